Background: an optimization exercise with open tools, aiming at small area. Do not read the settings as production practice.
At most, simulation tests tie the RTL to the original design; equivalence was not proved.
The runs stand in the order in which they began. Some may have run side by side, so a run need not build on the results above it, and the first need not be the original design.
Some runs may be left out. An edit can pass the tests and still lose a function that they never use.
Only the layout flow was run in runs 1 and 2; the RTL was not checked for function there.
The clock cells of runs 8 and 9 come from the design's own scripts or RTL, not from TritonCTS.
The clock port is modelled as an ideal driver, which makes a skipped or thinned clock tree look cheaper than it is; a real chip needs a root buffer or a tree.
No activity file was given, so power comes from the tool's default toggle rates.

### design/flow/design.v
`timescale 1ns / 1ps
module spi_master (
    input  logic        clk,
    input  logic        rst_n,
    input  logic        start,
    input  logic [7:0]  tx_data,
    output logic [7:0]  rx_bits,    
    output logic        rx_load,    
    output logic        busy,
    output logic        done,
    output logic        sclk,
    output logic        mosi,
    input  logic        miso,
    output logic        cs_n
);
    logic [1:0] st;
    logic [6:0] cnt;
    logic [2:0] bit_cnt;
    logic [6:0] sr;
    wire idle   = ~st[1] & ~st[0];
    wire in_st  = ~st[1] &  st[0];
    wire trans  =  st[1] &  st[0];
    wire sample = trans & (&cnt[5:0]);
    wire fall   = trans & (&cnt[6:4]);
    wire last   = fall & (bit_cnt == 3'd0);
    wire shift  = fall & (bit_cnt != 3'd0);
    wire load   = idle & start;
    assign busy    = st[1] | st[0];
    assign cs_n    = ~st[1];
    assign sclk    = st[1] & cnt[6];
    assign rx_bits = {mosi, sr};
    assign rx_load = st[1] & ~st[0];
    always_ff @(posedge clk or negedge rst_n) begin
        if (!rst_n) begin
            st   <= 2'b00;
            done <= 1'b0;
            mosi <= 1'b0;
        end else begin
            st[1] <= st[0];
            st[0] <= (~st[1] & (st[0] | start)) | (trans & ~last);
            done  <= st[1] & ~st[0];
            if (in_st)      mosi <= sr[0];
            else if (shift) mosi <= sr[6];
        end
    end
    always_ff @(posedge clk) begin
        if (trans & ~fall) cnt <= cnt + 7'd1;
        else               cnt <= 7'd13;
        if (!trans)    bit_cnt <= 3'd7;
        else if (fall) bit_cnt <= bit_cnt - 3'd1;
        if (load)        sr <= {tx_data[6:1], tx_data[7]};
        else if (shift)  sr[6:1] <= sr[5:0];
        else if (sample) sr[0] <= miso;
    end
endmodule
`timescale 1ns / 1ps
module spi_ip #
(
    parameter integer C_S_AXI_DATA_WIDTH = 32,
    parameter integer C_S_AXI_ADDR_WIDTH = 4
)
(
    input  logic                                s_axi_aclk,
    input  logic                                s_axi_aresetn,
    input  logic [C_S_AXI_ADDR_WIDTH-1 : 0]     s_axi_awaddr,
    input  logic [2 : 0]                        s_axi_awprot,
    input  logic                                s_axi_awvalid,
    output logic                                s_axi_awready,
    input  logic [C_S_AXI_DATA_WIDTH-1 : 0]     s_axi_wdata,
    input  logic [(C_S_AXI_DATA_WIDTH/8)-1 : 0] s_axi_wstrb,
    input  logic                                s_axi_wvalid,
    output logic                                s_axi_wready,
    output logic [1 : 0]                        s_axi_bresp,
    output logic                                s_axi_bvalid,
    input  logic                                s_axi_bready,
    input  logic [C_S_AXI_ADDR_WIDTH-1 : 0]     s_axi_araddr,
    input  logic [2 : 0]                        s_axi_arprot,
    input  logic                                s_axi_arvalid,
    output logic                                s_axi_arready,
    output logic [C_S_AXI_DATA_WIDTH-1 : 0]     s_axi_rdata,
    output logic [1 : 0]                        s_axi_rresp,
    output logic                                s_axi_rvalid,
    input  logic                                s_axi_rready,
    output logic                                spi_sclk,
    output logic                                spi_mosi,
    input  logic                                spi_miso,
    output logic                                spi_cs_n
);
    logic [31:0] reg_ctrl;
    logic [31:0] reg_tx;
    logic [7:0]  reg_rx;
    logic axi_ready_w, axi_bvalid, axi_arready, axi_rvalid;
    logic        rd_ctrl, rd_tx;
    logic [7:0]  rd_lo;
    logic [7:0]  rx_bits;
    logic        rx_load, spi_busy, spi_done;
    spi_master u_spi_master (
        .clk     (s_axi_aclk),
        .rst_n   (s_axi_aresetn),
        .start   (reg_ctrl[0]),
        .tx_data (reg_tx[7:0]),
        .rx_bits (rx_bits),
        .rx_load (rx_load),
        .busy    (spi_busy),
        .done    (spi_done),
        .sclk    (spi_sclk),
        .mosi    (spi_mosi),
        .miso    (spi_miso),
        .cs_n    (spi_cs_n)
    );
    assign s_axi_awready = axi_ready_w;
    assign s_axi_wready  = axi_ready_w;
    assign s_axi_bvalid  = axi_bvalid;
    assign s_axi_bresp   = 2'b00;
    assign s_axi_arready = axi_arready;
    assign s_axi_rvalid  = axi_rvalid;
    assign s_axi_rresp   = 2'b00;
    assign s_axi_rdata   = ({32{rd_ctrl}} & reg_ctrl) | ({32{rd_tx}} & reg_tx) | {24'b0, rd_lo};
    wire rstn   = s_axi_aresetn;
    wire wr     = rstn & axi_ready_w;
    wire wr_c   = wr & (s_axi_awaddr[3:2] == 2'b00);
    wire wr_t   = wr & (s_axi_awaddr[3:2] == 2'b10);
    wire keep_c = rstn & ~wr_c;
    wire keep_t = rstn & ~wr_t;
    wire ld_rx  = rstn & rx_load;
    wire keep_rx = rstn & ~rx_load;
    wire cap    = ~axi_rvalid;
    wire cap_st = cap & (s_axi_araddr[3:2] == 2'b01);
    wire cap_rx = cap & (s_axi_araddr[3:2] == 2'b11);
    always_ff @(posedge s_axi_aclk) begin
        reg_ctrl <= ({32{wr_c}} & s_axi_wdata) | ({32{keep_c}} & reg_ctrl);
        reg_tx   <= ({32{wr_t}} & s_axi_wdata) | ({32{keep_t}} & reg_tx);
        reg_rx   <= ({8{ld_rx}} & rx_bits)     | ({8{keep_rx}} & reg_rx);
        axi_ready_w <= rstn & ~axi_ready_w & s_axi_awvalid & s_axi_wvalid;
        axi_bvalid  <= rstn & (axi_ready_w | (axi_bvalid & ~s_axi_bready));
        axi_arready <= rstn & ~axi_arready & s_axi_arvalid;
        axi_rvalid  <= rstn & ((axi_arready & s_axi_arvalid & ~axi_rvalid) |
                               (axi_rvalid & ~s_axi_rready));
        rd_ctrl <= (axi_rvalid & rd_ctrl) | (cap & (s_axi_araddr[3:2] == 2'b00));
        rd_tx   <= (axi_rvalid & rd_tx)   | (cap & (s_axi_araddr[3:2] == 2'b10));
        rd_lo   <= ({8{axi_rvalid}} & rd_lo) | ({8{cap_rx}} & reg_rx) |
                   ({8{cap_st}} & {6'b0, spi_done, spi_busy});
    end
endmodule
### design/flow/run.sh
#!/bin/bash
# synth_recipe.tcl (not shown) runs the flow's synth.tcl, then flattens the netlist and writes it again
# the make line also repeats each setting of config.mk as NAME=value (left out here)
make -C /OpenROAD-flow-scripts/flow DESIGN_CONFIG=/design/flow/config.mk WORK_HOME=/design/flow/orfs CLKGATE_MAP_FILE= SYNTH_SCRIPT=/design/flow/synth_recipe.tcl finish
### design/flow/config.mk
export PLATFORM = sky130hd
export DESIGN_NAME = spi_ip
export DESIGN_NICKNAME = spi_ip
export VERILOG_FILES = /design/flow/design.v
export SDC_FILE = /design/flow/constraint.sdc
export NUM_CORES = 4
export LEC_CHECK = 0
export CAP_MARGIN = 20
export CORE_MARGIN = 2
export CORE_UTILIZATION = 40
export SLEW_MARGIN = 20
### design/flow/constraint.sdc
create_clock -name core_clock -period 10.0 [get_ports {s_axi_aclk}]
set_input_delay 2.0000 -clock core_clock [delete_from_list [all_inputs] [get_ports {s_axi_aclk}]]
set_output_delay 2.0000 -clock core_clock [all_outputs]
set_load 0.01 [all_outputs]
==> flow_summary_export.csv, run 1 <==
group,metric,value,unit
worst_setup_path,endpoint_kind,"output pin",
drt,first_pass_iters,4,
worst_setup_path,worstRegToRegCells,4,
drt,top_layer_used,"met4",
die,dieArea,0.0115,mm²
drt,dr_wl_met2,4390,µm
power,ir_drop,0.0000928,V
global_route,grt_usage,17.8,%
worst_setup_path,cp.buffers_inverters,2,
timing,slew_headroom,36.1,%
worst_setup_path,worst-setup-path-type,"reg -> out",
timing,setup-violations-final,0,
worst_setup_path,required,8.00,ns
timing,setup_tns,0,ns
final_layout,drive_above_1_share,5.89,%
worst_setup_path,cp.arrival,1.94,ns
drt,avgRoutedWirePerCell,14.2,µm
drt,drcViolationCount,0,
worst_hold_path,hp-class,"reg -> reg",
drt,wl_met1,5020,µm
drt,drtIter0Drc,139,
timing,skew,0.00748,ns
logic_synthesis,syn-cell-area,0.00426,mm²
global_route,grt_max_degree,83,
drt,drt-total-wl,9910,µm
die,num_io_pins,102,
clock_tree,post_cts_buffers,0,
global_route,grt_pass1_wl,16100,µm
worst_setup_path,regToRegSetupSlack,8.01,ns
worst_setup_path,critPathTopFamily,"buffers and inverters",
drt,avgViaCountPerCell,5.08,
worst_hold_path,hold_depth,1,
global_route,antenna_found_initial,0,
job,drv_cap,0,
final_layout,fin_nets,616,
logic_synthesis,ys.flop_type,"dfxtp_1",
clock_tree,cts-root-buf,"clkbuf_8",
clock_tree,cts.repair.resized,0,
logic_synthesis,synth_most_common_cell,"nand2_1",
final_layout,antenna_cells,0,
worst_setup_path,r2r_start,"u_spi_master.bit_cnt[0]",
place,dp_hpwl,6090,µm
clock_tree,postCtsHoldBufs,0,
timing,rsz0062_at_grt,"no",
worst_setup_path,slowest_delay,0.50,ns
logic_synthesis,synthArstFlopShare,3.74,%
timing,report.final.slew_viol_count,0,
logic_synthesis,ys_ff_latch,107,
drt,vias,3537,
logic_synthesis,ys_types,40,
logic_synthesis,synth_top_area_share,44.1,%
clock_tree,clkTransAtPathRegs,0.09,ns
die,start_util,41.3,%
worst_hold_path,hold_path.startpoint,"u_spi_master.cnt[0]",
worst_setup_path,cp.depth,3,
clock_tree,cts_buffers,9,
worst_setup_path,timing.rr.end,"u_spi_master.sr[6]",
worst_hold_path,holdPathEnd,"u_spi_master.cnt[0]",
logic_synthesis,synth_common_cells,"nand2_1, dfxtp_1, o21ai_0, a22o_1, clkbuf_1",
final_layout,fillers,982,
place,port_buffers,83,
global_route,overflow,0,
die,rows,37,
worst_setup_path,cp_max_fo,32,
power,power_leakage,1.91,nW
timing,hold_violations,0,
final_layout,synthToLayoutAreaGrowth,25.6,%
drt,wl_met3,358,µm
worst_setup_path,worst_path_max_delay_cell,"clkdlybuf4s50_1",
clock_tree,cts_tree,"yes",
clock_tree,cts_max_level,3,
timing,finalCritPeriodShare,39.4,%
worst_setup_path,worstPathCellList,"buf_4 -> a221o_1 -> clkdlybuf4s50_1",
run_status,outcome,"finished clean",
logic_synthesis,postSynthCellCount,493,
logic_synthesis,synth_seq_area_share,52.8,%
place,post-place-cells,680,
clock_tree,clockBufferDepth,2,
worst_setup_path,critPathLaunchType,"register",
die,core_area,0.0103,mm²
logic_synthesis,yosysWarnings,2,
timing,max_freq,254,MHz
timing,worst_slew_pin_slew,0.951,ns
timing,period_minus_slack,3.94,ns
logic_synthesis,synth_area_leaders,"dfxtp_1, nand2_1, o21ai_0",
drt,ant_nets,0,
die,die_width,107,µm
logic_synthesis,synth.avg_cell_area,8.65,µm²
clock_tree,clk-insertion-delay-late,0.37,ns
final_layout,instances_no_fill,696,
place,place_congestion,0.754,
die,die_y,107,µm
logic_synthesis,yosysTopAreaCell,"dfxtp_1",
global_route,grt_pass1_vias,3330,
clock_tree,cts.sinks,107,
logic_synthesis,synth_edf_count,9,
power,powerDensity,166,mW/mm²
==> state kept, by name, summed over array words and instances (netlist names), named ones only <==
signal and flops:
reg_rx 8, axi_bvalid 1, reg_tx 32, u_spi_master.done 1
u_spi_master.cnt 7, axi_ready_w 1, u_spi_master.mosi 1, u_spi_master.st 2
u_spi_master.bit_cnt 3, axi_arready 1, rd_lo 8, axi_rvalid 1
u_spi_master.sr 7, reg_ctrl 32
==> cells in the final DEF (no fill, tap or decap), types with 8 or more instances in the layout <==
cell,n
nand2_1,166
dfxtp_1,94
clkdlybuf4s50_1,82
o21ai_0,73
a22o_1,25
edfxtp_1,9
clkbuf_8,9
mux2_2,8
a21boi_0,8
a221o_1,8
==> worst register-to-register path: stages (launching register included) <==
cell,delay [ns]
dfxtp_1,0.35
inv_1,0.05
ha_1,0.19
ha_1,0.23
o31ai_1,0.82
==> stage by stage <==
step	hold WS [ns]	power (mW)	util, %	worst slack, ns	area, µm²
floorplan	0.349	0.539	-	6.98	4280
global placement	0.399	0.587	49.5	5.72	5110
detailed placement	0.405	0.589	49.5	5.61	5110
CTS	0.429	0.899	51.8	6.02	5350
global route	0.446	0.933	51.9	5.97	5360
finish	0.430	0.889	51.9	6.06	5360
==> how the worst max path moves through the flow <==
stage                        startpoint             end
final                          register  s_axi_rdata[6]
after global routing           register  s_axi_rdata[6]
after CTS                 s_axi_aresetn      reg_tx[13]
after detailed placement  s_axi_aresetn      reg_tx[13]
after global placement    s_axi_aresetn       reg_tx[9]
after floorplan                register  s_axi_rdata[1]
==> final cells by class <==
class | count | area [µm²] | share of cell area (%)
inverter | 6 | 22.5 | 0.421
clock inverter | 7 | 116 | 2.17
multi-input combinational | 344 | 1810 | 33.9
timing repair buffer | 87 | 856 | 16.0
tap | 136 | 170 | 3.18
sequential | 107 | 2250 | 42.1
clock buffer | 9 | 124 | 2.31
==> where the power goes <==
group | switching (mW) | leakage [nW] | total (mW) | internal [mW]
logic | 0.0552 | 0.901 | 0.106 | 0.0506
clock network | 0.145 | 0.109 | 0.311 | 0.165
registers | 0.0199 | 0.896 | 0.473 | 0.453
==> metal layers <==
metal  global-route usage [%]  vias to the layer above
li1                         -                     1784
met1                     23.2                     1674
met2                     29.3                       67
met3                     2.78                       12
met4                     7.42                        0
met5                        0                        -
==> cells by family (layout without fill, tap and decap cells) <==
group | Yosys count | in the layout | synth area share, %
AO/OA/AOI/OAI | 124 | 124 | 18.6
other | 1 | 4 | 0.0879
buffers and inverters | 45 | 109 | 4.99
multiplexers | 8 | 8 | 2.11
AND/OR/NAND/NOR | 201 | 201 | 19.7
XOR/XNOR | 4 | 4 | 0.822
flip-flops | 107 | 107 | 52.8
adder cells (fa/ha/maj) | 3 | 3 | 0.880
==> inputs of run 2 (changes only) <==
--- a/design/flow/config.mk
+++ b/design/flow/config.mk
@@ -6,6 +6,8 @@
 export NUM_CORES = 4
 export LEC_CHECK = 0
+export ABC_AREA = 1
 export CAP_MARGIN = 20
 export CORE_MARGIN = 2
-export CORE_UTILIZATION = 40
+export CORE_UTILIZATION = 70
+export CTS_BUF_LIST = sky130_fd_sc_hd__clkbuf_2 sky130_fd_sc_hd__clkbuf_4 sky130_fd_sc_hd__clkbuf_8
 export SLEW_MARGIN = 20
==> flow_summary_export.csv, run 2 <==
group,metric,value,unit
run_status,outcome,"finished clean",
final_layout,synthToLayoutAreaGrowth,25.1,%
clock_tree,cts-root-buf,"clkbuf_8",
logic_synthesis,yosysTopAreaCell,"dfxtp_1",
logic_synthesis,synthArstFlopShare,3.74,%
global_route,grt_pass1_wl,18200,µm
worst_hold_path,hold_depth,1,
die,num_io_pins,102,
logic_synthesis,synth_top_area_share,46.2,%
drt,ant_nets,0,
worst_setup_path,worstRegToRegCells,6,
timing,max_freq,226,MHz
final_layout,largestRegisters,"reg_ctrl: 32 flops, reg_tx: 32 flops",
final_layout,final_common_cell,"inv_1",
drt,avgViaCountPerCell,6.06,
worst_setup_path,r2r_start,"axi_ready_w",
worst_hold_path,hold_path.startpoint,"u_spi_master.cnt[0]",
timing,setup_tns,0,ns
clock_tree,clk-insertion-delay-late,0.37,ns
final_layout,fin_nets,628,
worst_setup_path,timing.rr.end,"reg_ctrl[31]",
worst_setup_path,required,8.00,ns
worst_setup_path,critPathTopFamily,"buffers and inverters",
die,dieArea,0.00645,mm²
logic_synthesis,ys_ff_latch,107,
die,start_util,73.1,%
logic_synthesis,synth_seq_area_share,55.2,%
die,rows,27,
place,place_congestion,0.791,
logic_synthesis,synth_area_leaders,"dfxtp_1, o22ai_1, inv_1",
timing,period_minus_slack,4.43,ns
logic_synthesis,synth_most_common_cell,"inv_1",
clock_tree,clkTransAtPathRegs,0.10,ns
power,ir_drop,0.000164,V
place,port_buffers,83,
clock_tree,cts_buffers,9,
die,core_area,0.00557,mm²
timing,setup-violations-final,0,
final_layout,final_cell_mix,"inv_1, dfxtp_1, clkdlybuf4s50_1, o22ai_1, nand2_1",
drt,first_pass_iters,8,
logic_synthesis,yosysWarnings,2,
power,powerDensity,168,mW/mm²
worst_setup_path,endpoint_kind,"output pin",
final_layout,antenna_cells,0,
clock_tree,cts.sinks,107,
die,die_y,80.3,µm
timing,rsz0062_at_grt,"no",
timing,hold_violations,0,
clock_tree,postCtsHoldBufs,0,
logic_synthesis,synth_common_cells,"inv_1, dfxtp_1, o22ai_1, nand2_1, nand3_1",
worst_setup_path,worstPathCellList,"inv_1 -> o22ai_1 -> clkdlybuf4s50_1",
drt,vias,3902,
worst_hold_path,hp-class,"reg -> reg",
worst_setup_path,cp_max_fo,24,
clock_tree,cts_max_level,3,
global_route,grt_max_degree,42,
logic_synthesis,ys.flop_type,"dfxtp_1",
clock_tree,post_cts_buffers,0,
worst_setup_path,regToRegSetupSlack,7.86,ns
logic_synthesis,synth_edf_count,9,
logic_synthesis,postSynthCellCount,494,
timing,slew_headroom,28.0,%
worst_setup_path,worst-setup-path-type,"reg -> out",
drt,drt-total-wl,11400,µm
global_route,grt_usage,37.2,%
global_route,antenna_found_initial,0,
power,total_power,857,µW
clock_tree,cts.repair.resized,0,
final_layout,postLayoutCoreUtil,91.5,%
clock_tree,clockBufferDepth,2,
drt,drtIter0Drc,630,
timing,skew,0.00823,ns
die,die_width,80.3,µm
drt,avgRoutedWirePerCell,17.7,µm
worst_setup_path,slowest_delay,0.74,ns
clock_tree,cts_tree,"yes",
global_route,grt_pass1_vias,3831,
timing,worst_slew_pin_slew,1.08,ns
timing,report.final.slew_viol_count,0,
global_route,overflow,0,
worst_hold_path,holdPathEnd,"u_spi_master.cnt[0]",
timing,finalCritPeriodShare,44.3,%
worst_setup_path,worst_path_max_delay_cell,"inv_1",
drt,drcViolationCount,0,
worst_setup_path,cp.buffers_inverters,2,
logic_synthesis,syn-cell-area,0.00408,mm²
logic_synthesis,synth.avg_cell_area,8.25,µm²
worst_setup_path,cp.arrival,2.43,ns
final_layout,drive_above_1_share,3.67,%
power,power_leakage,2.05,nW
worst_setup_path,critPathLaunchType,"register",
logic_synthesis,ys_types,21,
place,dp_hpwl,6510,µm
job,drv_cap,0,
==> run 2: power breakdown <==
part	leakage (nW)	total, mW	internal (mW)	switching, mW
clock	0.107	0.269	0.125	0.144
sequential	0.896	0.472	0.453	0.0189
combinational	1.05	0.116	0.0485	0.0672
total	2.05	0.857	0.626	0.230
==> run 2: area by class of cell <==
cell class                      instances  area (µm²)
Sequential cell                       107        2250
Multi-Input combinational cell        244        1260
Timing Repair Buffer                   86         853
Fill cell                             238         474
Inverter                              119         447
Clock buffer                           11         145
Tap cell                               72        90.1
Clock inverter                          5        51.3
==> run 2: worst max-delay path by stage <==
stage,end,cells after the start,from
CTS,s_axi_rdata[5],3,register
detailed placement,reg_tx[12],8,s_axi_aresetn
global placement,reg_tx[25],8,s_axi_aresetn
floorplan,s_axi_rdata[11],4,register
finish,s_axi_rdata[31],3,register
global route,s_axi_rdata[5],3,register
==> run 2: kinds of logic (layout without fill, tap and decap cells) <==
logic type	Yosys count	after routing	share of synthesized area (%)
AO/OA/AOI/OAI	135	135	19.1
other	1	4	0.0920
flip-flops	107	107	55.2
AND/OR/NAND/NOR	101	101	10.3
adder cells (fa/ha/maj)	3	3	0.921
buffers and inverters	146	221	14.1
XOR/XNOR	1	1	0.215
==> run 2: routing by layer <==
| metal | global-route usage [%] | vias to the layer above | share of wire [%] |
|---|---|---|---|
| met5 | 0 | - | 0 |
| met4 | 21.9 | 0 | 5.8 |
| met3 | 9.10 | 76 | 9.8 |
| met2 | 61.4 | 318 | 47 |
| met1 | 43.9 | 1751 | 37 |
| li1 | - | 1757 | - |
==> run 2: worst register-to-register path: stages, from the launching register on <==
cell and delay [ns]:
dfxtp_1 0.35, nand2_1 0.10, inv_2 0.04, nand2_1 0.05
buf_4 0.39, nand2_1 0.68, o22ai_1 0.41
==> run 2: per-stage QoR <==
step                      std cells  hold WS (ns)  setup WS, ns  cell area, µm²
after floorplan                 497         0.396          6.90            4090
after global placement          628         0.413          5.55            4900
after detailed placement        628         0.422          5.51            4900
after CTS                       644         0.450          5.60            5100
after global routing            644         0.460          5.46            5100
final                           644         0.449          5.57            5100
==> inputs of run 3 (changes only) <==
--- a/design/flow/design.v
+++ b/design/flow/design.v
@@ -118,19 +118,21 @@
     assign s_axi_rdata   = ({32{rd_ctrl}} & reg_ctrl) | ({32{rd_tx}} & reg_tx) | {24'b0, rd_lo};
     wire rstn   = s_axi_aresetn;
-    wire wr     = rstn & axi_ready_w;
-    wire wr_c   = wr & (s_axi_awaddr[3:2] == 2'b00);
-    wire wr_t   = wr & (s_axi_awaddr[3:2] == 2'b10);
-    wire keep_c = rstn & ~wr_c;
-    wire keep_t = rstn & ~wr_t;
-    wire ld_rx  = rstn & rx_load;
-    wire keep_rx = rstn & ~rx_load;
+    wire aw_go  = rstn & ~axi_ready_w & s_axi_awvalid & s_axi_wvalid;
+    wire go_c   = aw_go & (s_axi_awaddr[3:2] == 2'b00);
+    wire go_t   = aw_go & (s_axi_awaddr[3:2] == 2'b10);
+    logic wr_c, keep_c, wr_t, keep_t;
     wire cap    = ~axi_rvalid;
     wire cap_st = cap & (s_axi_araddr[3:2] == 2'b01);
     wire cap_rx = cap & (s_axi_araddr[3:2] == 2'b11);
     always_ff @(posedge s_axi_aclk) begin
-        reg_ctrl <= ({32{wr_c}} & s_axi_wdata) | ({32{keep_c}} & reg_ctrl);
-        reg_tx   <= ({32{wr_t}} & s_axi_wdata) | ({32{keep_t}} & reg_tx);
-        reg_rx   <= ({8{ld_rx}} & rx_bits)     | ({8{keep_rx}} & reg_rx);
-        axi_ready_w <= rstn & ~axi_ready_w & s_axi_awvalid & s_axi_wvalid;
+        wr_c   <= go_c;
+        keep_c <= rstn & ~go_c;
+        wr_t   <= go_t;
+        keep_t <= rstn & ~go_t;
+        reg_ctrl[31:1] <= ({31{wr_c}} & s_axi_wdata[31:1]) | ({31{keep_c}} & reg_ctrl[31:1]);
+        reg_ctrl[0]    <= rstn & (wr_c ? s_axi_wdata[0] : reg_ctrl[0]);
+        reg_tx         <= ({32{wr_t}} & s_axi_wdata) | ({32{keep_t}} & reg_tx);
+        reg_rx         <= ({8{rx_load}} & rx_bits) | ({8{~rx_load & rstn}} & reg_rx);
+        axi_ready_w <= aw_go;
         axi_bvalid  <= rstn & (axi_ready_w | (axi_bvalid & ~s_axi_bready));
         axi_arready <= rstn & ~axi_arready & s_axi_arvalid;
==> design/flow/flow/run.sh (new file) <==
#!/bin/bash
# Standard layout, with the port buffers made from the smallest buffer cell.
set -euo pipefail
export BUFFER_PORTS_ARGS="-buffer_cell sky130_fd_sc_hd__buf_1"
bash standard.sh > standard.log 2>&1
==> design/flow/standard.sh (new file) <==
#!/bin/bash
# synth_recipe.tcl (not shown) runs the flow's synth.tcl, then flattens the netlist and writes it again
# the make line also repeats each setting of config.mk as NAME=value (left out here)
make -C /OpenROAD-flow-scripts/flow DESIGN_CONFIG=/design/flow/config.mk WORK_HOME=/design/flow/orfs CLKGATE_MAP_FILE= SYNTH_SCRIPT=/design/flow/synth_recipe.tcl "${@:-finish}"
==> design/flow/config.mk (replaced) <==
export PLATFORM = sky130hd
export DESIGN_NAME = spi_ip
export DESIGN_NICKNAME = spi_ip
export VERILOG_FILES = /design/flow/design.v
export SDC_FILE = /design/flow/constraint.sdc
export NUM_CORES = 4
export LEC_CHECK = 0
export CAP_MARGIN = 20
export CORE_MARGIN = 2
export CORE_UTILIZATION = 40
export SLEW_MARGIN = 20
removed: design/flow/run.sh
==> flow_summary_export.csv, run 3 <==
group,metric,value,unit
power,power_leakage,1.76,nW
logic_synthesis,synth_seq_area_share,57.6,%
clock_tree,cts.sinks,111,
logic_synthesis,synth_compound_area_share,24.9,%
logic_synthesis,synthAdderAreaFrac,0.926,%
logic_synthesis,synth_common_cells,"dfxtp_1, a22o_1, nand2_1, clkbuf_1, o21ai_0",
logic_synthesis,synth.avg_cell_area,11.1,µm²
clock_tree,cts_buffers,9,
global_route,top_usage_layer,"met2",
drt,vias,3069,
worst_hold_path,hp-class,"reg -> reg",
timing,skew,0.0121,ns
logic_synthesis,ys_types,41,
clock_tree,cts_max_level,3,
final_layout,drive_above_1_share,7.67,%
logic_synthesis,synth_mux_area_share,2.47,%
timing,rsz0062_at_grt,"no",
die,num_io_pins,102,
global_route,grt_pass1_wl,14800,µm
die,rows,36,
timing,slew_headroom,39.4,%
final_layout,instances_no_fill,576,
clock_tree,clk-insertion-delay-late,0.36,ns
logic_synthesis,synth_top_area_share,48.4,%
place,dpl_cell_area,0.00445,mm²
timing,setup-violations-final,0,
global_route,antenna_found_initial,0,
final_layout,fin_nets,499,
clock_tree,clockBufferDepth,2,
drt,first_pass_iters,5,
clock_tree,postCtsHoldBufs,0,
final_layout,postLayoutCoreUtil,47.3,%
timing,max_freq,278,MHz
run_status,outcome,"finished clean",
drt,drcViolationCount,0,
logic_synthesis,synth_most_common_cell,"dfxtp_1",
drt,avgViaCountPerCell,5.33,
drt,drtIter0Drc,154,
clock_tree,cts-root-buf,"clkbuf_8",
final_layout,seqCellArea,0.00233,mm²
logic_synthesis,synth_edf_count,9,
worst_setup_path,cp_max_fo,32,
power,powerDensity,185,mW/mm²
logic_synthesis,synth_xor_area_share,0.865,%
logic_synthesis,yosysTopAreaCell,"dfxtp_1",
place,place_congestion,0.771,
worst_setup_path,cp.arrival,1.60,ns
timing,worst_slew_pin_slew,0.901,ns
logic_synthesis,synth_area_leaders,"dfxtp_1, a22o_1, edfxtp_1",
timing,layout_setup_ws,6.40,ns
logic_synthesis,postSynthCellCount,366,
final_layout,synthToLayoutAreaGrowth,14.8,%
logic_synthesis,ys_ff_latch,111,
final_layout,finalInstanceArea,0.00465,mm²
timing,finalCritPeriodShare,36.0,%
timing,setup_tns,0,ns
final_layout,multi_input_area,0.00157,mm²
power,ir_drop,0.000101,V
die,dieArea,0.0109,mm²
die,die_y,105,µm
clock_tree,cts_tree,"yes",
global_route,grt_max_degree,33,
timing,whs,0.430,ns
die,die_width,105,µm
place,post-place-cells,560,
final_layout,largestRegisters,"reg_ctrl: 32 flops, reg_tx: 32 flops",
worst_setup_path,worst-setup-path-type,"reg -> out",
logic_synthesis,synthArstFlopShare,3.60,%
global_route,grt_pass1_vias,3007,
worst_setup_path,critPathLaunchType,"register",
global_route,grt_usage,16.6,%
clock_tree,clkTransAtPathRegs,0.10,ns
place,dp_hpwl,5800,µm
global_route,grt_use_met1,22.6,%
timing,hold_violations,0,
place,place_ws,6.79,ns
final_layout,antenna_cells,0,
worst_setup_path,required,8.00,ns
global_route,grt_use_met2,26.0,%
drt,drt-total-wl,8990,µm
clock_tree,cts.repair.resized,0,
job,drv_cap,0,
logic_synthesis,syn-cell-area,0.00405,mm²
power,total_power,859,µW
place,port_buffers,83,
global_route,grt_util_met3,3.81,%
die,core_area,0.00982,mm²
global_route,overflow,0,
logic_synthesis,yosysWarnings,2,
timing,period_minus_slack,3.60,ns
logic_synthesis,synth_top_family_by_area,"compound AO/OA/AOI/OAI gates",
drt,avgRoutedWirePerCell,15.6,µm
logic_synthesis,synthSimpleGateAreaFrac,9.08,%
clock_tree,post_cts_buffers,0,
drt,ant_nets,0,
final_layout,final_cell_mix,"dfxtp_1, a22o_1, buf_1, nand2_1, o21ai_0",
final_layout,final_common_cell,"dfxtp_1",
timing,report.final.slew_viol_count,0,
worst_setup_path,endpoint_kind,"output pin",
final_layout,fillers,955,
die,start_util,41.3,%
logic_synthesis,ys.flop_type,"dfxtp_1",
[run 3: power by group]
group | switching, mW | internal (mW)
logic | 0.0518 | 0.0347
registers | 0.0239 | 0.482
clock network | 0.157 | 0.110
total | 0.232 | 0.626
[run 3: logic make-up after synthesis]
| logic type | Yosys count |
|---|---|
| simple gates | 77 |
| flops | 111 |
| fa+ha+maj | 3 |
| compound gates | 123 |
| other cells | 1 |
| buf+inv | 38 |
| xor+xnor | 4 |
| mux | 9 |
[run 3: worst max-delay path, cell delays in order (launching register included)]
cell and delay (ns):
edfxtp_1 0.39, buf_4 0.26, a221o_1 0.44, buf_1 0.15
[run 3: final timing paths]
check / startpoint / endpoint / slack, ns / depth (start not counted)
min in group asynchronous: s_axi_aresetn / u_spi_master.done / 1.57 / 2
worst min register to register: u_spi_master.cnt[0] / u_spi_master.cnt[0] / 0.43 / 1
worst max register to register: u_spi_master.bit_cnt[0] / u_spi_master.sr[5] / 8.02 / 4
worst max-delay path: register / s_axi_rdata[7] / 6.40 / 3
max in group asynchronous: s_axi_aresetn / u_spi_master.st[1] / 8.25 / 2
worst min-delay path: u_spi_master.cnt[0] / u_spi_master.cnt[0] / 0.43 / 1
[run 3: routing by layer]
layer / vias up / share of wire [%]
met2: 81 / 46
met5: - / 0
met4: 0 / 1.7
met3: 13 / 4.5
met1: 1487 / 48
li1: 1488 / -
[run 3: final cells by class]
type | instances | area share (%)
clock inverters | 6 | 1.05
inverters | 6 | 0.484
clock buffers | 10 | 3.20
repair buffers | 90 | 7.83
multi-input cells | 220 | 33.7
well taps | 133 | 3.58
flip-flops and latches | 111 | 50.2
==> inputs of run 4 (changes only) <==
==> design/flow/flow/run.sh (replaced) <==
#!/bin/bash
# Standard layout (standard.sh, unchanged synthesis), except that the port
# buffers use the smallest buffer cell and clock tree synthesis adds no
# dummy loads. Each step's full log is under orfs/logs; make's own output
# goes to standard.log.
set -euo pipefail
export BUFFER_PORTS_ARGS="-buffer_cell sky130_fd_sc_hd__buf_1"
export CTS_ARGS="-sink_clustering_enable -repair_clock_nets -dont_use_dummy_load"
bash standard.sh > standard.log 2>&1
==> flow_summary_export.csv, run 4 <==
group,metric,value,unit
run_status,outcome,"finished clean",
logic_synthesis,yosysWarnings,2,
timing,worst_slew_pin_slew,0.889,ns
final_layout,drive_above_1_share,6.19,%
worst_setup_path,worst_path_max_delay_cell,"a221o_1",
drt,vias,3073,
logic_synthesis,synth_most_common_cell,"dfxtp_1",
die,rows,36,
logic_synthesis,synth.avg_cell_area,11.1,µm²
logic_synthesis,synth_top_area_share,48.4,%
worst_setup_path,worstPathCellList,"buf_4 -> a221o_1 -> buf_1",
final_layout,largestRegisters,"reg_ctrl: 32 flops, reg_tx: 32 flops",
logic_synthesis,postSynthCellCount,366,
final_layout,synthToLayoutAreaGrowth,12.9,%
die,core_area,0.00982,mm²
place,dpl_cell_area,0.00445,mm²
logic_synthesis,synth_area_leaders,"dfxtp_1, a22o_1, edfxtp_1",
timing,finalCritPeriodShare,35.6,%
job,drv_cap,0,
logic_synthesis,synthArstFlopShare,3.60,%
place,dp_hpwl,5800,µm
power,powerDensity,175,mW/mm²
logic_synthesis,ys.flop_type,"dfxtp_1",
timing,setup_tns,0,ns
logic_synthesis,yosysTopAreaCell,"dfxtp_1",
timing,slew_headroom,40.3,%
logic_synthesis,ys_types,41,
place,post-place-cells,560,
power,power_leakage,1.72,nW
clock_tree,clk-insertion-delay-late,0.35,ns
clock_tree,cts_tree,"yes",
global_route,antenna_found_initial,0,
final_layout,instances_no_fill,569,
logic_synthesis,synth_edf_count,9,
drt,ant_nets,0,
worst_setup_path,slowest_delay,0.44,ns
die,die_y,105,µm
clock_tree,cts-root-buf,"clkbuf_8",
clock_tree,cts.repair.resized,0,
clock_tree,cts_max_level,3,
final_layout,antenna_cells,0,
clock_tree,clkTransAtPathRegs,0.07,ns
drt,avgViaCountPerCell,5.40,
timing,setup-violations-final,0,
global_route,grt_pass1_wl,14800,µm
place,place_congestion,0.771,
clock_tree,postCtsHoldBufs,0,
power,power_frac_comb,10.8,%
final_layout,final_cell_mix,"dfxtp_1, a22o_1, buf_1, nand2_1, o21ai_0",
final_layout,fin_nets,499,
global_route,grt_pass1_vias,2993,
timing,skew,0.0268,ns
place,port_buffers,83,
timing,rsz0062_at_grt,"no",
die,start_util,41.3,%
drt,drt-total-wl,9030,µm
die,dieArea,0.0109,mm²
worst_setup_path,worst-setup-path-type,"reg -> out",
timing,report.final.slew_viol_count,0,
final_layout,postLayoutCoreUtil,46.6,%
global_route,overflow,0,
drt,first_pass_iters,4,
worst_setup_path,cp.depth,3,
power,switching_share,25.5,%
logic_synthesis,synth_common_cells,"dfxtp_1, a22o_1, nand2_1, clkbuf_1, o21ai_0",
worst_setup_path,endpoint_kind,"output pin",
worst_setup_path,required,8.00,ns
final_layout,fillers,967,
timing,max_freq,281,MHz
final_layout,finalInstanceArea,0.00458,mm²
power,ir_drop,0.0000756,V
timing,period_minus_slack,3.56,ns
drt,avgRoutedWirePerCell,15.9,µm
global_route,grt_max_degree,33,
clock_tree,clockBufferDepth,2,
logic_synthesis,ys_ff_latch,111,
worst_setup_path,critPathTopFamily,"compound AO/OA/AOI/OAI gates",
power,power.switching,205,µW
worst_setup_path,cp.buffers_inverters,2,
final_layout,seqCellArea,0.00233,mm²
worst_setup_path,r2r_start,"u_spi_master.bit_cnt[0]",
timing,hold_violations,0,
drt,drcViolationCount,0,
final_layout,multi_input_area,0.00157,mm²
final_layout,final_common_cell,"dfxtp_1",
power,total_power,803,µW
worst_setup_path,worstRegToRegCells,4,
worst_setup_path,cp.arrival,1.56,ns
power,p_int,598,µW
worst_setup_path,endpoint,"s_axi_rdata[7]",
worst_setup_path,timing.rr.end,"u_spi_master.sr[5]",
clock_tree,cts.sinks,111,
worst_setup_path,critPathLaunchType,"register",
worst_setup_path,regToRegSetupSlack,8.02,ns
die,die_width,105,µm
logic_synthesis,synth_seq_area_share,57.6,%
clock_tree,post_cts_buffers,0,
power,p_clk_share,26.3,%
worst_setup_path,cp_max_fo,32,
worst_hold_path,hp-class,"reg -> reg",
clock_tree,cts_buffers,9,
logic_synthesis,syn-cell-area,0.00405,mm²
drt,drtIter0Drc,190,
global_route,grt_usage,16.6,%
power,power_frac_seq,62.9,%
die,num_io_pins,102,
-- run 4: cell counts after synthesis --
Identical to the previous run, type by type.
-- run 4: worst min path at each step --
stage	startpoint	slack [ns]	depth (start not counted)	to
floorplan	u_spi_master.st[0]	0.35	0	u_spi_master.st[1]
global placement	u_spi_master.cnt[0]	0.40	1	u_spi_master.cnt[0]
detailed placement	u_spi_master.cnt[0]	0.41	1	u_spi_master.cnt[0]
CTS	u_spi_master.cnt[0]	0.42	1	u_spi_master.cnt[0]
global route	u_spi_master.cnt[0]	0.46	1	u_spi_master.cnt[0]
finish	u_spi_master.cnt[0]	0.42	1	u_spi_master.cnt[0]
-- run 4: cell type report --
type | instances | area share, %
Clock buffer | 9 | 2.71
Inverter | 6 | 0.492
Multi-Input combinational cell | 220 | 34.2
Sequential cell | 111 | 51.0
Tap cell | 133 | 3.64
Timing Repair Buffer | 90 | 7.96
-- run 4: metal layers --
metal	wire length, µm	global-route usage [%]	part of all wire, %	up-vias
met4	168	6.00	1.9	0
met5	0	0	0	-
met1	4270	22.7	47	1494
li1	-	-	-	1481
met2	4160	25.9	46	82
met3	425	3.81	4.7	16
-- run 4: power groups by stage --
stage / logic (mW) / registers, mW / clock network, mW
after global placement: 0.0859 / 0.513 / 0
after floorplan: 0.0618 / 0.507 / 0
final: 0.0864 / 0.505 / 0.211
after CTS: 0.0875 / 0.505 / 0.217
after global routing: 0.0976 / 0.510 / 0.237
after detailed placement: 0.0872 / 0.515 / 0
-- run 4: worst reg2reg max path, cell delays in order, from the launching register on --
cell and delay (ns):
dfxtp_1 0.35, inv_1 0.05, ha_1 0.19, ha_1 0.23, o31ai_1 0.77
-- run 4: through the flow --
step | hold WS (ns) | setup slack, ns
2_1_floorplan | 0.349 | 6.98
3_3_place_gp | 0.402 | 6.80
3_5_place_dp | 0.408 | 6.79
4_1_cts | 0.424 | 6.42
5_1_grt | 0.455 | 6.36
6_report | 0.423 | 6.44
-- run 4: cells by family (layout without fill, tap and decap cells) --
logic type                 after synthesis  count (layout)  share of synthesized area (%)
other                                    1               4                         0.0926
muxes                                    9               9                           2.47
and+or+nand+nor                         77              77                           9.08
AOI/OAI and AO/OA                      123             123                           24.9
xor gates and xnor gates                 4               4                          0.865
adders and majority gates                3               3                          0.927
DFF                                    111             111                           57.6
buffers and inverters                   38             105                           4.11
==> inputs of run 5 (changes only) <==
--- a/design/flow/design.v
+++ b/design/flow/design.v
@@ -44,4 +44,10 @@
         end
     end
+    wire keep_hi = ~load & ~shift;
+    wire keep_lo = ~load & ~sample;
+    spi_shreg #(.W(6)) u_sr_hi (.clk(clk), .ld(load), .sh(shift),  .keep(keep_hi),
+                                .d(tx_data[6:1]), .si(sr[0]), .q(sr[6:1]));
+    spi_shreg #(.W(1)) u_sr_lo (.clk(clk), .ld(load), .sh(sample), .keep(keep_lo),
+                                .d(tx_data[7]),   .si(miso),  .q(sr[0]));
     always_ff @(posedge clk) begin
         if (trans & ~fall) cnt <= cnt + 7'd1;
@@ -49,8 +55,22 @@
         if (!trans)    bit_cnt <= 3'd7;
         else if (fall) bit_cnt <= bit_cnt - 3'd1;
-        if (load)        sr <= {tx_data[6:1], tx_data[7]};
-        else if (shift)  sr[6:1] <= sr[5:0];
-        else if (sample) sr[0] <= miso;
     end
+endmodule
+module spi_shreg #(parameter integer W = 6) (
+    input  logic         clk,
+    input  logic         ld,
+    input  logic         sh,
+    input  logic         keep,
+    input  logic [W-1:0] d,
+    input  logic         si,
+    output logic [W-1:0] q
+);
+    logic [W-1:0] below;
+    if (W > 1) begin : g_below
+        assign below = {q[W-2:0], si};
+    end else begin : g_below1
+        assign below = si;
+    end
+    always_ff @(posedge clk) q <= ({W{ld}} & d) | ({W{sh}} & below) | ({W{keep}} & q);
 endmodule
 `timescale 1ns / 1ps
@@ -119,19 +139,18 @@
     wire rstn   = s_axi_aresetn;
     wire aw_go  = rstn & ~axi_ready_w & s_axi_awvalid & s_axi_wvalid;
-    wire go_c   = aw_go & (s_axi_awaddr[3:2] == 2'b00);
-    wire go_t   = aw_go & (s_axi_awaddr[3:2] == 2'b10);
-    logic wr_c, keep_c, wr_t, keep_t;
     wire cap    = ~axi_rvalid;
     wire cap_st = cap & (s_axi_araddr[3:2] == 2'b01);
     wire cap_rx = cap & (s_axi_araddr[3:2] == 2'b11);
+    wire wr_c   = rstn & axi_ready_w & (s_axi_awaddr[3:2] == 2'b00);
+    wire wr_t   = rstn & axi_ready_w & (s_axi_awaddr[3:2] == 2'b10);
+    wire keep_c = rstn & ~wr_c;
+    wire keep_t = rstn & ~wr_t;
+    spi_reg #(.W(32)) u_ctrl (.clk(s_axi_aclk), .ld(wr_c), .keep(keep_c), .d(s_axi_wdata), .q(reg_ctrl));
+    wire ld_rx   = rstn & rx_load;
+    wire keep_rx = rstn & ~rx_load;
+    spi_reg #(.W(8))  u_rx   (.clk(s_axi_aclk), .ld(ld_rx), .keep(keep_rx), .d(rx_bits), .q(reg_rx));
+    spi_reg #(.W(6))  u_rdlo (.clk(s_axi_aclk), .ld(cap_rx), .keep(axi_rvalid), .d(reg_rx[7:2]), .q(rd_lo[7:2]));
+    spi_reg #(.W(32)) u_tx   (.clk(s_axi_aclk), .ld(wr_t), .keep(keep_t), .d(s_axi_wdata), .q(reg_tx));
     always_ff @(posedge s_axi_aclk) begin
-        wr_c   <= go_c;
-        keep_c <= rstn & ~go_c;
-        wr_t   <= go_t;
-        keep_t <= rstn & ~go_t;
-        reg_ctrl[31:1] <= ({31{wr_c}} & s_axi_wdata[31:1]) | ({31{keep_c}} & reg_ctrl[31:1]);
-        reg_ctrl[0]    <= rstn & (wr_c ? s_axi_wdata[0] : reg_ctrl[0]);
-        reg_tx         <= ({32{wr_t}} & s_axi_wdata) | ({32{keep_t}} & reg_tx);
-        reg_rx         <= ({8{rx_load}} & rx_bits) | ({8{~rx_load & rstn}} & reg_rx);
         axi_ready_w <= aw_go;
         axi_bvalid  <= rstn & (axi_ready_w | (axi_bvalid & ~s_axi_bready));
@@ -141,6 +160,15 @@
         rd_ctrl <= (axi_rvalid & rd_ctrl) | (cap & (s_axi_araddr[3:2] == 2'b00));
         rd_tx   <= (axi_rvalid & rd_tx)   | (cap & (s_axi_araddr[3:2] == 2'b10));
-        rd_lo   <= ({8{axi_rvalid}} & rd_lo) | ({8{cap_rx}} & reg_rx) |
-                   ({8{cap_st}} & {6'b0, spi_done, spi_busy});
+        rd_lo[1:0] <= ({2{axi_rvalid}} & rd_lo[1:0]) | ({2{cap_rx}} & reg_rx[1:0]) |
+                      ({2{cap_st}} & {spi_done, spi_busy});
     end
 endmodule
+module spi_reg #(parameter integer W = 32) (
+    input  logic         clk,
+    input  logic         ld,
+    input  logic         keep,
+    input  logic [W-1:0] d,
+    output logic [W-1:0] q
+);
+    always_ff @(posedge clk) q <= ({W{ld}} & d) | ({W{keep}} & q);
+endmodule
--- a/design/flow/config.mk
+++ b/design/flow/config.mk
@@ -10,2 +10,3 @@
 export CORE_UTILIZATION = 40
 export SLEW_MARGIN = 20
+export SYNTH_HIERARCHICAL = 1
==> flow_summary_export.csv, run 5 <==
group,metric,value,unit
drt,first_pass_iters,5,
die,rows,36,
drt,vias,2966,
timing,rsz0062_at_grt,"no",
die,core_area,0.00973,mm²
clock_tree,cts-root-buf,"clkbuf_8",
worst_hold_path,hold_path.startpoint,"u_spi_master.cnt[0]",
logic_synthesis,postSynthCellCount,337,
final_layout,antenna_cells,0,
final_layout,final_common_cell,"dfxtp_1",
die,start_util,41.1,%
die,num_io_pins,102,
global_route,antenna_found_initial,0,
logic_synthesis,synthArstFlopShare,3.74,%
logic_synthesis,syn-cell-area,0.00400,mm²
worst_setup_path,critPathTopFamily,"flip-flops",
final_layout,seqCellArea,0.00218,mm²
global_route,grt_max_degree,33,
global_route,grt_usage,16.6,%
place,dp_hpwl,5850,µm
logic_synthesis,synth_area_leaders,"dfxtp_1, a22o_1, buf_6",
worst_setup_path,endpoint_kind,"output pin",
logic_synthesis,synth_most_common_cell,"dfxtp_1",
drt,ant_nets,0,
drt,avgViaCountPerCell,5.45,
logic_synthesis,synth_seq_area_share,54.6,%
worst_setup_path,worst_path_max_delay_cell,"edfxtp_1",
clock_tree,cts_max_level,3,
global_route,grt_pass1_vias,2927,
timing,slew_headroom,51.7,%
drt,drt-total-wl,8870,µm
final_layout,drive_above_1_share,6.33,%
logic_synthesis,yosysTopAreaCell,"dfxtp_1",
place,port_buffers,83,
worst_setup_path,slowest_delay,0.50,ns
worst_setup_path,cp.buffers_inverters,2,
job,drv_cap,0,
worst_setup_path,worstPathCellList,"buf_4 -> a221o_1 -> buf_1",
worst_setup_path,critPathLaunchType,"register",
timing,report.final.slew_viol_count,0,
final_layout,synthToLayoutAreaGrowth,10.5,%
clock_tree,cts.repair.resized,0,
clock_tree,cts_tree,"yes",
timing,worst_slew_pin_slew,0.718,ns
power,power_leakage,1.73,nW
timing,skew,0.0159,ns
clock_tree,clk-insertion-delay-late,0.35,ns
place,place_congestion,0.772,
final_layout,final_cell_mix,"dfxtp_1, a22o_1, buf_1, inv_1",
logic_synthesis,ys_ff_latch,107,
final_layout,multi_input_area,0.00152,mm²
global_route,grt_pass1_wl,14400,µm
final_layout,largestRegisters,"u_ctrl.q: 32 flops, u_tx.q: 32 flops, u_rx.q: 8 flops",
timing,finalCritPeriodShare,36.8,%
timing,setup_tns,0,ns
die,die_width,104,µm
clock_tree,cts.sinks,107,
die,die_y,104,µm
timing,max_freq,272,MHz
global_route,overflow,0,
timing,hold_violations,0,
clock_tree,postCtsHoldBufs,0,
drt,drtIter0Drc,125,
clock_tree,clockBufferDepth,2,
timing,period_minus_slack,3.68,ns
die,dieArea,0.0108,mm²
final_layout,instances_no_fill,544,
worst_setup_path,cp_max_fo,27,
logic_synthesis,synth_common_cells,"dfxtp_1, a22o_1, buf_6, inv_1, nor2_1",
worst_setup_path,r2r_start,"u_spi_master.bit_cnt[0]",
place,post-place-cells,535,
worst_hold_path,hp-class,"reg -> reg",
worst_setup_path,required,8.00,ns
drt,avgRoutedWirePerCell,16.3,µm
worst_setup_path,cp.arrival,1.68,ns
run_status,outcome,"finished clean",
timing,setup-violations-final,0,
logic_synthesis,ys.flop_type,"dfxtp_1",
worst_setup_path,worst-setup-path-type,"reg -> out",
logic_synthesis,yosysWarnings,13,
logic_synthesis,synth_edf_count,2,
logic_synthesis,synth_top_area_share,50.6,%
power,ir_drop,0.0000884,V
final_layout,fillers,973,
drt,drcViolationCount,0,
clock_tree,clkTransAtPathRegs,0.09,ns
clock_tree,cts_buffers,9,
final_layout,fin_nets,474,
logic_synthesis,synth.avg_cell_area,11.9,µm²
power,powerDensity,166,mW/mm²
clock_tree,post_cts_buffers,0,
logic_synthesis,ys_types,42,
-- run 5: worst paths after layout --
path                       slack (ns)                         to  cells after the start
hold reg to reg                  0.42        u_spi_master.cnt[0]                      1
setup / recovery                 6.32             s_axi_rdata[1]                      3
hold / removal                   0.42        u_spi_master.cnt[0]                      1
max in group asynchronous        8.31         u_spi_master.st[0]                      2
setup reg to reg                 7.74  u_spi_master.u_sr_hi.q[4]                      7
min in group asynchronous        1.54          u_spi_master.done                      2
-- run 5: modules after synthesis, one instance, submodules excluded, a selection --
module | cells inside | flip-flops and latches | times used
spi_master | 68 | 14 | 1
spi_ip | 78 | 8 | 1
-- run 5: metal layers --
metal	vias up	part of all wire, %	global-route usage, %
li1	1424	-	-
met1	1439	45	20.1
met2	94	48	29.1
met3	9	5.9	4.45
met4	0	1.2	4.63
met5	-	0	0
-- run 5: area by class of cell --
class | instances | area share, %
Tap cell | 133 | 3.77
Inverter | 15 | 1.28
Timing Repair Buffer | 90 | 8.25
Multi-Input combinational cell | 190 | 34.5
Sequential cell | 107 | 49.4
Clock buffer | 9 | 2.81
-- run 5: through the flow --
| step | worst slack [ns] | hold WS (ns) | power, mW | util [%] | cell area, µm² |
|---|---|---|---|---|---|
| finish | 6.32 | 0.416 | 0.732 | 45.4 | 4420 |
| global route | 6.24 | 0.440 | 0.769 | 45.4 | 4420 |
| CTS | 6.28 | 0.420 | 0.743 | 45.4 | 4420 |
| detailed placement | 6.48 | 0.402 | 0.539 | 44.1 | 4290 |
| global placement | 6.49 | 0.397 | 0.538 | 44.1 | 4290 |
| floorplan | 7.06 | 0.374 | 0.520 | - | 4010 |
-- run 5: report_power, final --
group	total [mW]	internal (mW)	switching, mW	leakage [nW]
clock network	0.204	0.0811	0.123	0.0647
registers	0.459	0.443	0.0163	0.891
logic	0.0692	0.0255	0.0437	0.773
-- run 5: kinds of logic (layout without fill, tap and decap cells) --
logic type | after synthesis | in the layout | synth area share (%)
AO/OA/AOI/OAI | 133 | 133 | 28.9
flip-flops | 107 | 107 | 54.6
AND/OR/NAND/NOR | 44 | 44 | 6.42
buffers and inverters | 43 | 114 | 7.70
adder cells (fa/ha/maj) | 3 | 3 | 0.939
XOR/XNOR | 3 | 3 | 0.657
multiplexers | 3 | 3 | 0.751
other | 1 | 4 | 0.0938
==> inputs of run 6 (changes only) <==
--- a/design/flow/design.v
+++ b/design/flow/design.v
@@ -14,6 +14,8 @@
     output logic        cs_n
 );
+    localparam logic [6:0] CNT0 = 7'd26;
     logic [1:0] st;
-    logic [6:0] cnt;
+    logic [6:0] cnt;      
+    logic       sclk_q;
     logic [2:0] bit_cnt;
     logic [6:0] sr;
@@ -21,12 +23,12 @@
     wire in_st  = ~st[1] &  st[0];
     wire trans  =  st[1] &  st[0];
-    wire sample = trans & (&cnt[5:0]);
-    wire fall   = trans & (&cnt[6:4]);
+    wire sample = ~sclk_q & cnt[1] & ~cnt[3] & cnt[4] & cnt[6];
+    wire fall   =  sclk_q & ~cnt[2] & ~cnt[4] & ~cnt[6];
     wire last   = fall & (bit_cnt == 3'd0);
-    wire shift  = fall & (bit_cnt != 3'd0);
+    wire shift  = in_st | (fall & (bit_cnt != 3'd0));
     wire load   = idle & start;
     assign busy    = st[1] | st[0];
     assign cs_n    = ~st[1];
-    assign sclk    = st[1] & cnt[6];
+    assign sclk    = sclk_q;
     assign rx_bits = {mosi, sr};
     assign rx_load = st[1] & ~st[0];
@@ -36,10 +38,11 @@
             done <= 1'b0;
             mosi <= 1'b0;
+            sclk_q <= 1'b0;
         end else begin
+            sclk_q <= trans & (sclk_q ? ~fall : sample);
             st[1] <= st[0];
             st[0] <= (~st[1] & (st[0] | start)) | (trans & ~last);
             done  <= st[1] & ~st[0];
-            if (in_st)      mosi <= sr[0];
-            else if (shift) mosi <= sr[6];
+            if (shift) mosi <= sr[6];
         end
     end
@@ -47,10 +50,10 @@
     wire keep_lo = ~load & ~sample;
     spi_shreg #(.W(6)) u_sr_hi (.clk(clk), .ld(load), .sh(shift),  .keep(keep_hi),
-                                .d(tx_data[6:1]), .si(sr[0]), .q(sr[6:1]));
+                                .d(tx_data[7:2]), .si(sr[0]), .q(sr[6:1]));
     spi_shreg #(.W(1)) u_sr_lo (.clk(clk), .ld(load), .sh(sample), .keep(keep_lo),
-                                .d(tx_data[7]),   .si(miso),  .q(sr[0]));
+                                .d(tx_data[1]),   .si(miso),  .q(sr[0]));
     always_ff @(posedge clk) begin
-        if (trans & ~fall) cnt <= cnt + 7'd1;
-        else               cnt <= 7'd13;
+        if (trans & ~fall) cnt <= {cnt[5:0], cnt[6] ^ cnt[0]};
+        else               cnt <= CNT0;
         if (!trans)    bit_cnt <= 3'd7;
         else if (fall) bit_cnt <= bit_cnt - 3'd1;
@@ -156,11 +159,22 @@
         axi_bvalid  <= rstn & (axi_ready_w | (axi_bvalid & ~s_axi_bready));
         axi_arready <= rstn & ~axi_arready & s_axi_arvalid;
-        axi_rvalid  <= rstn & ((axi_arready & s_axi_arvalid & ~axi_rvalid) |
-                               (axi_rvalid & ~s_axi_rready));
-        rd_ctrl <= (axi_rvalid & rd_ctrl) | (cap & (s_axi_araddr[3:2] == 2'b00));
-        rd_tx   <= (axi_rvalid & rd_tx)   | (cap & (s_axi_araddr[3:2] == 2'b10));
-        rd_lo[1:0] <= ({2{axi_rvalid}} & rd_lo[1:0]) | ({2{cap_rx}} & reg_rx[1:0]) |
-                      ({2{cap_st}} & {spi_done, spi_busy});
+        axi_rvalid  <= rstn & (axi_arready | (axi_rvalid & ~s_axi_rready));
     end
+    spi_reg #(.W(2)) u_rdsel (.clk(s_axi_aclk), .ld(cap), .keep(axi_rvalid),
+                              .d({s_axi_araddr[3:2] == 2'b10, s_axi_araddr[3:2] == 2'b00}),
+                              .q({rd_tx, rd_ctrl}));
+    spi_reg2 #(.W(2)) u_rdst (.clk(s_axi_aclk), .ld_a(cap_rx), .ld_b(cap_st), .keep(axi_rvalid),
+                              .a(reg_rx[1:0]), .b({spi_done, spi_busy}), .q(rd_lo[1:0]));
+endmodule
+module spi_reg2 #(parameter integer W = 2) (
+    input  logic         clk,
+    input  logic         ld_a,
+    input  logic         ld_b,
+    input  logic         keep,
+    input  logic [W-1:0] a,
+    input  logic [W-1:0] b,
+    output logic [W-1:0] q
+);
+    always_ff @(posedge clk) q <= ({W{ld_a}} & a) | ({W{ld_b}} & b) | ({W{keep}} & q);
 endmodule
 module spi_reg #(parameter integer W = 32) (
==> flow_summary_export.csv, run 6 <==
group,metric,value,unit
place,port_buffers,83,
logic_synthesis,synth_common_cells,"dfxtp_1, a22o_1, inv_1, buf_6, a222oi_1",
logic_synthesis,synth.avg_cell_area,12.2,µm²
timing,max_freq,267,MHz
logic_synthesis,synth_most_common_cell,"dfxtp_1",
final_layout,antenna_cells,0,
drt,ant_nets,0,
clock_tree,postCtsHoldBufs,0,
final_layout,finalInstanceArea,0.00438,mm²
power,switching_share,27.6,%
final_layout,drive_above_1_share,6.02,%
power,p_clk_share,24.3,%
timing,slew_headroom,49.5,%
timing,worst_slew_pin_slew,0.757,ns
die,die_width,103,µm
die,dieArea,0.0107,mm²
drt,drt-total-wl,9150,µm
logic_synthesis,ys_ff_latch,108,
place,place_congestion,0.771,
power,power_frac_comb,15.1,%
die,rows,36,
power,p_int,613,µW
die,num_io_pins,102,
final_layout,synthToLayoutAreaGrowth,10.9,%
clock_tree,cts_buffers,9,
logic_synthesis,yosysWarnings,15,
worst_setup_path,cp_max_fo,20,
global_route,grt_use_met2,28.3,%
drt,drcViolationCount,0,
worst_setup_path,required,8.00,ns
logic_synthesis,synthArstFlopShare,4.63,%
timing,setup_tns,0,ns
global_route,grt_util_met3,4.97,%
timing,setup-violations-final,0,
drt,first_pass_iters,5,
place,dp_hpwl,6010,µm
clock_tree,cts_max_level,3,
clock_tree,cts_tree,"yes",
power,ir_drop,0.000113,V
power,power_leakage,1.77,nW
worst_setup_path,endpoint,"s_axi_rdata[17]",
worst_setup_path,endpoint_kind,"output pin",
final_layout,final_cell_mix,"dfxtp_1, a22o_1, buf_1, inv_1",
global_route,grt_use_met1,23.0,%
clock_tree,cts-root-buf,"clkbuf_8",
worst_setup_path,worst_path_max_delay_cell,"dfxtp_1",
worst_setup_path,regToRegSetupSlack,8.27,ns
clock_tree,cts.repair.resized,0,
drt,avgRoutedWirePerCell,17.2,µm
logic_synthesis,ys.flop_type,"dfxtp_1",
logic_synthesis,synth_area_leaders,"dfxtp_1, a22o_1, buf_6",
timing,report.final.slew_viol_count,0,
drt,vias,2918,
clock_tree,post_cts_buffers,0,
drt,avgViaCountPerCell,5.48,
logic_synthesis,syn-cell-area,0.00395,mm²
final_layout,final_common_cell,"dfxtp_1",
worst_setup_path,timing.rr.end,"u_spi_master.u_sr_hi.q[4]",
die,core_area,0.00968,mm²
global_route,antenna_found_initial,0,
place,dpl_cell_area,0.00425,mm²
global_route,top_usage_layer,"met2",
global_route,grt_pass1_vias,2805,
worst_hold_path,hp-class,"reg -> reg",
run_status,outcome,"finished clean",
worst_setup_path,worstRegToRegCells,5,
global_route,grt_usage,17.4,%
job,drv_cap,0,
global_route,grt_max_degree,33,
logic_synthesis,ys_types,38,
power,power_frac_seq,60.6,%
timing,skew,0.0336,ns
timing,rsz0062_at_grt,"no",
global_route,overflow,0,
power,powerDensity,193,mW/mm²
die,die_y,103,µm
drt,drtIter0Drc,172,
worst_setup_path,worstPathCellList,"buf_4 -> a22o_1 -> buf_1",
power,power.switching,233,µW
worst_setup_path,critPathLaunchType,"register",
final_layout,largestRegisters,"u_ctrl.q: 32 flops, u_tx.q: 32 flops, u_rx.q: 8 flops",
timing,period_minus_slack,3.75,ns
logic_synthesis,synth_edf_count,0,
timing,hold_violations,0,
worst_setup_path,cp.arrival,1.75,ns
worst_setup_path,worst-setup-path-type,"reg -> out",
logic_synthesis,postSynthCellCount,325,
clock_tree,clk-insertion-delay-late,0.36,ns
logic_synthesis,synth_top_area_share,52.2,%
die,start_util,40.8,%
final_layout,fin_nets,461,
global_route,grt_pass1_wl,14400,µm
clock_tree,clockBufferDepth,2,
clock_tree,clkTransAtPathRegs,0.10,ns
worst_setup_path,slowest_delay,0.71,ns
logic_synthesis,yosysTopAreaCell,"dfxtp_1",
worst_setup_path,r2r_start,"u_spi_master.cnt[6]",
logic_synthesis,synth_seq_area_share,55.4,%
worst_setup_path,critPathLaunch,"u_rdsel.q[1]",
timing,finalCritPeriodShare,37.5,%
clock_tree,cts.sinks,108,
[run 6: cell types whose count changed in the layout (fill, tap and decap cells not counted), sizes merged, moves of 3 or more]
cell and change:
and3 +3, nand3 -3, mux2i -3, nand2 -5, nor2 -5
[run 6: modules after synthesis (local to each module, per instance), excerpt]
module | cells inside | copies in the design | area (µm²)
spi_master | 57 | 1 | 616
spi_ip | 67 | 1 | 571
[run 6: critical path: cells and delay by family (launching register included)]
kind | cells | cell delay (ns)
flip-flops | 1 | 0.71
buffers and inverters | 2 | 0.54
AO/OA/AOI/OAI | 1 | 0.16
[run 6: per-stage QoR]
stage          cells  total power, mW  hold slack, ns  utilization, %  worst slack [ns]
6_report         532            0.846           0.443            45.2              6.25
5_1_grt          532            0.893           0.455            45.2              6.09
4_1_cts          532            0.857           0.448            45.2              6.20
3_5_place_dp     523            0.650           0.423            43.9              6.34
3_3_place_gp     523            0.648           0.410            43.9              6.29
2_1_floorplan    328            0.614           0.349               -              7.07
[run 6: layer usage]
layer  wire (µm)  part of all wire (%)
met2        4250                    46
met3         512                   5.6
met1        4290                    47
met4          89                  0.97
met5           0                     0
[run 6: how the worst min path moves through the flow]
| stage | start | endpoint | depth (start not counted) |
|---|---|---|---|
| 6_report | u_spi_master.cnt[3] | u_spi_master.cnt[4] | 1 |
| 2_1_floorplan | u_spi_master.st[0] | u_spi_master.st[1] | 0 |
| 4_1_cts | u_spi_master.cnt[3] | u_spi_master.cnt[4] | 1 |
| 5_1_grt | u_spi_master.cnt[3] | u_spi_master.cnt[4] | 1 |
| 3_3_place_gp | u_spi_master.cnt[5] | u_spi_master.cnt[6] | 1 |
| 3_5_place_dp | u_spi_master.cnt[3] | u_spi_master.cnt[4] | 1 |
[run 6: layout make-up]
class	instances	area [µm²]
inverter	16	60.1
tap	133	166
multi-input combinational	177	1480
timing repair buffer	89	357
clock buffer	9	124
sequential	108	2190
fill	940	5310
[run 6: power by group through the flow]
stage / clock network [mW] / registers (mW) / logic (mW)
after global routing: 0.230 / 0.519 / 0.144
after global placement: 0 / 0.522 / 0.126
final: 0.206 / 0.513 / 0.127
after detailed placement: 0 / 0.523 / 0.127
after floorplan: 0 / 0.510 / 0.103
after CTS: 0.215 / 0.513 / 0.129
[run 6: kinds of logic after synthesis]
family,after synthesis,share of synthesized area (%)
AND/OR/NAND/NOR,35,5.92
adder cells (fa/ha/maj),2,0.634
buffers and inverters,43,7.45
other,1,0.0950
AO/OA/AOI/OAI,133,29.8
multiplexers,1,0.285
XOR/XNOR,2,0.444
flip-flops,108,55.4
==> inputs of run 7 (changes only) <==
--- a/design/flow/design.v
+++ b/design/flow/design.v
@@ -25,6 +25,6 @@
     wire sample = ~sclk_q & cnt[1] & ~cnt[3] & cnt[4] & cnt[6];
     wire fall   =  sclk_q & ~cnt[2] & ~cnt[4] & ~cnt[6];
-    wire last   = fall & (bit_cnt == 3'd0);
-    wire shift  = in_st | (fall & (bit_cnt != 3'd0));
+    wire last   = fall & (&bit_cnt);
+    wire shift  = in_st | (fall & ~(&bit_cnt));
     wire load   = idle & start;
     assign busy    = st[1] | st[0];
@@ -53,9 +53,8 @@
     spi_shreg #(.W(1)) u_sr_lo (.clk(clk), .ld(load), .sh(sample), .keep(keep_lo),
                                 .d(tx_data[1]),   .si(miso),  .q(sr[0]));
+    spi_cnt3 u_bits (.clk(clk), .inc(fall), .keep(trans & ~fall), .q(bit_cnt));
     always_ff @(posedge clk) begin
         if (trans & ~fall) cnt <= {cnt[5:0], cnt[6] ^ cnt[0]};
         else               cnt <= CNT0;
-        if (!trans)    bit_cnt <= 3'd7;
-        else if (fall) bit_cnt <= bit_cnt - 3'd1;
     end
 endmodule
@@ -76,4 +75,12 @@
     end
     always_ff @(posedge clk) q <= ({W{ld}} & d) | ({W{sh}} & below) | ({W{keep}} & q);
+endmodule
+module spi_cnt3 (
+    input  logic       clk,
+    input  logic       inc,
+    input  logic       keep,
+    output logic [2:0] q
+);
+    always_ff @(posedge clk) q <= ({3{inc}} & (q + 3'd1)) | ({3{keep}} & q);
 endmodule
 `timescale 1ns / 1ps
==> design/flow/flow/run.sh (replaced) <==
#!/bin/bash
# The standard layout (standard.sh, with its unchanged synthesis), plus:
# - after synthesis, every combinational cell is set to the smallest drive
#   strength of its function (downsize.py); the layout's repair steps size
#   up again where a net needs it;
# - the port buffers use the smallest buffer cell;
# - clock tree synthesis adds no dummy loads;
# - the constant outputs share one tie cell.
# Each step's full log is under orfs/logs; make's output goes to synth.log
# and standard.log, downsize.py's to downsize.log.
set -euo pipefail
export BUFFER_PORTS_ARGS="-buffer_cell sky130_fd_sc_hd__buf_1"
export CTS_ARGS="-sink_clustering_enable -repair_clock_nets -dont_use_dummy_load"
export SKIP_REPAIR_TIE_FANOUT=1
bash standard.sh synth > synth.log 2>&1
python3 flow/downsize.py orfs/results/$FLOW_PLATFORM/spi_ip/base/1_2_yosys.v \
  "$FLOW_HOME/platforms/$FLOW_PLATFORM/lib/sky130_fd_sc_hd__tt_025C_1v80.lib" > downsize.log 2>&1
bash standard.sh > standard.log 2>&1
==> design/flow/flow/downsize.py (new file) <==
#!/usr/bin/env python3
"""Swap every combinational cell of a synthesized netlist to the smallest
drive strength of the same function (sky130_fd_sc_hd__<fn>_<N> ->
<fn>_<smallest N in the library>). Flip-flops are left as they are; the
layout's repair steps size cells up again where a net needs it."""
import re, sys
net, lib = sys.argv[1], sys.argv[2]
dont_use = set(sys.argv[3].split()) if len(sys.argv) > 3 else set()
cells = set(re.findall(r'^\s*cell\s*\(\s*"?([A-Za-z0-9_]+)"?\s*\)', open(lib).read(), re.M))
by_fn = {}
for c in cells:
    m = re.match(r'(sky130_fd_sc_hd__[a-z0-9]+)_(\d+)$', c)
    if m and c not in dont_use:
        by_fn.setdefault(m.group(1), []).append(int(m.group(2)))
seq = ('df', 'edf', 'sdf', 'dl', 'conb', 'clk', 'tap', 'fill', 'decap', 'dly', 'probe', 'lpflow')
s = open(net).read()
count = 0
def sub(m):
    global count
    fn, n = m.group(1), int(m.group(2))
    if any(fn.split('__')[1].startswith(p) for p in seq) or fn not in by_fn:
        return m.group(0)
    best = min(by_fn[fn])
    if best < n:
        count += 1
        return f'{fn}_{best}'
    return m.group(0)
s = re.sub(r'\b(sky130_fd_sc_hd__[a-z0-9]+)_(\d+)\b(?=\s+\S+\s*\()', sub, s)
open(net, 'w').write(s)
print(f'downsize: {count} cells')
==> flow_summary_export.csv, run 7 <==
group,metric,value,unit
die,num_io_pins,102,
timing,setup-violations-final,0,
drt,avgRoutedWirePerCell,17.7,µm
drt,drtIter0Drc,110,
clock_tree,post_cts_buffers,0,
drt,drcViolationCount,0,
die,die_y,101,µm
worst_setup_path,regToRegSetupSlack,8.22,ns
timing,hold_violations,0,
drt,drt-total-wl,8900,µm
worst_setup_path,cp_max_fo,24,
clock_tree,clockBufferDepth,2,
worst_hold_path,hp-class,"reg -> reg",
worst_setup_path,cp.arrival,1.74,ns
timing,finalCritPeriodShare,37.4,%
final_layout,seqCellArea,0.00219,mm²
timing,period_minus_slack,3.74,ns
place,port_buffers,83,
worst_setup_path,required,8.00,ns
final_layout,finalInstanceArea,0.00428,mm²
final_layout,largestRegisters,"u_ctrl.q: 32 flops, u_tx.q: 32 flops, u_rx.q: 8 flops",
worst_setup_path,critPathLaunchType,"register",
timing,layout_setup_ws,6.26,ns
timing,max_freq,268,MHz
global_route,grt_usage,18.2,%
run_status,outcome,"finished clean",
final_layout,antenna_cells,0,
place,place_congestion,0.727,
worst_hold_path,holdPathEnd,"u_spi_master.cnt[6]",
timing,rsz0062_at_grt,"no",
drt,avgViaCountPerCell,5.72,
drt,vias,2871,
final_layout,fin_nets,452,
die,rows,35,
final_layout,postLayoutCoreUtil,46.8,%
final_layout,final_common_cell,"a22o_1",
worst_hold_path,hold_path.startpoint,"u_spi_master.cnt[5]",
worst_setup_path,timing.rr.end,"u_spi_master.u_sr_hi.q[2]",
clock_tree,cts-root-buf,"clkbuf_8",
worst_setup_path,r2r_start,"u_spi_master.sclk_q",
clock_tree,cts.sinks,108,
clock_tree,clk-insertion-delay-late,0.36,ns
drt,first_pass_iters,4,
clock_tree,cts.repair.resized,0,
final_layout,synthToLayoutAreaGrowth,14.3,%
clock_tree,cts_tree,"yes",
timing,setup_tns,0,ns
job,drv_cap,0,
die,core_area,0.00915,mm²
worst_setup_path,endpoint_kind,"output pin",
final_layout,drive_above_1_share,4.60,%
global_route,grt_pass1_vias,2852,
final_layout,final_cell_mix,"a22o_1, dfxtp_1, buf_1, inv_1",
worst_setup_path,worstRegToRegCells,6,
clock_tree,cts_max_level,3,
global_route,grt_pass1_wl,14300,µm
logic_synthesis,yosysWarnings,16,
timing,skew,0.0264,ns
clock_tree,cts_buffers,9,
place,place_ws,6.09,ns
power,powerDensity,192,mW/mm²
power,power_leakage,1.73,nW
timing,slew_headroom,48.8,%
logic_synthesis,syn-cell-area,0.00375,mm²
timing,worst_slew_pin_slew,0.769,ns
power,ir_drop,0.000114,V
global_route,grt_max_degree,33,
timing,whs,0.447,ns
final_layout,multi_input_area,0.00141,mm²
final_layout,fillers,872,
clock_tree,postCtsHoldBufs,0,
global_route,overflow,0,
worst_setup_path,worst-setup-path-type,"reg -> out",
die,dieArea,0.0102,mm²
place,dp_hpwl,5820,µm
die,die_width,101,µm
die,start_util,40.9,%
place,dpl_cell_area,0.00416,mm²
worst_hold_path,hold_depth,1,
logic_synthesis,postSynthCellCount,318,
clock_tree,clkTransAtPathRegs,0.09,ns
timing,report.final.slew_viol_count,0,
drt,ant_nets,0,
global_route,antenna_found_initial,0,
logic_synthesis,synth.avg_cell_area,11.8,µm²
run 7: worst max-delay path by stage:
stage / startpoint / end / slack (ns) / cells past startpoint
5_1_grt: u_rdsel.q[1] / s_axi_rdata[2] / 6.16 / 3
2_1_floorplan: s_axi_awaddr[2] / u_tx.q[10] / 7.09 / 4
6_report: u_rdsel.q[1] / s_axi_rdata[2] / 6.26 / 3
4_1_cts: u_rdsel.q[1] / s_axi_rdata[2] / 6.23 / 3
3_5_place_dp: s_axi_aresetn / u_tx.q[15] / 6.09 / 4
3_3_place_gp: s_axi_aresetn / u_tx.q[23] / 6.13 / 4
run 7: area by class of cell:
| cell class | count | area share, % |
|---|---|---|
| tap | 111 | 3.24 |
| multi-input combinational | 170 | 33.0 |
| timing repair buffer | 90 | 8.51 |
| inverter | 14 | 1.23 |
| sequential | 108 | 51.1 |
| clock buffer | 9 | 2.89 |
run 7: through the flow:
stage               cells  power [mW]
detailed placement    493       0.627
finish                502       0.822
floorplan             318       0.585
global route          502       0.870
global placement      493       0.625
CTS                   502       0.834
run 7: power by group:
group          internal, mW  total, mW  switching, mW
Clock                0.0812      0.205          0.124
Sequential            0.472      0.502         0.0295
Combinational        0.0483      0.116         0.0675
Total                 0.602      0.822          0.220
run 7: metal layers:
layer  share of wire, %  track usage [%]  vias to the layer above
li1                   -                -                     1380
met1                 46             23.4                     1400
met2                 47             29.7                       84
met3                6.5             6.03                        7
met4               0.83             3.79                        0
met5                  0                0                        -
run 7: critical path: stages (launching register included):
cell and delay (ns):
dfxtp_1 0.62, buf_4 0.38, a221o_1 0.22, buf_1 0.16
==> inputs of run 8 (changes only) <==
--- a/design/flow/flow/run.sh
+++ b/design/flow/flow/run.sh
@@ -5,5 +5,7 @@
 #   up again where a net needs it;
 # - the port buffers use the smallest buffer cell;
-# - clock tree synthesis adds no dummy loads;
+# - the clock tree is flat: after clock tree synthesis, clocktree.tcl
+#   replaces its buffers with four clkbuf_16, each driving one cluster of
+#   flip-flops straight from the clock port;
 # - the constant outputs share one tie cell.
 # Each step's full log is under orfs/logs; make's output goes to synth.log
@@ -13,4 +15,5 @@
 export CTS_ARGS="-sink_clustering_enable -repair_clock_nets -dont_use_dummy_load"
 export SKIP_REPAIR_TIE_FANOUT=1
+export POST_CTS_TCL="$PWD/flow/clocktree.tcl"
 bash standard.sh synth > synth.log 2>&1
 python3 flow/downsize.py orfs/results/$FLOW_PLATFORM/spi_ip/base/1_2_yosys.v \
==> design/flow/flow/clocktree.tcl (new file) <==
# Replace the clock tree built by clock_tree_synthesis with a flat one: the
# clock port drives CLOCK_BUFS (default 4) clkbuf_16 buffers, each driving
# the flip-flops of one cluster of sinks, placed at the cluster's centre.
set nbuf 4
if { [info exists ::env(CLOCK_BUFS)] } { set nbuf $::env(CLOCK_BUFS) }
set block [ord::get_db_block]
set db [ord::get_db]
set master [$db findMaster sky130_fd_sc_hd__clkbuf_16]

set port_net [[$block findBTerm s_axi_aclk] getNet]

# Walk the existing tree: every buffer/inverter reached from the port is
# removed, every other input pin reached is a sink.
set sinks {}
set old_insts {}
set old_nets {}
set todo [list $port_net]
while { [llength $todo] > 0 } {
  set net [lindex $todo 0]
  set todo [lrange $todo 1 end]
  foreach it [$net getITerms] {
    if { ![$it isInputSignal] } { continue }
    set inst [$it getInst]
    set m [[$inst getMaster] getName]
    if { [string match "sky130_fd_sc_hd__clkbuf_*" $m] || [string match "sky130_fd_sc_hd__clkinv*" $m] || [string match "sky130_fd_sc_hd__buf_*" $m] || [string match "sky130_fd_sc_hd__inv_*" $m] || [string match "sky130_fd_sc_hd__bufinv*" $m] || [string match "sky130_fd_sc_hd__clkinvlp*" $m]} {
      if { [string match "sky130_fd_sc_hd__*inv*" $m] } {
        utl::error FLW 1 "inverter $m in the clock tree"
      }
      lappend old_insts $inst
      foreach o [$inst getITerms] {
        if { [$o isOutputSignal] && [$o getNet] ne "NULL" } {
          lappend todo [$o getNet]
          lappend old_nets [$o getNet]
        }
      }
    } else {
      lappend sinks $it
    }
  }
}
puts "clocktree: [llength $sinks] sinks, removing [llength $old_insts] buffers"
foreach it $sinks { $it disconnect }
foreach inst $old_insts { odb::dbInst_destroy $inst }
foreach net $old_nets { odb::dbNet_destroy $net }

# Cluster sinks: k-means on pin locations, seeded by splitting along x.
set pts {}
foreach it $sinks {
  set inst [$it getInst]
  set loc [$inst getLocation]
  lappend pts [list [lindex $loc 0] [lindex $loc 1] $it]
}
set pts [lsort -integer -index 0 $pts]
set n [llength $pts]
set cent {}
for {set k 0} {$k < $nbuf} {incr k} {
  set sx 0; set sy 0; set c 0
  for {set i [expr {$k*$n/$nbuf}]} {$i < [expr {($k+1)*$n/$nbuf}]} {incr i} {
    set p [lindex $pts $i]; incr sx [lindex $p 0]; incr sy [lindex $p 1]; incr c
  }
  lappend cent [list [expr {$sx/$c}] [expr {$sy/$c}]]
}
for {set iter 0} {$iter < 20} {incr iter} {
  set groups {}
  for {set k 0} {$k < $nbuf} {incr k} { lappend groups {} }
  foreach p $pts {
    set best 0; set bd -1
    for {set k 0} {$k < $nbuf} {incr k} {
      set c [lindex $cent $k]
      set d [expr {abs([lindex $p 0]-[lindex $c 0]) + abs([lindex $p 1]-[lindex $c 1])}]
      if { $bd < 0 || $d < $bd } { set bd $d; set best $k }
    }
    lset groups $best [concat [lindex $groups $best] [list $p]]
  }
  set cent {}
  foreach g $groups {
    set sx 0; set sy 0; set c 0
    foreach p $g { incr sx [lindex $p 0]; incr sy [lindex $p 1]; incr c }
    if { $c == 0 } { set c 1 }
    lappend cent [list [expr {$sx/$c}] [expr {$sy/$c}]]
  }
}

for {set k 0} {$k < $nbuf} {incr k} {
  set g [lindex $groups $k]
  set c [lindex $cent $k]
  set inst [odb::dbInst_create $block $master "clkbuf_flat_$k"]
  $inst setLocation [lindex $c 0] [lindex $c 1]
  $inst setPlacementStatus PLACED
  set net [odb::dbNet_create $block "clknet_flat_$k"]
  $net setSigType CLOCK
  [$inst findITerm A] connect $port_net
  [$inst findITerm X] connect $net
  foreach p $g { [lindex $p 2] connect $net }
  puts "clocktree: buffer $k drives [llength $g] sinks"
}
$port_net setSigType CLOCK

detailed_placement
estimate_parasitics -placement
repair_timing -hold -setup_margin 0 -hold_margin 0
detailed_placement
check_placement -verbose
==> flow_summary_export.csv, run 8 <==
group,metric,value,unit
final_layout,final_cell_mix,"a22o_1, dfxtp_1, buf_1, inv_1, a222oi_1",
drt,drtIter0Drc,128,
timing,rsz0062_at_grt,"no",
global_route,antenna_found_initial,0,
final_layout,antenna_cells,0,
final_layout,synthToLayoutAreaGrowth,13.6,%
drt,first_pass_iters,6,
drt,drt-total-wl,8800,µm
global_route,overflow,0,
final_layout,fillers,868,
power,powerDensity,187,mW/mm²
timing,skew,0.0303,ns
timing,layout_setup_ws,6.32,ns
timing,hold_violations,0,
clock_tree,clkTransAtPathRegs,0.10,ns
final_layout,postLayoutCoreUtil,46.5,%
logic_synthesis,syn-cell-area,0.00375,mm²
timing,setup_tns,0,ns
drt,drcViolationCount,0,
worst_setup_path,required,10.09,ns
drt,ant_nets,0,
power,power_leakage,1.71,nW
timing,slew_headroom,48.2,%
worst_setup_path,endpoint_kind,"register",
die,die_width,101,µm
run_status,outcome,"finished clean",
final_layout,final_common_cell,"a22o_1",
worst_setup_path,cp_max_fo,21,
global_route,grt_pass1_wl,14100,µm
timing,worst_slew_pin_slew,0.778,ns
worst_setup_path,cp.arrival,3.77,ns
timing,finalCritPeriodShare,36.8,%
logic_synthesis,synth.avg_cell_area,11.8,µm²
drt,top_layer_used,"met4",
logic_synthesis,yosysWarnings,16,
timing,report.final.slew_viol_count,0,
power,ir_drop,0.000115,V
die,start_util,40.9,%
timing,period_minus_slack,3.68,ns
die,dieArea,0.0102,mm²
drt,dr_wl_met2,4190,µm
job,drv_cap,0,
drt,wl_met1,4120,µm
place,port_buffers,83,
timing,whs,0.449,ns
die,die_y,101,µm
global_route,grt_pass1_vias,2804,
clock_tree,clk-insertion-delay-late,0.17,ns
global_route,grt_usage,17.3,%
final_layout,drive_above_1_share,3.37,%
worst_setup_path,critPathLaunchType,"input port",
die,rows,35,
clock_tree,cts.sinks,108,
drt,wl_met3,458,µm
drt,avgViaCountPerCell,5.72,
place,place_congestion,0.727,
final_layout,largestRegisters,"u_ctrl.q: 32 flops, u_tx.q: 32 flops, u_rx.q: 8 flops",
logic_synthesis,postSynthCellCount,318,
die,num_io_pins,102,
final_layout,fin_nets,447,
timing,setup-violations-final,0,
place,place_ws,6.09,ns
die,core_area,0.00915,mm²
drt,vias,2842,
drt,avgRoutedWirePerCell,17.7,µm
global_route,grt_max_degree,34,
worst_hold_path,hp-class,"reg -> reg",
place,dp_hpwl,5820,µm
timing,max_freq,272,MHz
worst_setup_path,worst-setup-path-type,"in -> reg",
-- run 8: path summary, 6_finish.rpt --
kind / startpoint / to / slack, ns / cells past startpoint
max in group asynchronous: s_axi_aresetn / u_spi_master.st[1] / 7.75 / 1
worst max register to register: u_spi_master.sclk_q / u_spi_master.u_sr_hi.q[4] / 8.23 / 6
worst max-delay path: s_axi_aresetn / u_tx.q[21] / 6.32 / 4
worst min register to register: u_spi_master.cnt[5] / u_spi_master.cnt[6] / 0.45 / 1
min in group asynchronous: s_axi_aresetn / u_spi_master.st[0] / 1.81 / 1
worst min-delay path: u_spi_master.cnt[5] / u_spi_master.cnt[6] / 0.45 / 1
-- run 8: layout make-up --
class | count | area (µm²) | area share [%]
flip-flops and latches | 108 | 2190 | 51.4
multi-input cells | 170 | 1410 | 33.2
repair buffers | 90 | 364 | 8.55
well taps | 111 | 139 | 3.26
plain buffers | 4 | 100 | 2.35
inverters | 14 | 52.6 | 1.23
-- run 8: metal layers --
layer	GRT usage (%)	vias up
met4	1.90	0
li1	-	1370
met1	23.3	1399
met3	3.33	2
met2	29.8	71
met5	0	-
-- run 8: where the power goes --
group	internal, mW	switching (mW)	leakage [nW]
registers	0.472	0.0291	0.897
clock network	0.0739	0.106	0.0493
logic	0.0483	0.0674	0.767
-- run 8: per-stage QoR --
step	cell area (µm²)	std cells	power, mW
5_1_grt	4260	497	0.838
3_3_place_gp	4160	493	0.625
2_1_floorplan	3750	318	0.585
6_report	4260	497	0.797
3_5_place_dp	4160	493	0.627
-- run 8: worst max-delay path, stage by stage --
cell and delay, ns:
buf_1 0.49, a21boi_2 0.71, buf_4 0.39, a22o_1 0.17
==> inputs of run 9 (changes only) <==
--- a/design/flow/design.v
+++ b/design/flow/design.v
@@ -25,6 +25,8 @@
     wire sample = ~sclk_q & cnt[1] & ~cnt[3] & cnt[4] & cnt[6];
     wire fall   =  sclk_q & ~cnt[2] & ~cnt[4] & ~cnt[6];
-    wire last   = fall & (&bit_cnt);
-    wire shift  = in_st | (fall & ~(&bit_cnt));
+    wire all7   = &bit_cnt;
+    wire last   = fall & all7;
+    wire step   = fall & ~all7;
+    wire shift  = in_st | step;
     wire load   = idle & start;
     assign busy    = st[1] | st[0];
@@ -36,5 +38,4 @@
         if (!rst_n) begin
             st   <= 2'b00;
-            done <= 1'b0;
             mosi <= 1'b0;
             sclk_q <= 1'b0;
@@ -43,5 +44,4 @@
             st[1] <= st[0];
             st[0] <= (~st[1] & (st[0] | start)) | (trans & ~last);
-            done  <= st[1] & ~st[0];
             if (shift) mosi <= sr[6];
         end
@@ -53,5 +53,6 @@
     spi_shreg #(.W(1)) u_sr_lo (.clk(clk), .ld(load), .sh(sample), .keep(keep_lo),
                                 .d(tx_data[1]),   .si(miso),  .q(sr[0]));
-    spi_cnt3 u_bits (.clk(clk), .inc(fall), .keep(trans & ~fall), .q(bit_cnt));
+    spi_cnt3 u_bits (.clk(clk), .inc(step), .keep(st[1] & ~(st[0] & step)), .q(bit_cnt));
+    assign done = idle & all7;
     always_ff @(posedge clk) begin
         if (trans & ~fall) cnt <= {cnt[5:0], cnt[6] ^ cnt[0]};
@@ -121,4 +122,5 @@
     logic [7:0]  reg_rx;
     logic axi_ready_w, axi_bvalid, axi_arready, axi_rvalid;
+    logic [1:0]  rd_st;
     logic        rd_ctrl, rd_tx;
     logic [7:0]  rd_lo;
@@ -144,7 +146,11 @@
     assign s_axi_bresp   = 2'b00;
     assign s_axi_arready = axi_arready;
+    assign axi_rvalid    = rd_st[1] | rd_st[0];
+    assign rd_ctrl       = rd_st[1] & ~rd_st[0];
+    assign rd_tx         = rd_st[1] &  rd_st[0];
     assign s_axi_rvalid  = axi_rvalid;
     assign s_axi_rresp   = 2'b00;
-    assign s_axi_rdata   = ({32{rd_ctrl}} & reg_ctrl) | ({32{rd_tx}} & reg_tx) | {24'b0, rd_lo};
+    spi_rdmux u_rdmux (.sel_a(rd_ctrl), .sel_b(rd_tx), .a(reg_ctrl), .b(reg_tx), .lo(rd_lo),
+                       .y(s_axi_rdata));
     wire rstn   = s_axi_aresetn;
     wire aw_go  = rstn & ~axi_ready_w & s_axi_awvalid & s_axi_wvalid;
@@ -166,9 +172,10 @@
         axi_bvalid  <= rstn & (axi_ready_w | (axi_bvalid & ~s_axi_bready));
         axi_arready <= rstn & ~axi_arready & s_axi_arvalid;
-        axi_rvalid  <= rstn & (axi_arready | (axi_rvalid & ~s_axi_rready));
-    end
-    spi_reg #(.W(2)) u_rdsel (.clk(s_axi_aclk), .ld(cap), .keep(axi_rvalid),
-                              .d({s_axi_araddr[3:2] == 2'b10, s_axi_araddr[3:2] == 2'b00}),
-                              .q({rd_tx, rd_ctrl}));
+    end
+    wire rd_go   = rstn & axi_arready;
+    wire rd_keep = rstn & ~axi_arready & axi_rvalid & ~s_axi_rready;
+    spi_reg #(.W(2)) u_rdresp (.clk(s_axi_aclk), .ld(rd_go), .keep(rd_keep),
+                               .d({~s_axi_araddr[2], s_axi_araddr[3] | s_axi_araddr[2]}),
+                               .q(rd_st));
     spi_reg2 #(.W(2)) u_rdst (.clk(s_axi_aclk), .ld_a(cap_rx), .ld_b(cap_st), .keep(axi_rvalid),
                               .a(reg_rx[1:0]), .b({spi_done, spi_busy}), .q(rd_lo[1:0]));
@@ -194,2 +201,12 @@
     always_ff @(posedge clk) q <= ({W{ld}} & d) | ({W{keep}} & q);
 endmodule
+module spi_rdmux (
+    input  logic        sel_a,
+    input  logic        sel_b,
+    input  logic [31:0] a,
+    input  logic [31:0] b,
+    input  logic [7:0]  lo,
+    output logic [31:0] y
+);
+    assign y = ({32{sel_a}} & a) | ({32{sel_b}} & b) | {24'b0, lo};
+endmodule
==> flow_summary_export.csv, run 9 <==
group,metric,value,unit
clock_tree,cts.sinks,106,
clock_tree,clkTransAtPathRegs,0.10,ns
drt,ant_nets,0,
global_route,grt_max_degree,33,
final_layout,final_common_cell,"a22o_1",
drt,drtIter0Drc,139,
global_route,overflow,0,
power,powerDensity,183,mW/mm²
run_status,outcome,"finished clean",
drt,vias,2886,
final_layout,fin_nets,449,
drt,avgViaCountPerCell,5.78,
timing,skew,0.00710,ns
place,place_congestion,0.740,
drt,dr_wl_met2,4120,µm
global_route,grt_usage,17.4,%
drt,wl_met3,510,µm
worst_setup_path,required,8.00,ns
logic_synthesis,yosysWarnings,16,
place,port_buffers,83,
global_route,antenna_found_initial,0,
die,num_io_pins,102,
timing,slew_headroom,46.2,%
die,rows,35,
final_layout,drive_above_1_share,2.84,%
timing,max_freq,263,MHz
die,die_width,101,µm
final_layout,largestRegisters,"u_ctrl.q: 32 flops, u_tx.q: 32 flops, u_rx.q: 8 flops",
job,drv_cap,0,
worst_setup_path,critPathLaunchType,"register",
die,dieArea,0.0101,mm²
die,die_y,101,µm
place,dpl_cell_area,0.00413,mm²
worst_hold_path,hp-class,"reg -> reg",
worst_setup_path,cp_max_fo,21,
final_layout,synthToLayoutAreaGrowth,13.2,%
timing,rsz0062_at_grt,"no",
drt,avgRoutedWirePerCell,17.7,µm
timing,worst_slew_pin_slew,0.796,ns
timing,setup-violations-final,0,
power,power_leakage,1.71,nW
final_layout,antenna_cells,0,
place,dp_hpwl,5680,µm
drt,drcViolationCount,0,
timing,finalCritPeriodShare,38.0,%
drt,first_pass_iters,5,
drt,drt-total-wl,8840,µm
logic_synthesis,synth.avg_cell_area,11.6,µm²
drt,top_layer_used,"met3",
die,core_area,0.00915,mm²
drt,wl_met1,4200,µm
power,ir_drop,0.000130,V
timing,report.final.slew_viol_count,0,
logic_synthesis,syn-cell-area,0.00374,mm²
final_layout,finalInstanceArea,0.00423,mm²
timing,setup_tns,0,ns
worst_setup_path,worst-setup-path-type,"reg -> out",
timing,hold_violations,0,
global_route,grt_pass1_vias,2706,
final_layout,final_cell_mix,"a22o_1, dfxtp_1, buf_1, inv_1, a222oi_1",
clock_tree,clk-insertion-delay-late,0.16,ns
worst_setup_path,endpoint_kind,"output pin",
worst_setup_path,cp.arrival,1.80,ns
die,start_util,40.8,%
logic_synthesis,postSynthCellCount,323,
global_route,grt_pass1_wl,14200,µm
timing,period_minus_slack,3.80,ns
[run 9: per-stage QoR]
step           total power, mW  hold slack, ns  util [%]  cells  setup WS, ns
3_3_place_gp             0.603           0.417      45.1    495          6.38
5_1_grt                  0.813           0.475      46.2    499          6.08
3_5_place_dp             0.605           0.428      45.1    495          6.35
2_1_floorplan            0.569           0.401         -    323          6.87
6_report                 0.774           0.451      46.2    499          6.20
[run 9: worst paths after layout]
path | end | slack [ns] | cells after the start | startpoint
max in group asynchronous | u_spi_master.st[0] | 7.78 | 1 | s_axi_aresetn
worst min-delay path | u_spi_master.cnt[6] | 0.45 | 1 | u_spi_master.cnt[5]
worst max register to register | u_spi_master.u_sr_hi.q[4] | 8.00 | 5 | u_spi_master.sclk_q
worst min register to register | u_spi_master.cnt[6] | 0.45 | 1 | u_spi_master.cnt[5]
min in group asynchronous | u_spi_master.sclk_q | 1.82 | 1 | s_axi_aresetn
worst max-delay path | s_axi_rdata[28] | 6.20 | 4 | u_rdresp.q[1]
[run 9: where the power goes]
part           total [mW]  switching (mW)  internal (mW)
registers           0.489          0.0273          0.462
clock network       0.178           0.104         0.0738
logic               0.106          0.0606         0.0459
total               0.774           0.192          0.581
[run 9: worst max-delay path, cell delays in order (launching register included)]
cell and delay, ns:
dfxtp_1 0.39, and2_1 0.50, buf_4 0.38, a22o_1 0.19
buf_1 0.16
[run 9: layout make-up]
cell class	count	area [µm²]
fill	862	4920
timing repair buffer	88	349
sequential	106	2140
tap	111	139
inverter	16	60.1
buffer	4	100
multi-input combinational	174	1440
[run 9: per-layer routing]
metal | global-route usage [%] | vias up
li1 | - | 1378
met1 | 25.2 | 1416
met2 | 28.4 | 92
met3 | 2.84 | 0
met4 | 1.58 | 0
met5 | 0 | -

[re-timing with driven ports]
The results above use ideal ports. As a check the final layouts listed here were re-extracted and re-timed, cells and wires unchanged. Step 1, drivers: a clkbuf_16 drives s_axi_aclk and a buf_2 each remaining input, both assumed. Step 2 moves the port delays by t, midway between the first and last clock arrival at a register: inputs arrive t later, outputs are due t later. That takes back most of the time a late clock gives input paths. Three values: ideal ports, drivers, drivers and shift; two values: the first two.
run | t (ns) | setup slack, ns | worst hold slack (ns) | clock arrival spread, ns | worst data-port slew with drivers (ns)
run 1 | 0.392 | 6.065 / 6.033 / 6.013 | 0.430 / 0.430 / 0.430 | 0.012 / 0.012 | 0.05
run 2 | 0.394 | 5.574 / 5.542 / 5.453 | 0.449 / 0.449 / 0.449 | 0.009 / 0.008 | 0.05
run 3 | 0.383 | 6.403 / 6.371 / 6.754 | 0.430 / 0.430 / 0.430 | 0.014 / 0.014 | 0.05
run 4 | 0.373 | 6.444 / 6.410 / 6.783 | 0.423 / 0.423 / 0.423 | 0.038 / 0.038 | 0.05
run 5 | 0.378 | 6.319 / 6.288 / 6.445 | 0.416 / 0.416 / 0.416 | 0.020 / 0.019 | 0.05
run 6 | 0.374 | 6.249 / 6.215 / 6.334 | 0.443 / 0.443 / 0.443 | 0.034 / 0.035 | 0.05
run 7 | 0.379 | 6.263 / 6.232 / 6.195 | 0.447 / 0.447 / 0.447 | 0.030 / 0.029 | 0.05
run 8 | 0.228 | 6.323 / 6.346 / 6.140 | 0.449 / 0.449 / 0.449 | 0.031 / 0.031 | 0.05
run 9 | 0.225 | 6.202 / 6.137 / 6.362 | 0.451 / 0.451 / 0.451 | 0.008 / 0.008 | 0.05
After both steps setup and hold are still met in every run listed. The setup slack of run 8, which loses most, moves by +0.023 ns with the drivers and by -0.183 ns with both steps.
